Source: an optimization exercise on an open RTL-to-GDS flow (aim: small area, a short achievable clock period and few clock cycles per item). Production flows keep margins and buffers that such runs may drop. The RTL was checked by simulation tests, not by an equivalence proof against the original design. Runs are listed by start time; runs that overlapped did not see each other's results, and the first one shown may already differ from the original design. The series may have gaps, and a smaller design here may also do less where the tests do not look. No activity file was given, so power comes from the tool's default toggle rates.

### design/flow/design.v
`timescale 1ns/10ps
module alu(
    clk,
    reset,
    inA,
    inB,
    opcode,
    result,
    extra_result,
    PStart,
    PDone
    );
    input              clk, reset;
    input      [31:0]  inA, inB;
    input      [2:0]   opcode;
    output     [31:0]  result, extra_result;
    input              PStart;
    output reg         PDone;
    localparam ADD = 3'd0, SUB = 3'd1, OR = 3'd2, AND = 3'd3,
               NOT = 3'd4, MUL = 3'd5, SLL = 3'd6, SRL = 3'd7;
    reg  [2:0]  cnt;         
    reg  [33:0] acc;         
    reg  [31:0] lo;          
    assign result       = lo;
    assign extra_result = acc[31:0];
    wire first = (cnt == 3'd0);
    wire is_mul = (opcode == MUL);
    always @(posedge clk or posedge reset) begin
        if (reset) begin
            cnt   <= 3'd0;
            PDone <= 1'b0;
        end else begin
            cnt   <= PStart ? cnt + 3'd1 : 3'd0;
            PDone <= PStart & (~is_mul | (cnt == 3'd7));
        end
    end
    wire        sub = (opcode == SUB);
    wire [32:0] sum = {1'b0, inA} + {1'b0, inB ^ {32{sub}}} + {32'd0, sub};
    wire [4:0]  sh  = inB[4:0];
    wire        srl = opcode[0];
    wire [4:0]  rot_amt = srl ? (5'd0 - sh) : sh;
    wire [31:0] r0 = rot_amt[0] ? {inA[30:0], inA[31]}    : inA;
    wire [31:0] r1 = rot_amt[1] ? {r0[29:0], r0[31:30]}  : r0;
    wire [31:0] r2 = rot_amt[2] ? {r1[27:0], r1[31:28]}  : r1;
    wire [31:0] r3 = rot_amt[3] ? {r2[23:0], r2[31:24]}  : r2;
    wire [31:0] rot = rot_amt[4] ? {r3[15:0], r3[31:16]} : r3;
    wire [31:0] mask_l = 32'hffffffff << sh;
    wire [31:0] mask_r = 32'hffffffff >> sh;
    wire [32:0] bx = {1'b0, inB[31:1], 1'b0};
    wire [4:0]  w  = bx[{cnt, 2'b00} +: 5];
    wire        n0   = w[2];
    wire        one0 = w[1] ^ w[0];
    wire        two0 = (w[2] & ~w[1] & ~w[0]) | (~w[2] & w[1] & w[0]);
    wire        n1   = w[4];
    wire        one1 = w[3] ^ w[2];
    wire        two1 = (w[4] & ~w[3] & ~w[2]) | (~w[4] & w[3] & w[2]);
    wire [32:0] y0 = ({33{one0}} & {1'b0, inA}) | ({33{two0}} & {inA, 1'b0});
    wire [32:0] y1 = ({33{one1}} & {1'b0, inA}) | ({33{two1}} & {inA, 1'b0});
    wire [37:0] p0 = {5'd0, y0} ^ {38{n0}};
    wire [37:0] p1 = {5'd0, y1} ^ {38{n1}};
    wire [37:0] f  = first ? {6'd0, inA & {32{inB[0]}}} : {{4{acc[33]}}, acc};
    wire [37:0] q0 = {p0[36:0], n0};
    wire [37:0] q1 = {p1[34:0], {3{n1}}};
    wire [37:0] cs = f ^ q0 ^ q1;
    wire [37:0] cc = (f & q0) | (f & q1) | (q0 & q1);
    wire [38:0] tt = {cs, 1'b1} + {cc[36:0], n0, n1};
    wire [37:0] t  = tt[38:1];
    reg [31:0] nlo;
    reg [33:0] nacc;
    always @* begin
        case (opcode)
            ADD: begin nlo = sum[31:0];     nacc = {33'd0, sum[32]};   end
            SUB: begin nlo = sum[31:0];     nacc = {34{~sum[32]}};     end
            OR:  begin nlo = inA | inB;     nacc = 34'd0;              end
            AND: begin nlo = inA & inB;     nacc = 34'd0;              end
            NOT: begin nlo = ~inA;          nacc = {34{1'b1}};         end
            MUL: begin nlo = {t[3:0], lo[31:4]}; nacc = t[37:4];       end
            SLL: begin nlo = rot & mask_l;  nacc = {2'b00, rot & ~mask_l}; end
            default: begin nlo = rot & mask_r; nacc = 34'd0;           end
        endcase
    end
    always @(posedge clk) begin
        lo  <= nlo;
        acc <= nacc;
    end
endmodule
### design/flow/run.sh
#!/bin/bash
# synth_recipe.tcl (not shown) runs the flow's synth.tcl, then flattens the netlist and writes it again
# the make line also repeats each setting of config.mk as NAME=value (left out here)
make -C /OpenROAD-flow-scripts/flow DESIGN_CONFIG=/design/flow/config.mk WORK_HOME=/design/flow/orfs CLKGATE_MAP_FILE= SYNTH_SCRIPT=/design/flow/synth_recipe.tcl finish
### design/flow/config.mk
export PLATFORM = sky130hd
export DESIGN_NAME = alu
export DESIGN_NICKNAME = alu
export VERILOG_FILES = /design/flow/design.v
export SDC_FILE = /design/flow/constraint.sdc
export NUM_CORES = 4
export LEC_CHECK = 0
export CAP_MARGIN = 20
export CORE_MARGIN = 2
export CORE_UTILIZATION = 40
export PLACE_DENSITY = 0.6
export SLEW_MARGIN = 20
### design/flow/constraint.sdc
create_clock -name core_clock -period 16.0 [get_ports {clk}]
set_input_delay 3.2000 -clock core_clock [delete_from_list [all_inputs] [get_ports {clk}]]
set_output_delay 3.2000 -clock core_clock [all_outputs]
set_load 0.01 [all_outputs]
==> results of run 1 <==
==> worst min-delay path: cells and delay by family, from the launching register on <==
| family | cells | cell delay, ns |
|---|---|---|
| compound gates | 2 | 0.25 |
| flops | 1 | 0.33 |
==> per-layer routing <==
layer,GRT usage,wire (um)
met5,0,0
met2,0.525,27400
met3,0.0415,4850
met4,0.149,2880
met1,0.433,25700
==> logic make-up after synthesis <==
logic type | count (synthesis) | synth area share
buf+inv | 312 | 0.0944
xor+xnor | 91 | 0.0567
mux | 184 | 0.143
flops | 70 | 0.101
simple gates | 509 | 0.164
compound gates | 694 | 0.306
fa+ha+maj | 132 | 0.135
==> final cells by class <==
type	count	share of cell area
inverters	103	0.0246
clock inverters	5	0.00374
clock buffers	11	0.0154
repair buffers	178	0.105
flip-flops and latches	70	0.0904
multi-input cells	1610	0.724
well taps	455	0.0362
==> cell usage in the layout, fill, tap and decap left out, types with 35 or more instances in the layout <==
cell	instances
buf_4	45
fa_1	38
a21o_1	43
nand2_1	234
ha_1	79
a22oi_1	58
a21oi_1	238
mux2i_1	166
o21ai_0	138
inv_1	100
nor2_1	109
xnor2_1	63
clkdlybuf4s50_1	130
and3_1	41
dfxtp_1	66
o21ai_1	35
==> stage by stage <==
step	setup slack, ns	cells	cell area, um2
finish	6.18	2432	15700
global route	5.77	2432	15700
CTS	6.32	2432	15700
detailed placement	5.98	2416	15400
global placement	6.09	2416	15400
floorplan	7.76	1992	14100
==> final timing paths <==
kind / from / slack (ns) / cells past startpoint / end
worst max-delay path: inB[4] / 6.18 / 24 / acc[32]
worst min-delay path: lo[26] / 0.63 / 2 / lo[22]
worst max register to register: cnt[0] / 8.75 / 22 / acc[32]
worst min register to register: lo[26] / 0.63 / 2 / lo[22]
max in group asynchronous: reset / 12.84 / 2 / cnt[0]
min in group asynchronous: reset / 3.02 / 2 / PDone
==> flip-flops by register name, indices dropped and copies added, names as in the netlist <==
name	count
lo	32
acc	34
cnt	3
PDone	1
==> power by group <==
group	internal (uW)	total, uW	switching, uW
sequential	224	273	49.0
combinational	772	2080	1310
clock	125	216	91.3
==> flow_metrics.tcl, run 1 <==
set metrics [dict create \
    p_per_area_nw_per_um2 164 \
    h-tree-depth 3 \
    fp.dieW_um 191 \
    hp-class "flip-flop to flip-flop" \
    area_growth_pct 11.8 \
    post-route-period-util 0.614 \
    critPathCaptureType "flip-flop" \
    synth.most_common_cell "a21oi_1" \
    synth-edff-count 0 \
    hold_ws_ns 0.634 \
    syn_inst 1992 \
    synth_common_cells "238 x a21oi_1, 235 x nand2_1, 167 x mux2i_1" \
    rows 68 \
    run_status "no timing/DRC/antenna violations" \
    insertedDiodeCount 0 \
    ir_drop_mv 0.117 \
    path_cells "clkdlybuf4s50_1, buf_4, inv_1, or3_1, a31oi_1, and2_0, buf_4, nor3_2, buf_4, a22oi_1, o21ai_0, fa_1, inv_1, ha_1, a21oi_1, o21ai_1, a21o_1, a221o_1, or4b_1, o22ai_1, o31ai_1, a211oi_1, xor2_1, o21ai_1" \
    io_pins 135 \
    synthArstFlopShare 0.0571 \
    multiInputGateArea_um2 11400 \
    crit_path_frequent_cell "buf_4" \
    drc 0 \
    crit_path_top_delay_cell "fa_1" \
    vias_per_cell 6.33 \
    holdBufCountCts 0 \
    overflow 0 \
    path_buf_inv 6 \
    grt_max_degree 70 \
    hold_viol 0 \
    synth_area_leaders "mux2i_1 12%, dfxtp_1 9.4%, a21oi_1 8.5%" \
    final_util 0.455 \
    nets 2159 \
    synthFlopType "dfxtp_1" \
    antenna_found_initial 0 \
    power_leakage_uw 0.00679 \
    rsz0062_at_grt "false" \
    cpPeakStageDelay_ns 0.54 \
    core-area_um2 34500 \
    syn-num-nets 2179 \
    fmax_mhz 102 \
    clk_pin_slew_ns 0.07 \
    dp_hpwl_mm 46.2 \
    numClockSinks 70 \
    routed_wl_mm 60.8 \
    wl_per_cell_um 25.0 \
    gp_congestion 1.02 \
    setup_tns_ns 0 \
    die_y_um 191 \
    cts_max_path_buffers 2 \
    clock-root-buffer "clkbuf_16" \
    vias 15400 \
    die_area_um2 36700 \
    path_class "input port to flip-flop" \
    cp.required_ns 16.23 \
    yosysWarnings 1 \
    slew_headroom 0.340 \
    fin_crit_ns 9.82 \
    finalPower_uw 2570 \
    cap_violations 0 \
    cts_buffers 9 \
    synth_area_um2 14100 \
    finalMaxSlewViolations 0 \
    cts_resized 0 \
    postRouteAntennaNets 0 \
    grt_pass1_wl_mm 89.9 \
    port_buffers 134 \
    final_layout_size_suffix_gt1_frac 0.0561 \
    start_util 0.407 \
    cp.arrival_ns 10.05 \
    first_pass_iters 6 \
    cts_setup_buffers 0 \
    grt_usage 0.326 \
    worst_pin_slew_ns 0.988 \
    crit_fanout 47 \
    regArea_um2 1420 \
    n_fill_cell 3548 \
    path_delay_family "compound AO/OA/AOI/OAI gates" \
    ys_types 86 \
    ys_ff_latch 70 \
    yosysSeqAreaShare 0.101 \
    synth.top_cell.area_share 0.119 \
    startpoint_type "input port" \
    skew_ns 0.00879 \
    synth_top_area_cell "mux2i_1" \
    grt_pass1_vias 14400 \
    setup_viol 0 \
    drt_iter0_markers 1941 \
    cts_tree "done" \
    clkLatencyLatePin_ns 0.36 \
    synth_area_per_cell_um2 7.06 \
]
Testbench counts, summed over its fixed seeds: cycles 18,703, ops 4,800.
==> run 2: changes to the inputs <==
==> design/flow/design.v (replaced) <==
`timescale 1ns/10ps
module alu(
    clk,
    reset,
    inA,
    inB,
    opcode,
    result,
    extra_result,
    PStart,
    PDone
    );
    input              clk, reset;
    input      [31:0]  inA, inB;
    input      [2:0]   opcode;
    output     [31:0]  result, extra_result;
    input              PStart;
    output reg         PDone;
    localparam ADD = 3'd0, SUB = 3'd1, OR = 3'd2, AND = 3'd3,
               NOT = 3'd4, MUL = 3'd5, SLL = 3'd6, SRL = 3'd7;
    reg  [2:0]  cnt;         
    reg  [5:0]  bctl;        
    reg  [33:0] acc;         
    reg  [31:0] lo;          
    assign result       = lo;
    assign extra_result = acc[31:0];
    wire first  = (cnt == 3'd0);
    wire is_mul = (opcode == MUL);
    wire sub    = (opcode == SUB);
    function [5:0] booth2;
        input [4:0] w;
        begin
            booth2[0] = w[1] ^ w[0];
            booth2[1] = (w[2] & ~w[1] & ~w[0]) | (~w[2] & w[1] & w[0]);
            booth2[2] = w[2];
            booth2[3] = w[3] ^ w[2];
            booth2[4] = (w[4] & ~w[3] & ~w[2]) | (~w[4] & w[3] & w[2]);
            booth2[5] = w[4];
        end
    endfunction
    wire [32:0] bx = {1'b0, inB[31:1], 1'b0};
    wire [2:0]  cnt_n = cnt + 3'd1;
    always @(posedge clk or posedge reset) begin
        if (reset) begin
            cnt   <= 3'd0;
            PDone <= 1'b0;
        end else begin
            cnt   <= PStart ? cnt_n : 3'd0;
            PDone <= PStart & (~is_mul | (cnt == 3'd7));
        end
    end
    always @(posedge clk)
        bctl <= booth2(bx[{cnt_n, 2'b00} +: 5]);
    wire [5:0] bc = ~is_mul ? 6'd0 : first ? booth2({inB[4:1], 1'b0}) : bctl;
    wire one0 = bc[0], two0 = bc[1], n0 = bc[2];
    wire one1 = bc[3], two1 = bc[4], n1 = bc[5];
    wire neg0 = is_mul ? n0 : sub;
    wire [37:0] a1 = {5'd0, inA, 1'b0};
    wire [37:0] a2 = {4'd0, inA, 2'b0};
    wire [37:0] bb = {6'd0, inB & {32{~is_mul}}};
    wire [37:0] q0 = (({38{one0}} & a1) | ({38{two0}} & a2) | bb) ^ {38{neg0}};
    wire [34:0] s1 = ({35{one1}} & {3'd0, inA}) | ({35{two1}} & {2'd0, inA, 1'b0});
    wire [37:0] q1 = {s1[34:0] ^ {35{n1}}, {3{n1}}};
    wire [37:0] f  = ~is_mul ? {6'd0, inA} :
                     first   ? {6'd0, inA & {32{inB[0]}}} : {{4{acc[33]}}, acc};
    wire [37:0] cs = f ^ q0 ^ q1;
    wire [37:0] cc = (f & q0) | (f & q1) | (q0 & q1);
    wire [38:0] tt = {cs, 1'b1} + {cc[36:0], neg0, n1};
    wire [37:0] t  = tt[38:1];
    wire [4:0]  sh  = inB[4:0];
    wire        srl = opcode[0];
    wire [4:0]  rot_amt = srl ? (5'd0 - sh) : sh;
    wire [31:0] r0 = rot_amt[0] ? {inA[30:0], inA[31]}    : inA;
    wire [31:0] r1 = rot_amt[1] ? {r0[29:0], r0[31:30]}  : r0;
    wire [31:0] r2 = rot_amt[2] ? {r1[27:0], r1[31:28]}  : r1;
    wire [31:0] r3 = rot_amt[3] ? {r2[23:0], r2[31:24]}  : r2;
    wire [31:0] rot = rot_amt[4] ? {r3[15:0], r3[31:16]} : r3;
    wire [31:0] mask_l = 32'hffffffff << sh;
    wire [31:0] mask_r = 32'hffffffff >> sh;
    reg [31:0] nlo;
    reg [33:0] nacc;
    always @* begin
        case (opcode)
            ADD: begin nlo = t[31:0];        nacc = {33'd0, t[32]};   end
            SUB: begin nlo = t[31:0];        nacc = {34{t[32]}};      end
            OR:  begin nlo = cs[31:0] | cc[31:0]; nacc = 34'd0;       end
            AND: begin nlo = cc[31:0];       nacc = 34'd0;            end
            NOT: begin nlo = ~inA;           nacc = {34{1'b1}};       end
            MUL: begin nlo = {t[3:0], lo[31:4]}; nacc = t[37:4];      end
            SLL: begin nlo = rot & mask_l;   nacc = {2'b00, rot & ~mask_l}; end
            default: begin nlo = rot & mask_r; nacc = 34'd0;          end
        endcase
    end
    always @(posedge clk) begin
        lo  <= nlo;
        acc <= nacc;
    end
endmodule
--- a/design/flow/config.mk
+++ b/design/flow/config.mk
@@ -5,6 +5,7 @@
 export SDC_FILE = /design/flow/constraint.sdc
 export NUM_CORES = 4
 export LEC_CHECK = 0
+export ABC_AREA = 1
 export CAP_MARGIN = 20
 export CORE_MARGIN = 2
 export CORE_UTILIZATION = 40
==> run 2 against run 1 <==
Clock skew rose by 0.0035 ns. First-iteration DRC count is 18% higher. Clock power hardly changed. Combinational power shrank about 50%. Core utilization is 0.91 points higher. Count of clock-buffer cells in the layout shrank 2. Final cell count decreased by 3.0%. Power is 39% lower. Sequential cell count is 6 higher. Global-route usage increased by 8.4 points. Worst hold slack got worse by 0.12 ns. Critical endpoint is now acc[28].
==> flow_metrics.tcl, run 2 <==
set metrics [dict create \
    final_util 0.464 \
    setup_tns_ns 0 \
    nets 2121 \
    worst_pin_slew_ns 1.15 \
    largestRegisters "acc x34, lo x32, bctl x6" \
    run_status "no timing/DRC/antenna violations" \
    drc 0 \
    synth_area_leaders "nand2_1 13%, dfxtp_1 12%, o21ai_0 8.8%" \
    setup_viol 0 \
    yosysWarnings 1 \
    io_pins 135 \
    fin_crit_ns 9.50 \
    post-route-period-util 0.594 \
    min-delay-start "lo[8]" \
    vias 14700 \
    cp.arrival_ns 9.69 \
    syn-num-nets 2091 \
    holdBufCountCts 0 \
    synth_area_um2 11800 \
    synth-edff-count 0 \
    holdPathEnd "lo[4]" \
    final_layout_size_suffix_gt1_frac 0.0401 \
    synth_top_area_cell "nand2_1" \
    die_area_um2 30800 \
    gp_congestion 1.03 \
    crit_fanout 66 \
    dp_hpwl_mm 51.3 \
    hp-class "flip-flop to flip-flop" \
    final_cell_mix "420 x nand2_1, 206 x o21ai_0, 191 x inv_1, 154 x nand3_1, 145 x a21oi_1" \
    drt_iter0_markers 2288 \
    ys_types 55 \
    cts_tree "done" \
    critPathCaptureType "flip-flop" \
    h-tree-depth 3 \
    finalMaxSlewViolations 0 \
    antenna_found_initial 4 \
    cp.required_ns 16.19 \
    reg2reg_depth 24 \
    synth.top_cell.area_share 0.134 \
    clkLatencyLatePin_ns 0.37 \
    largest_reg_flops 34 \
    grt_max_degree 67 \
    ir_drop_mv 0.0760 \
    numClockSinks 76 \
    rows 62 \
    grt_pass1_vias 13700 \
    synth_common_cells "420 x nand2_1, 206 x o21ai_0, 191 x inv_1" \
    syn_inst 1937 \
    grt_pass1_wl_mm 92.9 \
    fp.dieW_um 175 \
    first_pass_iters 8 \
    cts_resized 0 \
    grt_usage 0.410 \
    cts_max_path_buffers 2 \
    slew_headroom 0.229 \
    routed_wl_mm 63.9 \
    start_util 0.408 \
    synth.most_common_cell "nand2_1" \
    synthArstFlopShare 0.0526 \
    startpoint_type "input port" \
    clk_pin_slew_ns 0.07 \
    cts_buffers 9 \
    ys_ff_latch 76 \
    clock-root-buffer "clkbuf_16" \
    postRouteAntennaNets 0 \
    synthFlopType "dfxtp_1" \
    area_growth_pct 13.9 \
    yosysSeqAreaShare 0.131 \
    reg2reg_slack_ns 8.78 \
    die_y_um 175 \
    vias_per_cell 6.22 \
    wl_per_cell_um 27.1 \
    power_leakage_uw 0.00601 \
    mostFrequentLayoutCell "nand2_1" \
    rr_endpoint "acc[28]" \
    core-area_um2 28900 \
    rsz0062_at_grt "false" \
    hold_depth 2 \
    synth_area_per_cell_um2 6.07 \
    skew_ns 0.0123 \
    fmax_mhz 105 \
    overflow 0 \
    regMostFlops "acc" \
    port_buffers 134 \
    p_per_area_nw_per_um2 117 \
    path_class "input port to flip-flop" \
    r2r_start "cnt[0]" \
    hold_viol 0 \
    cts_setup_buffers 0 \
    cap_violations 0 \
]
## run 2: logic make-up (layout without fill, tap and decap cells)
family | Yosys count | in the layout | share of synthesized area
AND/OR/NAND/NOR | 788 | 788 | 0.287
AO/OA/AOI/OAI | 561 | 561 | 0.279
buffers and inverters | 340 | 375 | 0.124
XOR/XNOR | 86 | 86 | 0.0640
adder cells (fa/ha/maj) | 84 | 84 | 0.113
flip-flops | 76 | 76 | 0.131
multiplexers | 2 | 2 | 0.00170
other | 0 | 4 | 0
## run 2: layout make-up
class	count	area [um2]
tap	384	480
antenna	4	10.0
sequential	76	1540
multi-input combinational	1521	8810
inverter	204	768
clock inverter	7	62.6
clock buffer	9	225
fill	3188	15500
timing repair buffer	155	1490
## run 2: per-stage QoR
stage	instance area [um2]	hold slack [ns]	std cells	setup slack [ns]	power, uW
5_1_grt	13400	0.526	2356	6.10	1650
2_1_floorplan	11800	0.518	1937	8.90	918
3_3_place_gp	13100	0.506	2340	6.43	1320
6_report	13400	0.514	2360	6.50	1570
3_5_place_dp	13100	0.480	2340	6.36	1310
4_1_cts	13400	0.508	2356	6.73	1530
## run 2: where the power goes
group / leakage, uW / total (uW) / switching (uW) / internal (uW)
Sequential: 0.000654 / 296 / 49.5 / 247
Combinational: 0.00522 / 1050 / 693 / 361
Clock: 0.000141 / 215 / 106 / 109
Total: 0.00601 / 1570 / 849 / 716
## run 2: routing by layer
layer  global-route usage  vias up  part of all wire
met5                    0        -           0.00020
met4                0.220        2             0.064
met3               0.0939      198              0.11
met2                0.625     1003              0.43
met1                0.536     6824              0.40
li1                     -     6641                 -
## run 2: worst max-delay path: stages
cell and delay (ns):
clkdlybuf4s50_1 0.83, nand2_4 0.17, nor2_8 0.76, nand2_1 0.86
clkinv_1 0.59, nand2_1 0.09, o221ai_1 0.10, xor2_1 0.13
fa_1 0.43, ha_1 0.39, a21o_1 0.21, a21boi_0 0.29
nand3_2 0.16, a21o_2 0.25, nand2_1 0.08, nand3_1 0.11
nand3_1 0.12, nand2_2 0.10, inv_2 0.57, nand3_1 0.18
## run 2: how the worst max path moves through the flow
stage	start	endpoint	depth (start not counted)
2_1_floorplan	inB[3]	acc[13]	21
5_1_grt	opcode[0]	acc[32]	23
3_5_place_dp	opcode[0]	acc[32]	18
3_3_place_gp	opcode[0]	acc[32]	18
4_1_cts	opcode[0]	acc[32]	18
6_report	opcode[0]	acc[28]	20
Testbench counts for the RTL of run 2, summed over its fixed seeds: cycles 18,703, ops 4,800.
==> run 3: changes to the inputs <==
==> design/flow/flow/run.sh (new file) <==
#!/bin/bash
# The standard layout, with timing repair asked to reach a setup slack of
# SETUP_SLACK_MARGIN ns (the clock period and constraints are unchanged).
set -euo pipefail
cd "$(dirname "$0")/.."
bash standard.sh SETUP_SLACK_MARGIN=8 finish > standard_flow.log 2>&1
==> design/flow/standard.sh (new file) <==
#!/bin/bash
# synth_recipe.tcl (not shown) runs the flow's synth.tcl, then flattens the netlist and writes it again
# the make line also repeats each setting of config.mk as NAME=value (left out here)
make -C /OpenROAD-flow-scripts/flow DESIGN_CONFIG=/design/flow/config.mk WORK_HOME=/design/flow/orfs CLKGATE_MAP_FILE= SYNTH_SCRIPT=/design/flow/synth_recipe.tcl "${@:-finish}"
removed: design/flow/run.sh
==> run 3 against run 2 <==
Still clean on timing, DRC and antenna. Sequential cell count did not move. Core utilization rose by 1.2 points. Combinational power barely moved. Critical path type unchanged. Critical endpoint is now acc[23]. Largest cell class unchanged.
==> flow_metrics.tcl, run 3 <==
set metrics [dict create \
    run_status "no timing/DRC/antenna violations" \
    synth_area_leaders "nand2_1 13%, dfxtp_1 12%, o21ai_0 8.8%" \
    syn_inst 1937 \
    numClockSinks 76 \
    synth.top_cell.area_share 0.134 \
    p_switching_uw 864 \
    drt_iter0_markers 2311 \
    ys_types 55 \
    syn-num-nets 2091 \
    antenna_found_initial 3 \
    area_growth_pct 16.8 \
    min-delay-start "lo[8]" \
    synthArstFlopShare 0.0526 \
    skew_ns 0.0167 \
    finalMaxSlewViolations 0 \
    final_layout_size_suffix_gt1_frac 0.0576 \
    cts_max_path_buffers 2 \
    wl_per_cell_um 27.8 \
    cp.required_ns 16.26 \
    regMostFlops "acc" \
    synth_common_cells "420 x nand2_1, 206 x o21ai_0, 191 x inv_1" \
    clk_pin_slew_ns 0.07 \
    regArea_um2 1540 \
    power_leakage_uw 0.00617 \
    crit_path_frequent_cell "nand3_1" \
    post-route-period-util 0.489 \
    hp-class "flip-flop to flip-flop" \
    rsz0062_at_grt "true" \
    final_cell_mix "419 x nand2_1, 203 x o21ai_0, 189 x inv_1, 154 x nand3_1, 144 x a21oi_1" \
    ys_ff_latch 76 \
    fp.dieW_um 175 \
    pre_cts_slack_ns 6.36 \
    vias_per_cell 6.27 \
    crit_fanout 32 \
    synthFlopType "dfxtp_1" \
    reg2reg_slack_ns 9.56 \
    clkLatencyLatePin_ns 0.38 \
    yosysWarnings 1 \
    path_cells "clkdlybuf4s50_1, clkinvlp_4, nand3_1, nand3_1, o211ai_1, buf_4, o22ai_1, xor2_1, fa_1, inv_1, ha_1, a21oi_1, o21ai_0, a21o_1, nor2_1, nand2_1, nand3_1, nand3b_1, nand3_1, nand3_1" \
    p_per_area_nw_per_um2 116 \
    p_int_uw 724 \
    largest_reg_flops 34 \
    cts_tree "done" \
    ir_drop_mv 0.0764 \
    port_buffers 134 \
    synth_top_area_cell "nand2_1" \
    cap_violations 0 \
    worst_slack_ns 8.17 \
    yosysSeqAreaShare 0.131 \
    vias 14900 \
    synth.most_common_cell "nand2_1" \
    fmax_mhz 128 \
    start_util 0.408 \
    path_buf_inv 4 \
    routed_wl_mm 66.2 \
    fin_crit_ns 7.83 \
    largestRegisters "acc x34, lo x32, bctl x6" \
    gp_congestion 1.03 \
    path_class "input port to flip-flop" \
    grt_usage 0.421 \
    seqPwrFrac 0.187 \
    synth_area_um2 11800 \
    postRouteAntennaNets 0 \
    power_frac_clock 0.135 \
    setup_viol 0 \
    die_y_um 175 \
    n_fill_cell 3167 \
    combPwrFrac 0.678 \
    io_pins 135 \
    rows 62 \
    switching_share 0.544 \
    setup_tns_ns 0 \
    die_area_um2 30800 \
    startpoint "inB[3]" \
    crit_path_top_delay_cell "clkdlybuf4s50_1" \
    cpPeakStageDelay_ns 0.64 \
    nets 2144 \
    first_pass_iters 8 \
    path_delay_family "buffers and inverters" \
    synth-edff-count 0 \
    startpoint_type "input port" \
    cts_buffers 9 \
    grt_max_degree 63 \
    core-area_um2 28900 \
    mostFrequentLayoutCell "nand2_1" \
    slew_headroom 0.309 \
    synth_area_per_cell_um2 6.07 \
    overflow 0 \
    drc 0 \
    critPathCaptureType "flip-flop" \
    grt_pass1_wl_mm 94.9 \
    worst_pin_slew_ns 1.03 \
    clock-root-buffer "clkbuf_16" \
    hold_viol 0 \
    h-tree-depth 3 \
    r2r_start "cnt[0]" \
    dp_hpwl_mm 51.3 \
    cp.arrival_ns 8.08 \
    multiInputGateArea_um2 8910 \
    grt_pass1_vias 13800 \
]
[run 3: cell counts after synthesis]
Identical to the previous run, type by type.
[run 3: path summary, 6_finish.rpt]
| path | endpoint | cells after the start |
|---|---|---|
| worst max-delay path | acc[23] | 20 |
| worst min-delay path | lo[4] | 2 |
| worst max register to register | acc[23] | 24 |
| worst min register to register | lo[4] | 2 |
| max in group asynchronous | cnt[2] | 2 |
| min in group asynchronous | cnt[1] | 2 |
[run 3: area by class of cell]
| class | count | area share |
|---|---|---|
| Multi-Input combinational cell | 1525 | 0.649 |
| Timing Repair Buffer | 173 | 0.124 |
| Sequential cell | 76 | 0.112 |
| Inverter | 204 | 0.0579 |
| Tap cell | 384 | 0.0350 |
| Clock buffer | 9 | 0.0164 |
| Clock inverter | 7 | 0.00456 |
| Timing Repair inverter | 1 | 0.000820 |
| Antenna cell | 1 | 0.000182 |
[run 3: per-stage QoR]
stage	std cells	util	hold WS (ns)	total power, uW	area (um2)
2_1_floorplan	1937	-	0.518	918	11800
3_3_place_gp	2340	0.454	0.506	1320	13100
3_5_place_dp	2340	0.454	0.480	1310	13100
4_1_cts	2367	0.469	0.508	1540	13500
5_1_grt	2379	0.476	0.526	1670	13700
6_report	2380	0.476	0.511	1590	13700
[run 3: cells by family (layout without fill, tap and decap cells)]
family	count (synthesis)	count (layout)	synth area share
AOI/OAI and AO/OA	561	562	0.279
xor gates and xnor gates	86	86	0.0640
adders and majority gates	84	84	0.113
buffers and inverters	340	394	0.124
DFF	76	76	0.131
muxes	2	2	0.00170
other	0	1	0
and+or+nand+nor	788	791	0.287
[run 3: per-layer routing]
layer,GRT usage,vias up,part of all wire
li1,-,6691,-
met1,0.553,6891,0.40
met2,0.634,1101,0.42
met3,0.0981,247,0.11
met4,0.234,4,0.072
met5,0,-,0.00035
[run 3: what timing repair did]
action / CTS / global route
buffers inserted: 7 / 10
gates cloned: 4 / 2
gates resized for setup: 13 / 26
hold buffers: 0 / 0
endpoints found under the setup margin: 65 / 51
pin swaps: 5 / 1
[run 3: power groups by stage]
stage | Combinational [uW] | Clock [uW] | Sequential (uW)
5_1_grt | 1150 | 222 | 298
4_1_cts | 1030 | 215 | 292
2_1_floorplan | 632 | 0 | 285
6_report | 1080 | 215 | 296
3_3_place_gp | 1020 | 0 | 296
3_5_place_dp | 1020 | 0 | 295
[run 3: worst min-delay path: stages (launching register included)]
cell     delay (ns)
dfxtp_1        0.34
a21oi_1        0.07
nand3_1        0.08
==> run 4: changes to the inputs <==
--- a/design/flow/design.v
+++ b/design/flow/design.v
@@ -20,12 +20,19 @@
                NOT = 3'd4, MUL = 3'd5, SLL = 3'd6, SRL = 3'd7;
     reg  [2:0]  cnt;         
     reg  [5:0]  bctl;        
-    reg  [33:0] acc;         
-    reg  [31:0] lo;          
-    assign result       = lo;
-    assign extra_result = acc[31:0];
+    reg  [37:0] xr, yr;      
+    reg         cr;          
+    reg  [31:0] lor;         
+    reg         mul_r, sll_r, sx_r;
+    wire [38:0] zz = {xr, 1'b1} + {yr, cr};
+    wire [37:0] z  = zz[38:1];
+    assign result       = mul_r ? {z[3:0], lor[31:4]} : z[31:0];
+    assign extra_result = mul_r ? z[35:4] :
+                          sll_r ? lor :
+                          sx_r  ? {32{z[32]}} : {31'd0, z[32]};
     wire first  = (cnt == 3'd0);
     wire is_mul = (opcode == MUL);
+    wire is_add = (opcode == ADD) | (opcode == SUB);
     wire sub    = (opcode == SUB);
     function [5:0] booth2;
         input [4:0] w;
@@ -60,13 +67,11 @@
     wire [37:0] bb = {6'd0, inB & {32{~is_mul}}};
     wire [37:0] q0 = (({38{one0}} & a1) | ({38{two0}} & a2) | bb) ^ {38{neg0}};
     wire [34:0] s1 = ({35{one1}} & {3'd0, inA}) | ({35{two1}} & {2'd0, inA, 1'b0});
-    wire [37:0] q1 = {s1[34:0] ^ {35{n1}}, {3{n1}}};
+    wire [37:0] q1 = {s1 ^ {35{n1}}, {3{n1}}};
     wire [37:0] f  = ~is_mul ? {6'd0, inA} :
-                     first   ? {6'd0, inA & {32{inB[0]}}} : {{4{acc[33]}}, acc};
+                     first   ? {6'd0, inA & {32{inB[0]}}} : {{4{z[37]}}, z[37:4]};
     wire [37:0] cs = f ^ q0 ^ q1;
     wire [37:0] cc = (f & q0) | (f & q1) | (q0 & q1);
-    wire [38:0] tt = {cs, 1'b1} + {cc[36:0], neg0, n1};
-    wire [37:0] t  = tt[38:1];
     wire [4:0]  sh  = inB[4:0];
     wire        srl = opcode[0];
     wire [4:0]  rot_amt = srl ? (5'd0 - sh) : sh;
@@ -77,22 +82,24 @@
     wire [31:0] rot = rot_amt[4] ? {r3[15:0], r3[31:16]} : r3;
     wire [31:0] mask_l = 32'hffffffff << sh;
     wire [31:0] mask_r = 32'hffffffff >> sh;
-    reg [31:0] nlo;
-    reg [33:0] nacc;
+    reg [37:0] nx;
     always @* begin
         case (opcode)
-            ADD: begin nlo = t[31:0];        nacc = {33'd0, t[32]};   end
-            SUB: begin nlo = t[31:0];        nacc = {34{t[32]}};      end
-            OR:  begin nlo = cs[31:0] | cc[31:0]; nacc = 34'd0;       end
-            AND: begin nlo = cc[31:0];       nacc = 34'd0;            end
-            NOT: begin nlo = ~inA;           nacc = {34{1'b1}};       end
-            MUL: begin nlo = {t[3:0], lo[31:4]}; nacc = t[37:4];      end
-            SLL: begin nlo = rot & mask_l;   nacc = {2'b00, rot & ~mask_l}; end
-            default: begin nlo = rot & mask_r; nacc = 34'd0;          end
+            OR:      nx = {6'd0, inA | inB};
+            AND:     nx = {6'd0, inA & inB};
+            NOT:     nx = ~{6'd0, inA};
+            SLL:     nx = {6'd0, rot & mask_l};
+            SRL:     nx = {6'd0, rot & mask_r};
+            default: nx = cs;
         endcase
     end
     always @(posedge clk) begin
-        lo  <= nlo;
-        acc <= nacc;
+        xr    <= nx;
+        yr    <= (is_mul | is_add) ? {cc[36:0], neg0} : 38'd0;
+        cr    <= is_mul & n1;
+        lor   <= is_mul ? {z[3:0], lor[31:4]} : (rot & ~mask_l);
+        mul_r <= is_mul;
+        sll_r <= (opcode == SLL);
+        sx_r  <= sub | (opcode == NOT);
     end
 endmodule
==> design/flow/run.sh (new file) <==
#!/bin/bash
# synth_recipe.tcl (not shown) runs the flow's synth.tcl, then flattens the netlist and writes it again
# the make line also repeats each setting of config.mk as NAME=value (left out here)
make -C /OpenROAD-flow-scripts/flow DESIGN_CONFIG=/design/flow/config.mk WORK_HOME=/design/flow/orfs CLKGATE_MAP_FILE= SYNTH_SCRIPT=/design/flow/synth_recipe.tcl finish
removed: design/flow/flow/run.sh
removed: design/flow/standard.sh
==> run 4 against run 3 <==
Still clean. Synthesized cell count is 16% higher. Count of clock-buffer cells in the layout is 9 higher. Area after synthesis is 16% higher.
==> flow_metrics.tcl, run 4 <==
set metrics [dict create \
    run_status "no timing/DRC/antenna violations" \
    vias_per_cell 6.05 \
    grt_usage 0.382 \
    io_pins 135 \
    gp_congestion 1.04 \
    crit_fanout 51 \
    fp.dieW_um 189 \
    ys_types 51 \
    startpoint_type "input port" \
    cp.required_ns 16.34 \
    cts_setup_buffers 0 \
    wl_per_cell_um 25.2 \
    ir_drop_mv 0.0948 \
    syn-num-nets 2398 \
    antenna_found_initial 6 \
    synth_area_um2 13600 \
    cts_resized 0 \
    cp.arrival_ns 7.63 \
    path_delay_family "buffers and inverters" \
    cap_violations 0 \
    cts_tree "done" \
    start_util 0.407 \
    area_growth_pct 16.0 \
    grt_pass1_vias 14800 \
    setup_tns_ns 0 \
    startpoint "opcode[1]" \
    r2r_start "cnt[0]" \
    regMostFlops "yr" \
    final_cells 2759 \
    synth-edff-count 0 \
    ys_ff_latch 121 \
    mostFrequentLayoutCell "nand2_1" \
    hp-class "flip-flop to flip-flop" \
    postRouteAntennaNets 0 \
    cts_buffers 17 \
    path_class "input port to flip-flop" \
    dp_hpwl_mm 55.5 \
    vias 16700 \
    hold_viol 0 \
    final_layout_size_suffix_gt1_frac 0.0537 \
    grt_max_degree 87 \
    post-route-period-util 0.456 \
    die_y_um 189 \
    port_buffers 134 \
    cpPeakStageDelay_ns 1.03 \
    dp.cells 2726 \
    synth_area_leaders "dfxtp_1 17%, nand2_1 13%, a21oi_1 7.7%" \
    holdBufCountCts 0 \
    synthArstFlopShare 0.0331 \
    grt_pass1_wl_mm 99.9 \
    critPathCaptureType "flip-flop" \
    clkLatencyLatePin_ns 0.43 \
    regArea_um2 2440 \
    drt_iter0_markers 1913 \
    nets 2451 \
    routed_wl_mm 69.5 \
    synth_area_per_cell_um2 6.08 \
    final_util 0.472 \
    final_cell_mix "489 x nand2_1, 221 x inv_1, 210 x a21oi_1, 205 x nor2_1, 196 x o21ai_0" \
    synth.top_cell.area_share 0.172 \
    drc 0 \
    syn_inst 2244 \
    overflow 0 \
    clk_pin_slew_ns 0.06 \
    synth.most_common_cell "nand2_1" \
    core-area_um2 33500 \
    multiInputGateArea_um2 9800 \
    synth_common_cells "489 x nand2_1, 222 x inv_1, 211 x a21oi_1" \
    fin_crit_ns 7.29 \
    path_cells "clkdlybuf4s50_1, nor3_4, buf_4, inv_2, buf_4, nor2_1, o21ai_4, o22ai_1, xor2_1, fa_1, a21oi_1" \
    largestRegisters "yr x38, xr x37, lor x32" \
    crit_path_top_delay_cell "clkdlybuf4s50_1" \
    h-tree-depth 4 \
    finalMaxSlewViolations 0 \
    yosysSeqAreaShare 0.179 \
    cts_max_path_buffers 2 \
    fmax_mhz 137 \
    first_pass_iters 6 \
    power_leakage_uw 0.00720 \
    clock-root-buffer "clkbuf_16" \
    setup_viol 0 \
    largest_reg_flops 38 \
    rows 67 \
    synthFlopType "dfxtp_1" \
    slew_headroom 0.182 \
    yosysWarnings 1 \
    p_per_area_nw_per_um2 102 \
    rsz0062_at_grt "false" \
    min-delay-start "lor[6]" \
    skew_ns 0.0139 \
    worst_pin_slew_ns 1.22 \
    die_area_um2 35600 \
    synth_top_area_cell "dfxtp_1" \
    crit_path_frequent_cell "buf_4" \
    n_fill_cell 3593 \
    path_buf_inv 4 \
    numClockSinks 121 \
]
## run 4: area by class of cell
cell class / instances / share of cell area
Multi-Input combinational cell: 1763 / 0.620
Sequential cell: 121 / 0.154
Timing Repair Buffer: 159 / 0.0964
Inverter: 235 / 0.0558
Tap cell: 448 / 0.0354
Clock buffer: 18 / 0.0271
Clock inverter: 14 / 0.0109
Antenna cell: 1 / 0.000158
## run 4: cell families after synthesis
family	synth area share
AO/OA/AOI/OAI	0.239
AND/OR/NAND/NOR	0.319
buffers and inverters	0.106
XOR/XNOR	0.0584
flip-flops	0.179
multiplexers	0.000734
adder cells (fa/ha/maj)	0.0980
## run 4: path summary, 6_finish.rpt
path,to,slack [ns],depth (start not counted)
max,xr[34],8.71,11
min,lor[2],0.48,2
max reg2reg,xr[5],10.87,17
min reg2reg,lor[2],0.48,2
max in group asynchronous,cnt[2],12.91,2
min in group asynchronous,PDone,2.94,2
## run 4: power breakdown
part | switching, uW | leakage, uW | internal [uW]
sequential | 31.9 | 0.00102 | 348
combinational | 548 | 0.00588 | 270
clock | 161 | 0.000299 | 246
total | 741 | 0.00720 | 865
## run 4: per-layer routing
metal  wire, um  vias up  track usage
li1           -     7629            -
met1      29700     7800        0.537
met2      27300     1101        0.528
met3       8370      155       0.0980
met4       4110        8        0.206
met5         80        -            0
## run 4: worst min-delay path, stage by stage (launching register included)
cell	delay, ns
dfxtp_1	0.32
nand2_1	0.06
o21ai_1	0.05
## run 4: per-stage QoR
stage / total power (uW) / instance area [um2] / setup WS, ns / hold slack, ns
after floorplan: 823 / 13600 / 10.57 / 0.445
after global placement: 1170 / 15200 / 8.51 / 0.465
after detailed placement: 1170 / 15200 / 8.42 / 0.469
after CTS: 1580 / 15800 / 8.87 / 0.473
after global routing: 1680 / 15800 / 8.61 / 0.484
final: 1610 / 15800 / 8.71 / 0.476
Testbench counts for the RTL of run 4, summed over its fixed seeds: cycles 18,703, ops 4,800.
==> run 5: changes to the inputs <==
==> design/flow/design.v (replaced) <==
`timescale 1ns/10ps
module alu(
    clk,
    reset,
    inA,
    inB,
    opcode,
    result,
    extra_result,
    PStart,
    PDone
    );
    input              clk, reset;
    input      [31:0]  inA, inB;
    input      [2:0]   opcode;
    output     [31:0]  result, extra_result;
    input              PStart;
    output reg         PDone;
    localparam ADD = 3'd0, SUB = 3'd1, OR = 3'd2, AND = 3'd3,
               NOT = 3'd4, MUL = 3'd5, SLL = 3'd6, SRL = 3'd7;
    reg  [3:0]  cnt;         
    reg  [31:0] ar;          
    reg  [2:0]  opr;         
    reg  [5:0]  bctl;        
    reg  [33:0] acc;         
    reg  [31:0] lo;          
    assign result       = lo;
    assign extra_result = acc[31:0];
    wire c0     = (cnt == 4'd0);
    wire c1     = (cnt == 4'd1);
    wire c7     = (cnt == 4'd7);
    wire mulr   = (opr == MUL);
    wire subr   = (opr == SUB);
    always @(posedge clk or posedge reset) begin
        if (reset) begin
            cnt   <= 4'd0;
            PDone <= 1'b0;
        end else begin
            cnt   <= PStart ? cnt + 4'd1 : 4'd0;
            PDone <= PStart & (mulr ? (cnt == 4'd8) : c1);
        end
    end
    function [5:0] booth2;
        input [4:0] w;
        begin
            booth2[0] = w[1] ^ w[0];
            booth2[1] = (w[2] & ~w[1] & ~w[0]) | (~w[2] & w[1] & w[0]);
            booth2[2] = w[2];
            booth2[3] = w[3] ^ w[2];
            booth2[4] = (w[4] & ~w[3] & ~w[2]) | (~w[4] & w[3] & w[2]);
            booth2[5] = w[4];
        end
    endfunction
    always @(posedge clk) begin
        ar   <= inA;
        opr  <= opcode;
        bctl <= c0 ? booth2({inB[4:1], 1'b0}) : booth2({lo[8] & ~c7, lo[7:4]});
    end
    wire [5:0] bc = bctl & {6{mulr}};
    wire one0 = bc[0], two0 = bc[1], n0 = bc[2];
    wire one1 = bc[3], two1 = bc[4], n1 = bc[5];
    wire neg0 = mulr ? n0 : subr;
    wire [37:0] a1 = {5'd0, ar, 1'b0};
    wire [37:0] a2 = {4'd0, ar, 2'b0};
    wire [37:0] bb = {6'd0, lo & {32{~mulr}}};
    wire [37:0] q0 = (({38{one0}} & a1) | ({38{two0}} & a2) | bb) ^ {38{neg0}};
    wire [34:0] s1 = ({35{one1}} & {3'd0, ar}) | ({35{two1}} & {2'd0, ar, 1'b0});
    wire [37:0] q1 = {s1 ^ {35{n1}}, {3{n1}}};
    wire [37:0] f  = ~mulr ? {6'd0, ar} :
                     c1    ? {6'd0, ar & {32{lo[0]}}} : {{4{acc[33]}}, acc};
    wire [37:0] cs = f ^ q0 ^ q1;
    wire [37:0] cc = (f & q0) | (f & q1) | (q0 & q1);
    wire [38:0] tt = {cs, 1'b1} + {cc[36:0], neg0, n1};
    wire [37:0] t  = tt[38:1];
    wire [4:0]  sh  = lo[4:0];
    wire        srl = opr[0];
    wire [4:0]  rot_amt = srl ? (5'd0 - sh) : sh;
    wire [31:0] r0 = rot_amt[0] ? {ar[30:0], ar[31]}     : ar;
    wire [31:0] r1 = rot_amt[1] ? {r0[29:0], r0[31:30]}  : r0;
    wire [31:0] r2 = rot_amt[2] ? {r1[27:0], r1[31:28]}  : r1;
    wire [31:0] r3 = rot_amt[3] ? {r2[23:0], r2[31:24]}  : r2;
    wire [31:0] rot = rot_amt[4] ? {r3[15:0], r3[31:16]} : r3;
    wire [31:0] mask_l = 32'hffffffff << sh;
    wire [31:0] mask_r = 32'hffffffff >> sh;
    reg [31:0] nlo;
    reg [33:0] nacc;
    always @* begin
        case (opr)
            ADD: begin nlo = t[31:0];        nacc = {33'd0, t[32]};   end
            SUB: begin nlo = t[31:0];        nacc = {34{t[32]}};      end
            OR:  begin nlo = ar | lo;        nacc = 34'd0;            end
            AND: begin nlo = ar & lo;        nacc = 34'd0;            end
            NOT: begin nlo = ~ar;            nacc = {34{1'b1}};       end
            MUL: begin nlo = {t[3:0], lo[31:4]}; nacc = t[37:4];      end
            SLL: begin nlo = rot & mask_l;   nacc = {2'b00, rot & ~mask_l}; end
            default: begin nlo = rot & mask_r; nacc = 34'd0;          end
        endcase
    end
    always @(posedge clk) begin
        lo  <= c0 ? inB : nlo;
        acc <= nacc;
    end
endmodule
==> design/flow/flow/run.sh (new file) <==
#!/bin/bash
# The standard layout, with two changes to how it is made (the clock period and
# the constraints are unchanged):
# - timing repair is asked to reach a setup slack of SETUP_SLACK_MARGIN ns;
# - the port buffers are buf_4 cells (the default pick is a slow delay buffer).
set -euo pipefail
cd "$(dirname "$0")/.."
bash standard.sh SETUP_SLACK_MARGIN=11.5 \
  "BUFFER_PORTS_ARGS=-buffer_cell sky130_fd_sc_hd__buf_4" finish > standard_flow.log 2>&1
==> design/flow/standard.sh (new file) <==
#!/bin/bash
# synth_recipe.tcl (not shown) runs the flow's synth.tcl, then flattens the netlist and writes it again
# the make line also repeats each setting of config.mk as NAME=value (left out here)
make -C /OpenROAD-flow-scripts/flow DESIGN_CONFIG=/design/flow/config.mk WORK_HOME=/design/flow/orfs CLKGATE_MAP_FILE= SYNTH_SCRIPT=/design/flow/synth_recipe.tcl "${@:-finish}"
removed: design/flow/run.sh
==> run 5 against run 4 <==
Largest power group unchanged. Clock skew fell by 0.0038 ns. Wire length decreased by 3.9%. Largest cell class unchanged. Count of clock-buffer cells in the layout shrank 8. Sequential cell count shrank 9. Power up 73%. Die area is 3.7% lower. Sequential power increased by about 20%. Area after synthesis down 3.7%. Maximum frequency grew 62%.
==> flow_metrics.tcl, run 5 <==
set metrics [dict create \
    synth.top_cell.area_share 0.163 \
    dr_wl_met2_mm 29.2 \
    cp.required_ns 16.17 \
    reg2reg_depth 22 \
    slew_headroom 0.364 \
    area_growth_pct 14.8 \
    ys_types 54 \
    gp_congestion 1.04 \
    core-area_um2 32500 \
    clkLatencyLatePin_ns 0.38 \
    cts_buffers 9 \
    cts_tree "done" \
    drt_iter0_markers 2075 \
    critPathCaptureType "flip-flop" \
    numClockSinks 112 \
    wl_per_cell_um 25.5 \
    antenna_found_initial 1 \
    skew_ns 0.0100 \
    synth_common_cells "505 x nand2_1, 266 x nand3_1, 250 x inv_1" \
    clk_pin_slew_ns 0.08 \
    grt_pass1_vias 14800 \
    run_status "no timing/DRC/antenna violations" \
    wl_met1_mm 27.7 \
    start_util 0.404 \
    multiInputGateArea_um2 9490 \
    largestRegisters "acc x34, ar x32, lo x32" \
    crit_fanout 13 \
    cp.arrival_ns 4.67 \
    syn_inst 2119 \
    die_area_um2 34300 \
    die_y_um 185 \
    startpoint "opr[0]" \
    synth.most_common_cell "nand2_1" \
    grt_pass1_wl_mm 95.7 \
    final_area_um2 15100 \
    worst_pin_slew_ns 0.950 \
    synth_top_area_cell "dfxtp_1" \
    min-delay-start "cnt[0]" \
    routed_wl_mm 66.8 \
    largest_reg_flops 34 \
    io_pins 135 \
    ys_ff_latch 112 \
    first_pass_iters 6 \
    yosysSeqAreaShare 0.173 \
    final_layout_size_suffix_gt1_frac 0.140 \
    regArea_um2 2280 \
    fin_crit_ns 4.50 \
    synthArstFlopShare 0.0446 \
    hp-class "flip-flop to flip-flop" \
    synthFlopType "dfxtp_1" \
    clock-root-buffer "clkbuf_16" \
    setup_tns_ns 0 \
    cts_max_path_buffers 2 \
    grt_usage 0.384 \
    finalMaxSlewViolations 0 \
    power_leakage_uw 0.00711 \
    fmax_mhz 222 \
    p_per_area_nw_per_um2 184 \
    insertedDiodeCount 0 \
    drc 0 \
    n_fill_cell 3553 \
    dr_wl_met3_mm 6.98 \
    h-tree-depth 3 \
    finalPower_uw 2780 \
    dp_hpwl_mm 52.9 \
    rows 66 \
    dp.cells 2580 \
    setup_viol 0 \
    post-route-period-util 0.281 \
    port_buffers 134 \
    regMostFlops "acc" \
    syn-num-nets 2271 \
    path_class "flip-flop to flip-flop" \
    vias 15900 \
    nets 2322 \
    synth_area_leaders "dfxtp_1 16%, nand2_1 14%, nand3_1 10%" \
    routed.top_layer "met5" \
    overflow 0 \
    synth-edff-count 0 \
    startpoint_type "flip-flop" \
    r2r_start "opr[0]" \
    place_area_um2 14100 \
    cap_violations 0 \
    final_cell_mix "493 x nand2_1, 260 x nand3_1, 248 x inv_1, 158 x buf_4, 124 x o21ai_0" \
    yosysWarnings 1 \
    hold_depth 1 \
    rsz0062_at_grt "true" \
    final_cells 2617 \
    fp.dieW_um 185 \
    ir_drop_mv 0.120 \
    synth_area_um2 13100 \
    reg2reg_slack_ns 11.50 \
    holdBufCountCts 0 \
    postRouteAntennaNets 0 \
    hold_viol 0 \
    synth_area_per_cell_um2 6.19 \
    vias_per_cell 6.08 \
    mostFrequentLayoutCell "nand2_1" \
    grt_max_degree 65 \
]
[run 5: changes by cell type after synthesis, moves of 28 or more]
cell	previous run	this run
or2_2	44	9
inv_1	222	250
nand3_1	185	266
o21ai_0	196	135
nor2_1	207	136
a21oi_1	211	95
clkbuf_1	66	36
buf_4	3	44
[run 5: cells by family (layout without fill, tap and decap cells)]
| logic type | count (synthesis) | count (layout) | share of synthesized area |
|---|---|---|---|
| adders and majority gates | 82 | 82 | 0.0993 |
| and+or+nand+nor | 999 | 1000 | 0.330 |
| DFF | 112 | 112 | 0.173 |
| AOI/OAI and AO/OA | 447 | 447 | 0.209 |
| xor gates and xnor gates | 82 | 82 | 0.0553 |
| buffers and inverters | 397 | 452 | 0.134 |
[run 5: layout make-up]
cell class	instances	area share
inverters	265	0.0695
clock inverters	6	0.00398
repair inverters	4	0.00216
flip-flops and latches	112	0.151
well taps	442	0.0367
repair buffers	167	0.0909
multi-input cells	1611	0.629
clock buffers	10	0.0159
[run 5: path summary, 6_finish.rpt]
path | to
max in group asynchronous | cnt[2]
worst max register to register | acc[3]
worst min-delay path | cnt[0]
worst max-delay path | acc[3]
worst min register to register | cnt[0]
min in group asynchronous | cnt[0]
[run 5: where the power goes]
group          switching [uW]  internal (uW)
sequential                107            349
clock                     120            114
combinational            1460            630
total                    1680           1090
[run 5: timing repair]
item / in CTS / in global routing
cloned: 6 / 1
endpoints found under the setup margin: 68 / 66
pin swaps: 3 / 9
buffers inserted: 8 / 6
gates resized for setup: 47 / 87
[run 5: per-layer routing]
| metal | GRT usage | vias up |
|---|---|---|
| met3 | 0.0910 | 168 |
| met2 | 0.593 | 932 |
| met1 | 0.517 | 7598 |
| met4 | 0.147 | 2 |
| li1 | - | 7209 |
| met5 | 0 | - |
[run 5: critical path, stage by stage, from the launching register on]
cell and delay (ns):
dfxtp_4 0.38, inv_8 0.11, nor2_4 0.06, nand2_4 0.12
clkinv_8 0.11, nand2_8 0.10, buf_12 0.15, clkinvlp_4 0.11
buf_12 0.16, nand2_1 0.05, o221ai_1 0.20, xor2_1 0.23
fa_1 0.43, inv_1 0.07, ha_1 0.31, a21o_1 0.22
a31oi_2 0.21, o21ai_0 0.16, a21oi_1 0.24, nand4_1 0.27
nand3_2 0.23, buf_4 0.15, o2111ai_1 0.20
[run 5: through the flow]
| stage | worst slack [ns] | hold WS (ns) | utilization |
|---|---|---|---|
| final | 11.50 | 0.538 | 0.464 |
| after global placement | 9.87 | 0.495 | 0.433 |
| after detailed placement | 9.76 | 0.516 | 0.434 |
| after global routing | 11.37 | 0.561 | 0.464 |
| after CTS | 11.51 | 0.524 | 0.452 |
| after floorplan | 12.16 | 0.473 | - |
Testbench counts for the RTL of run 5, summed over its fixed seeds: cycles 23,503, ops 4,800.
==> run 6: changes to the inputs <==
==> design/flow/design.v (replaced) <==
`timescale 1ns/10ps
module alu(
    clk,
    reset,
    inA,
    inB,
    opcode,
    result,
    extra_result,
    PStart,
    PDone
    );
    input              clk, reset;
    input      [31:0]  inA, inB;
    input      [2:0]   opcode;
    output     [31:0]  result, extra_result;
    input              PStart;
    output reg         PDone;
    localparam ADD = 3'd0, SUB = 3'd1, OR = 3'd2, AND = 3'd3,
               NOT = 3'd4, MUL = 3'd5, SLL = 3'd6, SRL = 3'd7;
    reg  [3:0]  cnt;         
    reg  [31:0] ar;          
    reg  [4:0]  shr;         
    reg  [2:0]  opr;         
    reg         mulf, subf;
    reg  [5:0]  bctl;        
    reg         neg0;        
    reg  [33:0] acc;         
    reg  [31:0] lo;          
    assign result       = lo;
    assign extra_result = acc[31:0];
    wire c0 = (cnt == 4'd0);
    wire c7 = (cnt == 4'd7);
    wire in_mul   = (opcode == MUL);
    wire in_sub   = (opcode == SUB);
    wire in_not   = (opcode == NOT);
    wire in_logic = (opcode == OR) | (opcode == AND) | in_not;
    always @(posedge clk or posedge reset) begin
        if (reset) begin
            cnt   <= 4'd0;
            PDone <= 1'b0;
        end else begin
            cnt   <= PStart ? cnt + 4'd1 : 4'd0;
            PDone <= PStart & (c0 ? in_logic : mulf ? (cnt == 4'd8) : (cnt == 4'd1));
        end
    end
    function [5:0] booth2;
        input [4:0] w;
        begin
            booth2[0] = w[1] ^ w[0];
            booth2[1] = (w[2] & ~w[1] & ~w[0]) | (~w[2] & w[1] & w[0]);
            booth2[2] = w[2];
            booth2[3] = w[3] ^ w[2];
            booth2[4] = (w[4] & ~w[3] & ~w[2]) | (~w[4] & w[3] & w[2]);
            booth2[5] = w[4];
        end
    endfunction
    always @(posedge clk) begin
        ar   <= inA;
        shr  <= inB[4:0];
        opr  <= opcode;
        mulf <= in_mul;
        subf <= in_sub;
        if (c0) begin
            bctl <= in_mul ? booth2({inB[4:1], 1'b0}) : 6'd0;
            neg0 <= in_mul ? inB[2] : in_sub;
        end else begin
            bctl <= mulf ? booth2({lo[8] & ~c7, lo[7:4]}) : 6'd0;
            neg0 <= mulf ? lo[6] : subf;
        end
    end
    wire one0 = bctl[0], two0 = bctl[1];
    wire one1 = bctl[3], two1 = bctl[4], n1 = bctl[5];
    wire [37:0] a1 = {5'd0, ar, 1'b0};
    wire [37:0] a2 = {4'd0, ar, 2'b0};
    wire [37:0] bb = {6'd0, lo & {32{~mulf}}};
    wire [37:0] q0 = (({38{one0}} & a1) | ({38{two0}} & a2) | bb) ^ {38{neg0}};
    wire [34:0] s1 = ({35{one1}} & {3'd0, ar}) | ({35{two1}} & {2'd0, ar, 1'b0});
    wire [37:0] q1 = {s1 ^ {35{n1}}, {3{n1}}};
    wire [37:0] f  = {{4{acc[33]}}, acc};
    wire [37:0] cs = f ^ q0 ^ q1;
    wire [37:0] cc = (f & q0) | (f & q1) | (q0 & q1);
    wire [38:0] tt = {cs, 1'b1} + {cc[36:0], neg0, n1};
    wire [37:0] t  = tt[38:1];
    wire [4:0]  sh  = shr;
    wire [4:0]  rot_amt = opr[0] ? (5'd0 - sh) : sh;
    wire [31:0] r0 = rot_amt[0] ? {ar[30:0], ar[31]}     : ar;
    wire [31:0] r1 = rot_amt[1] ? {r0[29:0], r0[31:30]}  : r0;
    wire [31:0] r2 = rot_amt[2] ? {r1[27:0], r1[31:28]}  : r1;
    wire [31:0] r3 = rot_amt[3] ? {r2[23:0], r2[31:24]}  : r2;
    wire [31:0] rot = rot_amt[4] ? {r3[15:0], r3[31:16]} : r3;
    wire [31:0] mask_l = 32'hffffffff << sh;
    wire [31:0] mask_r = 32'hffffffff >> sh;
    reg [31:0] lo0;
    always @* begin
        case (opcode)
            OR:      lo0 = inA | inB;
            AND:     lo0 = inA & inB;
            NOT:     lo0 = ~inA;
            default: lo0 = inB;
        endcase
    end
    wire [33:0] acc0 = in_not ? {34{1'b1}} :
                       in_logic ? 34'd0 : {2'b00, inA & {32{~in_mul | inB[0]}}};
    reg [31:0] nlo;
    reg [33:0] nacc;
    always @* begin
        case (opr)
            MUL: begin nlo = {t[3:0], lo[31:4]}; nacc = t[37:4];      end
            SLL: begin nlo = rot & mask_l;   nacc = {2'b00, rot & ~mask_l}; end
            SRL: begin nlo = rot & mask_r;   nacc = 34'd0;            end
            SUB: begin nlo = t[31:0];        nacc = {34{t[32]}};      end
            default: begin nlo = t[31:0];    nacc = {33'd0, t[32]};   end
        endcase
    end
    always @(posedge clk) begin
        lo  <= c0 ? lo0 : nlo;
        acc <= c0 ? acc0 : nacc;
    end
endmodule
==> design/flow/flow/run.sh (replaced) <==
#!/bin/bash
# The standard layout, with two changes to how it is made (the clock period and
# the constraints are unchanged):
# - timing repair is asked to reach a setup slack of SETUP_SLACK_MARGIN ns;
# - the port buffers are buf_2 cells (the default pick is a slow delay buffer).
set -euo pipefail
cd "$(dirname "$0")/.."
bash standard.sh SETUP_SLACK_MARGIN=11.8 \
  "BUFFER_PORTS_ARGS=-buffer_cell sky130_fd_sc_hd__buf_2" finish > standard_flow.log 2>&1
==> run 6 against run 5 <==
Critical endpoint is now acc[22]. Critical path type is now input port to flip-flop. Die area up 3.8%. Setup slack improved by 0.27 ns. Area after synthesis rose by 3.8%. Still clean on timing, DRC and antenna.
==> flow_metrics.tcl, run 6 <==
set metrics [dict create \
    run_status "no timing/DRC/antenna violations" \
    critPathCaptureType "flip-flop" \
    routed_wl_mm 72.9 \
    switching_share 0.595 \
    synthArstFlopShare 0.0420 \
    mostFrequentLayoutCell "nand2_1" \
    skew_ns 0.0146 \
    crit_cells 9 \
    h-tree-depth 4 \
    ys_ff_latch 119 \
    startpoint "opcode[0]" \
    slew_headroom 0.0261 \
    fmax_mhz 236 \
    postRouteAntennaNets 0 \
    p_switching_uw 1910 \
    grt_pass1_wl_mm 102 \
    synth.most_common_cell "nand2_1" \
    cts_buffers 17 \
    worst_pin_slew_ns 1.46 \
    setup_tns_ns 0 \
    r2r_start "shr[0]" \
    final_area_um2 15500 \
    area_growth_pct 13.6 \
    synth_area_um2 13600 \
    synth.top_cell.area_share 0.178 \
    grt_pass1_vias 15100 \
    cts_max_path_buffers 2 \
    cp.required_ns 16.38 \
    place_area_um2 14300 \
    final_layout_size_suffix_gt1_frac 0.137 \
    use_met1 0.550 \
    wl_per_cell_um 26.2 \
    synth-edff-count 0 \
    finalMaxSlewViolations 0 \
    numClockSinks 119 \
    ys_types 57 \
    synth_area_leaders "nand2_1 18%, dfxtp_1 17%, nand3_1 12%" \
    p_int_uw 1300 \
    grt_max_degree 74 \
    path_class "input port to flip-flop" \
    io_pins 135 \
    rows 67 \
    overflow 0 \
    fp.dieW_um 189 \
    synth_top_area_cell "nand2_1" \
    nets 2466 \
    p_per_area_nw_per_um2 207 \
    yosysSeqAreaShare 0.177 \
    port_buffers 134 \
    clk_pin_slew_ns 0.06 \
    dp_hpwl_mm 56.0 \
    cpPeakStageDelay_ns 0.28 \
    die_y_um 189 \
    syn-num-nets 2405 \
    fin_crit_ns 4.23 \
    yosysWarnings 1 \
    combPwrFrac 0.728 \
    synth_area_per_cell_um2 6.05 \
    hold_depth 1 \
    setup_viol 0 \
    grt_use_met3 0.0935 \
    largestRegisters "acc x34, ar x32, lo x32" \
    top_usage_layer "met2" \
    power_frac_clock 0.111 \
    synthFlopType "dfxtp_1" \
    ir_drop_mv 0.134 \
    synth_common_cells "648 x nand2_1, 322 x nand3_1, 296 x inv_1" \
    grt_usage 0.395 \
    crit_path_top_delay_cell "nor4_4" \
    rsz0062_at_grt "true" \
    final_cell_mix "643 x nand2_1, 316 x nand3_1, 293 x inv_1, 131 x buf_2, 119 x nor2_1" \
    cts_tree "done" \
    regMostFlops "acc" \
    first_pass_iters 6 \
    power_leakage_uw 0.00795 \
    syn_inst 2254 \
    start_util 0.406 \
    drt_iter0_markers 2211 \
    vias 16600 \
    vias_per_cell 5.98 \
    holdPathEnd "cnt[0]" \
    reg2reg_depth 15 \
    path_cells "clkbuf_4, nand3_4, buf_12, inv_1, nor4_4, buf_4, buf_6, a31oi_1, nand2_1" \
    clkLatencyLatePin_ns 0.44 \
    core-area_um2 33500 \
    hp-class "flip-flop to flip-flop" \
    rr_endpoint "acc[4]" \
    seqPwrFrac 0.160 \
    cap_violations 0 \
    cp.arrival_ns 4.61 \
    final_util 0.462 \
    post-route-period-util 0.264 \
    die_area_um2 35600 \
    gp_congestion 1.03 \
    largest_reg_flops 34 \
    clock-root-buffer "clkbuf_16" \
    grtUsageMet2 0.585 \
    path_delay_family "buffers and inverters" \
    antenna_found_initial 0 \
    min-delay-start "cnt[0]" \
    startpoint_type "input port" \
    path_buf_inv 5 \
    hold_viol 0 \
    drc 0 \
    reg2reg_slack_ns 11.87 \
    crit_fanout 8 \
]
[run 6: cell families after synthesis]
| kind of cell | after synthesis | share of synthesized area |
|---|---|---|
| simple gates | 1168 | 0.369 |
| buf+inv | 449 | 0.143 |
| compound gates | 352 | 0.162 |
| flops | 119 | 0.177 |
| xor+xnor | 85 | 0.0552 |
| fa+ha+maj | 81 | 0.0947 |
[run 6: through the flow]
step | total power, uW | setup slack (ns) | hold WS, ns | instances
after floorplan | 1880 | 11.75 | 0.449 | 2254
after global routing | 3410 | 11.74 | 0.509 | 2776
final | 3210 | 11.77 | 0.493 | 2777
after CTS | 3070 | 11.77 | 0.500 | 2760
after global placement | 2660 | 10.87 | 0.478 | 2713
after detailed placement | 2660 | 10.93 | 0.492 | 2713
[run 6: repair_timing]
action | 4_1_cts | 5_1_grt
pin swaps | 5 | 8
setup buffers | 10 | 10
hold buffers | 0 | 0
cloned | 5 | 6
endpoints found under the setup margin | 100 | 68
resized for setup | 63 | 58
[run 6: how the worst max path moves through the flow]
stage / slack [ns] / end
2_1_floorplan: 11.75 / acc[28]
3_3_place_gp: 10.87 / acc[9]
3_5_place_dp: 10.93 / acc[28]
4_1_cts: 11.77 / acc[12]
5_1_grt: 11.74 / acc[7]
6_report: 11.77 / acc[22]
[run 6: power groups by stage]
stage               Sequential (uW)  Combinational, uW  Clock (uW)
finish                          514               2330         357
global route                    511               2540         367
CTS                             501               2220         353
detailed placement              501               2160           0
global placement                505               2160           0
floorplan                       448               1440           0
[run 6: cell type report]
type                    instances  area, um2
diodes                          1       2.50
clock buffers                  18        429
clock inverters                14        104
fillers                      3642      18100
inverters                     308       1190
multi-input cells            1692       9520
flip-flops and latches        119       2480
well taps                     448        561
repair buffers                175       1170
repair inverters                2       15.0
[run 6: layer usage]
layer  wire length [um]  vias up
li1                   -     7545
met1              30300     7714
met2              29600     1155
met3               9300      199
met4               3680        0
met5                  0        -
Testbench counts for the RTL of run 6, summed over its fixed seeds: cycles 21,722, ops 4,800.
==> run 7: changes to the inputs <==
==> design/flow/flow/run.sh (replaced) <==
#!/bin/bash
# The standard layout, with three changes to how it is made (the clock period
# and the constraints are unchanged):
# - timing repair is asked to reach a setup slack of SETUP_SLACK_MARGIN ns;
# - the port buffers are buf_2 cells (the default pick is a slow delay buffer);
# - clock tree synthesis inserts no dummy loads.
set -euo pipefail
cd "$(dirname "$0")/.."
bash standard.sh SETUP_SLACK_MARGIN=11.8 \
  "BUFFER_PORTS_ARGS=-buffer_cell sky130_fd_sc_hd__buf_2" \
  "CTS_ARGS=-sink_clustering_enable -repair_clock_nets -dont_use_dummy_load" \
  finish > standard_flow.log 2>&1
==> run 7 against run 6 <==
Still clean on timing, DRC and antenna. Synthesized cell count is the same. Die area unchanged. Count of clock-buffer cells in the layout shrank 1. Clock skew increased by 0.011 ns. Wire length fell by 0.41%. Clock power fell by 13%. Sequential cell count stayed put. Combinational power about the same. First-iteration DRC count grew 11%. Sequential power rose by 1%. Maximum frequency hardly changed. Critical path type is now flip-flop to output pin. Critical endpoint is now result[3]. Largest power group unchanged. Highest routed layer unchanged.
==> flow_metrics.tcl, run 7 <==
set metrics [dict create \
    ir_drop_mv 0.136 \
    synthSimpleGateAreaFrac 0.369 \
    hold_depth 1 \
    cap_violations 0 \
    regMostFlops "acc" \
    crit_fanout 2 \
    yosysWarnings 1 \
    routed_wl_mm 72.6 \
    postRouteAntennaNets 0 \
    post-route-period-util 0.264 \
    h-tree-depth 4 \
    cts_buffers 17 \
    synth-edff-count 0 \
    muxShareOfSynthArea 0 \
    synth_xor_area_frac 0.0552 \
    slew_headroom 0.0769 \
    synth-adder-area-share 0.0947 \
    overflow 0 \
    synth.most_common_cell "nand2_1" \
    syn_inst 2254 \
    synthFlopType "dfxtp_1" \
    final_layout_size_suffix_gt1_frac 0.130 \
    dp_hpwl_mm 56.0 \
    place_area_um2 14300 \
    yosysSeqAreaShare 0.177 \
    final_area_um2 15400 \
    dr_wl_met3_mm 9.12 \
    ys_ff_latch 119 \
    synthArstFlopShare 0.0420 \
    holdPathEnd "cnt[0]" \
    synth_top_family_by_area "simple AND/OR/NAND/NOR gates" \
    nets 2467 \
    path_class "flip-flop to output pin" \
    cts_max_path_buffers 2 \
    hold_viol 0 \
    rsz0062_at_grt "true" \
    antenna_found_initial 0 \
    path_buf_inv 1 \
    first_pass_iters 7 \
    clk_pin_slew_ns 0.05 \
    cp.arrival_ns 1.03 \
    pre_cts_slack_ns 10.93 \
    port_buffers 134 \
    worst_slack_ns 11.77 \
    reg2reg_depth 15 \
    startpoint_type "flip-flop" \
    setup_tns_ns 0 \
    p_per_area_nw_per_um2 204 \
    gp_congestion 1.03 \
    vias_per_cell 5.99 \
    io_pins 135 \
    synth.top_cell.area_share 0.178 \
    clock-root-buffer "clkbuf_16" \
    synth_area_per_cell_um2 6.05 \
    drt_iter0_markers 2465 \
    clkLatencyLatePin_ns 0.44 \
    rows 67 \
    fin_crit_ns 4.23 \
    cp.required_ns 12.80 \
    drc 0 \
    grt_pass1_wl_mm 102 \
    cts_tree "done" \
    critPathCaptureType "output pin" \
    ys_types 57 \
    skew_ns 0.0253 \
    crit_path_top_delay_cell "dfxtp_1" \
    power_leakage_uw 0.00792 \
    hold_ws_ns 0.492 \
    reg2reg_slack_ns 11.95 \
    hp-class "flip-flop to flip-flop" \
    core-area_um2 33500 \
    mostFrequentLayoutCell "nand2_1" \
    wl_per_cell_um 26.3 \
    r2r_start "shr[0]" \
    routed.top_layer "met4" \
    min-delay-start "cnt[0]" \
    synth_common_cells "648 x nand2_1, 322 x nand3_1, 296 x inv_1" \
    setup_viol 0 \
    dr_wl_met2_mm 29.7 \
    rr_endpoint "acc[4]" \
    fmax_mhz 236 \
    die_area_um2 35600 \
    grt_usage 0.396 \
    vias 16500 \
    final_cell_mix "644 x nand2_1, 320 x nand3_1, 293 x inv_1, 129 x buf_2, 119 x nor2_1" \
    path_delay_family "flip-flops" \
    insertedDiodeCount 0 \
    largest_reg_flops 34 \
    syn-num-nets 2405 \
    start_util 0.406 \
    largestRegisters "acc x34, ar x32, lo x32" \
    cpPeakStageDelay_ns 0.43 \
    area_growth_pct 13.1 \
    synth_top_area_cell "nand2_1" \
    finalMaxSlewViolations 0 \
    synth_compound_area_frac 0.162 \
    path_cells "buf_2" \
    numClockSinks 119 \
    worst_pin_slew_ns 1.38 \
    fp.dieW_um 189 \
    run_status "no timing/DRC/antenna violations" \
    wl_met1_mm 30.2 \
    synth_area_leaders "nand2_1 18%, dfxtp_1 17%, nand3_1 12%" \
    grt_max_degree 74 \
    final_util 0.460 \
    die_y_um 189 \
    synth_area_um2 13600 \
    grt_pass1_vias 15200 \
]
-- run 7: cell counts after synthesis --
Identical to the previous run, type by type.
-- run 7: worst max path at each step --
stage / depth (start not counted) / slack, ns / from / end
floorplan: 7 / 11.75 / opcode[2] / acc[28]
finish: 1 / 11.77 / lo[3] / result[3]
global route: 9 / 11.76 / opcode[2] / acc[0]
detailed placement: 7 / 10.93 / opcode[0] / acc[28]
CTS: 5 / 11.77 / opcode[0] / neg0
global placement: 6 / 10.87 / opcode[0] / acc[9]
-- run 7: layout make-up --
cell class                 count  area (um2)
clock buffer                  17         425
fill                        3649       18100
inverter                     308        1210
multi-input combinational   1692        9530
sequential                   119        2470
tap                          448         561
timing repair buffer         176        1210
timing repair inverter         2        15.0
-- run 7: logic make-up (layout without fill, tap and decap cells) --
logic type / after synthesis / after routing
and+or+nand+nor: 1168 / 1174
buffers and inverters: 449 / 503
AOI/OAI and AO/OA: 352 / 352
DFF: 119 / 119
xor gates and xnor gates: 85 / 85
adders and majority gates: 81 / 81
-- run 7: report_power, final --
part | switching [uW] | leakage, uW | internal, uW
Combinational | 1610 | 0.00668 | 705
Sequential | 126 | 0.00103 | 393
Clock | 127 | 0.000209 | 183
Total | 1860 | 0.00792 | 1280
-- run 7: timing repair --
action / CTS / global route
hold buffers: 0 / 0
setup endpoints to repair: 90 / 63
setup buffers: 10 / 11
pin swaps: 5 / 5
gates resized for setup: 59 / 63
cloned: 7 / 4
-- run 7: metrics by stage --
step,power (uW),std cells
floorplan,1880,2254
detailed placement,2660,2713
global placement,2660,2713
finish,3140,2762
CTS,3020,2747
global route,3360,2762
-- run 7: per-layer routing --
| layer | GRT usage | up-vias |
|---|---|---|
| met4 | 0.150 | 0 |
| met2 | 0.589 | 1136 |
| li1 | - | 7528 |
| met3 | 0.0916 | 178 |
| met1 | 0.553 | 7701 |
| met5 | 0 | - |
==> run 8: changes to the inputs <==
--- a/design/flow/config.mk
+++ b/design/flow/config.mk
@@ -8,6 +8,6 @@
 export ABC_AREA = 1
 export CAP_MARGIN = 20
 export CORE_MARGIN = 2
-export CORE_UTILIZATION = 40
-export PLACE_DENSITY = 0.6
+export CORE_UTILIZATION = 50
+export PLACE_DENSITY = 0.7
 export SLEW_MARGIN = 20
==> run 8 against run 7 <==
Via count grew 2.2%. Cell area shrank 1.5%. Non-clock buffer count grew 2. Wire length shrank 7.3%. Setup slack lost 0.0079 ns. Count of clock-buffer cells in the layout is the same. Combinational power shrank 3%. Critical endpoint is now result[18]. Sequential power is essentially flat. Sequential cell count is the same. Final cell count shrank 3.9%. Highest routed layer is now met5.
==> flow_metrics.tcl, run 8 <==
set metrics [dict create \
    run_status "no timing/DRC/antenna violations" \
    multiInputGateArea_um2 9460 \
    start_util 0.507 \
    synth-edff-count 0 \
    synth-adder-area-share 0.0947 \
    grt_pass1_wl_mm 95.1 \
    postRouteAntennaNets 0 \
    critPathCaptureType "output pin" \
    die_y_um 169 \
    grt_max_degree 66 \
    largest_reg_flops 34 \
    first_pass_iters 9 \
    area_growth_pct 11.4 \
    synth_area_per_cell_um2 6.05 \
    n_fill_cell 2736 \
    clkLatencyLatePin_ns 0.43 \
    cpPeakStageDelay_ns 0.44 \
    setup_tns_ns 0 \
    synth_compound_area_frac 0.162 \
    cts_buffers 17 \
    regMostFlops "acc" \
    final_cells 2653 \
    post-route-period-util 0.265 \
    ir_drop_mv 0.105 \
    syn_inst 2254 \
    gp_congestion 1.10 \
    insertedDiodeCount 0 \
    cap_violations 0 \
    cp.arrival_ns 1.04 \
    numClockSinks 119 \
    worst_pin_slew_ns 0.960 \
    routed_wl_mm 67.3 \
    drc 0 \
    port_buffers 134 \
    finalMaxSlewViolations 0 \
    synthArstFlopShare 0.0420 \
    setup_viol 0 \
    path_cells "buf_2" \
    final_cell_mix "646 x nand2_1, 321 x nand3_1, 292 x inv_1, 131 x buf_2, 119 x nor2_1" \
    cp.required_ns 12.80 \
    holdBufCountCts 0 \
    wl_per_cell_um 25.4 \
    power_leakage_uw 0.00788 \
    dp.cells 2608 \
    core-area_um2 26900 \
    clock-root-buffer "clkbuf_16" \
    vias_per_cell 6.37 \
    yosysSeqAreaShare 0.177 \
    synth_top_area_cell "nand2_1" \
    rows 60 \
    ys_ff_latch 119 \
    h-tree-depth 4 \
    synth.top_cell.area_share 0.178 \
    dp_hpwl_mm 51.3 \
    antenna_found_initial 2 \
    fmax_mhz 236 \
    path_buf_inv 1 \
    synth_xor_area_frac 0.0552 \
    synth_area_um2 13600 \
    hp-class "flip-flop to flip-flop" \
    startpoint_type "flip-flop" \
    synth_common_cells "648 x nand2_1, 322 x nand3_1, 296 x inv_1" \
    slew_headroom 0.358 \
    die_area_um2 28600 \
    final_layout_size_suffix_gt1_frac 0.120 \
    mostFrequentLayoutCell "nand2_1" \
    hold_viol 0 \
    cts_tree "done" \
    crit_path_top_delay_cell "dfxtp_1" \
    nets 2465 \
    synthSimpleGateAreaFrac 0.369 \
    syn-num-nets 2405 \
    grt_pass1_vias 15100 \
    fin_crit_ns 4.24 \
    path_delay_family "flip-flops" \
    fp.dieW_um 169 \
    final_util 0.565 \
    synth.most_common_cell "nand2_1" \
    rsz0062_at_grt "true" \
    crit_fanout 3 \
    regArea_um2 2460 \
    drt_iter0_markers 2874 \
    p_per_area_nw_per_um2 203 \
    clk_pin_slew_ns 0.05 \
    muxShareOfSynthArea 0 \
    overflow 0 \
    vias 16900 \
    io_pins 135 \
    skew_ns 0.0277 \
    synthFlopType "dfxtp_1" \
    synth_top_family_by_area "simple AND/OR/NAND/NOR gates" \
    largestRegisters "acc x34, ar x32, lo x32" \
    cts_max_path_buffers 2 \
    synth_area_leaders "nand2_1 18%, dfxtp_1 17%, nand3_1 12%" \
    ys_types 57 \
    yosysWarnings 1 \
    grt_usage 0.450 \
    path_class "flip-flop to output pin" \
]
[run 8: final cells by class]
cell class / count / share of cell area
Clock buffer: 17 / 0.0280
Inverter: 308 / 0.0793
Multi-Input combinational cell: 1688 / 0.623
Sequential cell: 119 / 0.162
Tap cell: 341 / 0.0281
Timing Repair Buffer: 178 / 0.0783
Timing Repair inverter: 2 / 0.000989
[run 8: final timing paths]
path,startpoint,cells after the start,slack (ns),endpoint
max reg2reg,bctl[5],22,11.87,acc[11]
min in group asynchronous,reset,2,2.67,cnt[3]
min,cnt[0],1,0.49,cnt[0]
max in group asynchronous,reset,2,13.12,PDone
min reg2reg,cnt[0],1,0.49,cnt[0]
max,lo[18],1,11.76,result[18]
[run 8: kinds of logic (layout without fill, tap and decap cells)]
logic type,after synthesis,in the layout
buffers and inverters,449,505
AOI/OAI and AO/OA,352,352
xor gates and xnor gates,85,85
DFF,119,119
and+or+nand+nor,1168,1170
adders and majority gates,81,81
[run 8: repair_timing]
action,in CTS,in global routing
endpoints found under the setup margin,83,53
cloned,3,5
resized for setup,42,48
setup buffers,7,13
pin swaps,2,4
endpoints found under the hold margin,0,0
[run 8: stage by stage]
stage	setup WS [ns]	instance area [um2]	hold WS (ns)	power (uW)
2_1_floorplan	11.75	13700	0.449	1880
3_3_place_gp	10.96	14100	0.478	2590
3_5_place_dp	10.90	14100	0.480	2600
4_1_cts	11.80	14800	0.485	2940
5_1_grt	11.79	15200	0.500	3280
6_report	11.76	15200	0.487	3090
[run 8: power by group]
group	internal (uW)	leakage, uW	switching [uW]
combinational	691	0.00664	1570
clock	183	0.000209	127
sequential	390	0.00103	131
[run 8: routing by layer]
layer / global-route usage / part of all wire / wire [um]
met5: 0 / 0.00019 / 13
met4: 0.240 / 0.068 / 4580
met3: 0.130 / 0.15 / 10200
met2: 0.652 / 0.40 / 26700
met1: 0.605 / 0.38 / 25800
==> run 9: changes to the inputs <==
--- a/design/flow/design.v
+++ b/design/flow/design.v
@@ -102,6 +102,17 @@
     end
     wire [33:0] acc0 = in_not ? {34{1'b1}} :
                        in_logic ? 34'd0 : {2'b00, inA & {32{~in_mul | inB[0]}}};
+    wire [31:0] tsx;
+    genvar gi;
+    generate
+        for (gi = 0; gi < 32; gi = gi + 1) begin : g_sx
+            if (gi == 0) begin : g0
+                assign tsx[gi] = t[32];
+            end else begin : gn
+                assign tsx[gi] = t[33 + (gi - 1) % 5];
+            end
+        end
+    endgenerate
     reg [31:0] nlo;
     reg [33:0] nacc;
     always @* begin
@@ -109,8 +120,7 @@
             MUL: begin nlo = {t[3:0], lo[31:4]}; nacc = t[37:4];      end
             SLL: begin nlo = rot & mask_l;   nacc = {2'b00, rot & ~mask_l}; end
             SRL: begin nlo = rot & mask_r;   nacc = 34'd0;            end
-            SUB: begin nlo = t[31:0];        nacc = {34{t[32]}};      end
-            default: begin nlo = t[31:0];    nacc = {33'd0, t[32]};   end
+            default: begin nlo = t[31:0];    nacc = {2'b00, tsx};     end
         endcase
     end
     always @(posedge clk) begin
--- a/design/flow/config.mk
+++ b/design/flow/config.mk
@@ -8,6 +8,6 @@
 export ABC_AREA = 1
 export CAP_MARGIN = 20
 export CORE_MARGIN = 2
-export CORE_UTILIZATION = 50
-export PLACE_DENSITY = 0.7
+export CORE_UTILIZATION = 40
+export PLACE_DENSITY = 0.6
 export SLEW_MARGIN = 20
==> run 9 against run 8 <==
Sequential power is essentially flat. Still clean. Combinational power is essentially flat. Highest routed layer unchanged. Largest cell class unchanged. Count of clock-buffer cells in the layout unchanged.
==> flow_metrics.tcl, run 9 <==
set metrics [dict create \
    postRouteAntennaNets 0 \
    worst_pin_slew_ns 1.08 \
    die_area_um2 35300 \
    synth_common_cells "598 x nand2_1, 356 x nand3_1, 318 x inv_1" \
    drt_iter0_markers 2126 \
    port_buffers 134 \
    post-route-period-util 0.263 \
    mostFrequentLayoutCell "nand2_1" \
    dp.cells 2731 \
    start_util 0.405 \
    critPathCaptureType "output pin" \
    dp_hpwl_mm 57.3 \
    numClockSinks 119 \
    die_y_um 188 \
    grt_pass1_wl_mm 102 \
    cp.arrival_ns 1.01 \
    final_area_um2 15300 \
    rsz0062_at_grt "true" \
    synth_top_area_cell "dfxtp_1" \
    synth_area_leaders "dfxtp_1 17%, nand2_1 17%, nand3_1 13%" \
    ir_drop_mv 0.0990 \
    yosysSeqAreaShare 0.178 \
    place_area_um2 14300 \
    final_cells 2776 \
    vias 16500 \
    largest_reg_flops 34 \
    synthFlopType "dfxtp_1" \
    hp-class "flip-flop to flip-flop" \
    gp_congestion 1.02 \
    rows 67 \
    crit_cells 1 \
    reg2reg_depth 19 \
    finalPower_uw 3090 \
    cts_buffers 17 \
    synth-edff-count 0 \
    synth_area_um2 13500 \
    clock-root-buffer "clkbuf_16" \
    syn_inst 2265 \
    setup_viol 0 \
    synth.top_cell.area_share 0.169 \
    run_status "no timing/DRC/antenna violations" \
    cpPeakStageDelay_ns 0.42 \
    core-area_um2 33400 \
    ys_ff_latch 119 \
    clkLatencyLatePin_ns 0.43 \
    grt_max_degree 67 \
    path_class "flip-flop to output pin" \
    yosysWarnings 1 \
    fp.dieW_um 188 \
    path_delay_family "flip-flops" \
    cts_max_path_buffers 2 \
    hold_viol 0 \
    cp.required_ns 12.80 \
    wl_per_cell_um 26.0 \
    final_cell_mix "595 x nand2_1, 350 x nand3_1, 311 x inv_1, 131 x buf_2, 118 x nor2_1" \
    vias_per_cell 5.95 \
    startpoint_type "flip-flop" \
    setup_tns_ns 0 \
    hold_depth 1 \
    synthArstFlopShare 0.0420 \
    skew_ns 0.0275 \
    holdBufCountCts 0 \
    fmax_mhz 237 \
    regMostFlops "acc" \
    path_cells "buf_2" \
    grt_usage 0.399 \
    overflow 0 \
    crit_path_top_delay_cell "dfxtp_2" \
    ys_types 46 \
    first_pass_iters 8 \
    cap_violations 0 \
    p_per_area_nw_per_um2 202 \
    synth.most_common_cell "nand2_1" \
    finalMaxSlewViolations 0 \
    fin_crit_ns 4.21 \
    clk_pin_slew_ns 0.05 \
    io_pins 135 \
    final_util 0.457 \
    synth_area_per_cell_um2 5.98 \
    crit_fanout 3 \
    final_layout_size_suffix_gt1_frac 0.130 \
    nets 2480 \
    path_buf_inv 1 \
    power_leakage_uw 0.00774 \
    routed_wl_mm 72.2 \
    largestRegisters "acc x34, ar x32, lo x32" \
    slew_headroom 0.271 \
    cts_tree "done" \
    h-tree-depth 4 \
    grt_pass1_vias 14900 \
    area_growth_pct 12.9 \
    syn-num-nets 2416 \
    drc 0 \
    antenna_found_initial 2 \
]
[run 9: metrics by stage]
stage	worst slack, ns	hold slack (ns)
2_1_floorplan	11.76	0.449
3_3_place_gp	10.90	0.473
3_5_place_dp	10.85	0.494
4_1_cts	11.80	0.499
5_1_grt	11.76	0.512
6_report	11.79	0.492
[run 9: final cells by class]
class                      instances  area [um2]
multi-input combinational       1678        9360
timing repair buffer             174        1110
fill                            3634       18200
clock buffer                      17         425
sequential                       119        2480
inverter                         335        1310
tap                              448         561
timing repair inverter             4        32.5
antenna                            1        2.50
[run 9: routing by layer]
layer,up-vias,global-route usage,wire length (um)
li1,7507,-,-
met1,7717,0.569,30900
met2,1127,0.577,29700
met3,168,0.0867,8410
met4,2,0.165,3190
met5,-,0,18
[run 9: final timing paths]
kind,startpoint,slack (ns),endpoint
min,cnt[0],0.49,cnt[0]
max in group asynchronous,reset,13.17,cnt[3]
max reg2reg,mulf,11.96,acc[29]
max,lo[2],11.79,result[2]
min reg2reg,cnt[0],0.49,cnt[0]
min in group asynchronous,reset,2.65,PDone
[run 9: what timing repair did]
action                     in CTS  in global routing
pin swaps                       3                  9
setup endpoints to repair     102                 68
gates cloned                    5                  0
buffers inserted               14                  8
resized for setup              72                 47
[run 9: cell families (layout without fill, tap and decap cells)]
family / count (synthesis) / count (layout) / share of synthesized area
adders and majority gates: 81 / 81 / 0.0953
and+or+nand+nor: 1149 / 1149 / 0.366
DFF: 119 / 119 / 0.178
other: 0 / 1 / 0
AOI/OAI and AO/OA: 366 / 366 / 0.164
buffers and inverters: 468 / 530 / 0.143
xor gates and xnor gates: 82 / 82 / 0.0541
[run 9: power by group]
group	switching, uW	internal, uW
sequential	128	393
combinational	1570	687
clock	129	183
total	1830	1260
Testbench counts for the RTL of run 9, summed over its fixed seeds: cycles 21,722, ops 4,800.
==> run 10: changes to the inputs <==
--- a/design/flow/config.mk
+++ b/design/flow/config.mk
@@ -8,6 +8,6 @@
 export ABC_AREA = 1
 export CAP_MARGIN = 20
 export CORE_MARGIN = 2
-export CORE_UTILIZATION = 40
-export PLACE_DENSITY = 0.6
+export CORE_UTILIZATION = 50
+export PLACE_DENSITY = 0.7
 export SLEW_MARGIN = 20
==> run 10 against run 9 <==
Sequential cell count is the same. Die area shrank 20%. Power shrank 1.6%. Core utilization grew 11 points. Critical path type unchanged. Clock skew grew 0.0040 ns. Setup slack lost 0.010 ns. Maximum frequency shrank 0.24%. Wire length shrank 3.7%.
==> flow_metrics.tcl, run 10 <==
set metrics [dict create \
    run_status "no timing/DRC/antenna violations" \
    p_switching_uw 1790 \
    post-route-period-util 0.264 \
    setup_viol 0 \
    numClockSinks 119 \
    synth_area_um2 13500 \
    power_leakage_uw 0.00770 \
    seqPwrFrac 0.168 \
    vias 17200 \
    worst_pin_slew_ns 0.975 \
    slew_headroom 0.343 \
    largest_reg_flops 34 \
    synthArstFlopShare 0.0420 \
    drt_iter0_markers 3006 \
    critPathCaptureType "output pin" \
    hold_viol 0 \
    grt_pass1_vias 15200 \
    overflow 0 \
    synth_common_cells "598 x nand2_1, 356 x nand3_1, 318 x inv_1" \
    synth-edff-count 0 \
    cts_max_path_buffers 2 \
    final_cells 2664 \
    start_util 0.505 \
    crit_fanout 2 \
    p_int_uw 1250 \
    grt_max_degree 68 \
    final_util 0.564 \
    clk_pin_slew_ns 0.06 \
    cp.required_ns 12.80 \
    skew_ns 0.0315 \
    postRouteAntennaNets 0 \
    ir_drop_mv 0.128 \
    die_area_um2 28400 \
    path_delay_family "flip-flops" \
    synth_area_per_cell_um2 5.98 \
    largestRegisters "acc x34, ar x32, lo x32" \
    clkLatencyLatePin_ns 0.44 \
    vias_per_cell 6.45 \
    n_fill_cell 2684 \
    path_buf_inv 1 \
    h-tree-depth 4 \
    min-delay-start "cnt[0]" \
    dp_hpwl_mm 53.6 \
    rows 60 \
    wl_per_cell_um 26.1 \
    holdPathEnd "cnt[0]" \
    cts_buffers 17 \
    ys_types 46 \
    die_y_um 169 \
    synth.most_common_cell "nand2_1" \
    core-area_um2 26800 \
    cpPeakStageDelay_ns 0.42 \
    yosysWarnings 1 \
    crit_path_top_delay_cell "dfxtp_1" \
    antenna_found_initial 2 \
    r2r_start "bctl[4]" \
    hp-class "flip-flop to flip-flop" \
    yosysSeqAreaShare 0.178 \
    holdBufCountCts 0 \
    final_cell_mix "595 x nand2_1, 351 x nand3_1, 310 x inv_1, 131 x buf_2" \
    power_frac_clock 0.105 \
    regMostFlops "acc" \
    synth_area_leaders "dfxtp_1 17%, nand2_1 17%, nand3_1 13%" \
    io_pins 135 \
    drc 0 \
    grt_usage 0.474 \
    cts_tree "done" \
    cp.arrival_ns 1.02 \
    path_cells "buf_2" \
    port_buffers 134 \
    hold_depth 1 \
    reg2reg_slack_ns 11.89 \
    fin_crit_ns 4.22 \
    routed_wl_mm 69.5 \
    dp.cells 2623 \
    p_per_area_nw_per_um2 201 \
    finalMaxSlewViolations 0 \
    synthFlopType "dfxtp_1" \
    combPwrFrac 0.727 \
    ys_ff_latch 119 \
    rsz0062_at_grt "true" \
    syn-num-nets 2416 \
    area_growth_pct 11.7 \
    grt_pass1_wl_mm 98.6 \
    setup_tns_ns 0 \
    final_layout_size_suffix_gt1_frac 0.126 \
    nets 2475 \
    rr_endpoint "acc[25]" \
    mostFrequentLayoutCell "nand2_1" \
    fmax_mhz 237 \
    first_pass_iters 8 \
    path_class "flip-flop to output pin" \
    startpoint_type "flip-flop" \
    clock-root-buffer "clkbuf_16" \
    cap_violations 0 \
    syn_inst 2265 \
    fp.dieW_um 169 \
    reg2reg_depth 18 \
    gp_congestion 1.05 \
    synth_top_area_cell "dfxtp_1" \
    synth.top_cell.area_share 0.169 \
    switching_share 0.589 \
]
[run 10: cell count changes in the layout (fill, tap and decap cells not counted), moves of 3 or more]
cell	before	now
a31oi_1	22	17
buf_6	12	5
dfxtp_1	69	85
buf_4	24	28
dfxtp_4	8	4
a31oi_4	2	5
dfxtp_2	37	25
[run 10: through the flow]
stage                     power [uW]  hold slack [ns]  area [um2]  worst slack [ns]
final                           3040            0.518       15100             11.78
after global routing            3230            0.548       15100             11.71
after CTS                       2900            0.518       14800             11.80
after detailed placement        2560            0.510       14100             10.45
after global placement          2550            0.491       14100             10.56
after floorplan                 1860            0.449       13600             11.76
[run 10: power groups by stage]
stage / Clock, uW / Combinational [uW] / Sequential (uW)
after floorplan: 0 / 1410 / 447
after global placement: 0 / 2060 / 493
after detailed placement: 0 / 2070 / 491
after CTS: 310 / 2100 / 493
after global routing: 324 / 2400 / 504
final: 319 / 2210 / 511
[run 10: worst max path at each step]
stage	from	cells past startpoint	end
after global placement	opcode[1]	9	acc[27]
after detailed placement	opcode[1]	9	acc[28]
after global routing	opcode[1]	10	acc[24]
after floorplan	opcode[1]	9	acc[29]
after CTS	acc[12]	1	extra_result[12]
final	acc[4]	1	extra_result[4]
[run 10: cells by family (layout without fill, tap and decap cells)]
kind of cell | count (synthesis) | count (layout) | synth area share
AOI/OAI and AO/OA | 366 | 366 | 0.164
other | 0 | 1 | 0
adders and majority gates | 81 | 81 | 0.0953
and+or+nand+nor | 1149 | 1150 | 0.366
DFF | 119 | 119 | 0.178
xor gates and xnor gates | 82 | 82 | 0.0541
buffers and inverters | 468 | 524 | 0.143
[run 10: repair_timing]
item | 4_1_cts | 5_1_grt
endpoints found under the setup margin | 69 | 55
pin swaps | 3 | 9
buffers inserted | 14 | 5
gates cloned | 3 | 1
gates resized for setup | 49 | 51
[run 10: metal layers]
metal / track usage / wire length, um / vias to the layer above
met3: 0.127 / 10400 / 310
met2: 0.691 / 27900 / 1474
met4: 0.237 / 4660 / 0
li1: - / - / 7496
met5: 0 / 0 / -
met1: 0.644 / 26600 / 7902
[run 10: cell type report]
class	instances	area [um2]	area share
well taps	341	427	0.0282
diodes	1	2.50	0.000165
clock buffers	17	425	0.0281
repair buffers	170	1040	0.0689
multi-input cells	1679	9470	0.626
repair inverters	2	15.0	0.000993
flip-flops and latches	119	2450	0.162
inverters	335	1290	0.0856

[separate check: timing with driven ports]
The flow's constraints put no driver on any port. The routed layouts listed below were extracted and timed again, unchanged, in two steps.
Step 1 assumes that a clkbuf_16 drives the clock port and a buf_2 every other input.
Step 2 adds t to the input delays and takes it off the output delays; t is the mean of the earliest and latest rising clock arrival at the registers after step 1. Input paths then give back, and output paths get back, about the clock's delay inside the block.
Slacks: no drivers / after step 1 / after step 2; pairs: no drivers / after step 1.
run | t (ns) | setup slack, ns | worst setup path at the end | worst slew at a driven data input, ns
run 1 | 0.411 | 6.178 / 6.205 / 5.794 | input to register | 0.04
run 2 | 0.409 | 6.504 / 6.526 / 6.117 | input to register | 0.06
run 3 | 0.418 | 8.172 / 8.197 / 7.779 | input to register | 0.06
run 4 | 0.481 | 8.710 / 8.742 / 8.261 | input to register | 0.06
run 5 | 0.426 | 11.501 / 11.501 / 11.501 | register to register | 0.06
run 6 | 0.487 | 11.771 / 11.740 / 11.312 | input to register | 0.05
run 7 | 0.475 | 11.771 / 11.719 / 11.353 | input to register | 0.05
run 8 | 0.470 | 11.763 / 11.712 / 11.346 | input to register | 0.06
run 9 | 0.471 | 11.786 / 11.732 / 11.367 | input to register | 0.05
run 10 | 0.476 | 11.776 / 11.722 / 11.335 | input to register | 0.07
After both steps every run listed still meets setup and hold. For run 6, which loses most, drivers alone change the setup slack by -0.031 ns; drivers and shift together by -0.459 ns.
